From an optimization exercise on the open Yosys and OpenROAD flow, aimed at small area, a short achievable clock period and few clock cycles; shortcuts taken in it are not production practice. The RTL was checked by simulation tests, not by an equivalence proof against the original design. The runs stand in the order in which they began. Some may have run side by side, so a run need not build on the results above it, and the first need not be the original design. Some runs may be left out. An edit can pass the tests and still lose a function that they never use. Power figures rest on the tool's default switching activity, not on a simulated workload.

### run.sh
#!/bin/bash
# synth_recipe.tcl (not shown) runs the flow's synth.tcl, then flattens the netlist and writes it again
# the make line also repeats each setting of config.mk as NAME=value (left out here)
make -C /OpenROAD-flow-scripts/flow DESIGN_CONFIG=/design/flow/config.mk WORK_HOME=/design/flow/orfs CLKGATE_MAP_FILE= SYNTH_SCRIPT=/design/flow/synth_recipe.tcl finish
### config.mk
export PLATFORM = sky130hd
export DESIGN_NAME = circuit
export DESIGN_NICKNAME = circuit
export VERILOG_FILES = /design/flow/design.v
export SDC_FILE = /design/flow/constraint.sdc
export NUM_CORES = 4
export LEC_CHECK = 0
export CAP_MARGIN = 20
export CORE_MARGIN = 2
export CORE_UTILIZATION = 40
export PLACE_DENSITY = 0.6
export SLEW_MARGIN = 20
### constraint.sdc
create_clock -name core_clock -period 10.0 [get_ports {clk}]
set_input_delay 2.0000 -clock core_clock [delete_from_list [all_inputs] [get_ports {clk}]]
set_output_delay 2.0000 -clock core_clock [all_outputs]
set_load 0.01 [all_outputs]
### design.v
module memory( input logic rd, wr, clk, input logic [7:0] rdaddr, wraddr,
              input logic [7:0] in, output logic [7:0] out
);
  logic [7:0] mem [0:255];
  assign out = mem[rdaddr];
  always_ff @(posedge clk) if (wr) mem[wraddr] <= in;
endmodule
module interpreter(input clk, nrst, in_valid,out_ack,start,input logic [7:0] in_data,
output logic in_ack, out_valid, ready, output logic [7:0] out_data);
const logic [2:0] READY = 0, ZERO = 1, WORK = 2, WRITE = 3, 
READ = 4, RIGHT = 5, LEFT = 6;
const logic [7:0] PLUS = 8'h2b, MINUS = 8'h2d, BRC_L = 8'h5b,
BRC_R = 8'h5d, SHIFT_L = 8'h3c, SHIFT_R = 8'h3e, DOT = 8'h2e,
COMMA = 8'h2c, EOF = 8'h00;
logic [2:0] state;
logic [7:0] program_counter,head,op,value,c,data;
logic we_code,we_tape;
always_comb begin
  out_valid = state == WRITE;
  in_ack = state == READ || in_valid && state == READY && !start;
  we_code = in_valid && state == READY && !start;
  we_tape = (state == WORK && (op == PLUS || op == MINUS)) 
  || state == READ || state == ZERO || state == READY && start;
  data = state == READ ? in_data : 
  state == WORK && op == PLUS ? value + 1 :
  state == WORK && op == MINUS ? value - 1 : 0;
end
memory code(1'b1,we_code,clk,program_counter,program_counter,in_data,op);
memory tape(1'b1,we_tape,clk,head,head,data,value);
always_ff @(posedge clk or negedge nrst)
if(!nrst) begin 
  state <= READY;
  program_counter <= 0;
  head <= 0;
  ready <= 1;
end else case(state)
READY: if (start && ready) begin
  state <= ZERO;
  head <= head + 1;
  program_counter <= 0;
  ready <= 0;
end else if(in_valid) program_counter <= program_counter + 1;
ZERO: if(head == 255) begin 
  state <= WORK;
  head <= 0;
end else begin 
  head <= head + 1;
end
WORK: begin 
  case(op)
  SHIFT_L: begin head <= head - 1; program_counter <= program_counter + 1; end
  SHIFT_R: begin head <= head + 1; program_counter <= program_counter + 1; end
  DOT: state <= WRITE;
  COMMA: state <= READ;
  BRC_L: if(value != 0) program_counter <= program_counter + 1;
  else begin program_counter <= program_counter + 1; state <= RIGHT; c <= 0;end
  BRC_R: if(value != 0) begin program_counter <= program_counter - 1; state <= LEFT; c <= 0;end
  else program_counter <= program_counter + 1;
  EOF: begin program_counter <= 0; head <= 0; state <= READY; ready <= 1; end
  PLUS: program_counter <= program_counter + 1;
  MINUS: program_counter <= program_counter + 1;
  default: begin program_counter <= 0; head <= 0; state <= READY; ready <= 1; end
  endcase
end
WRITE: if(out_ack) begin program_counter <= program_counter + 1; state <= WORK; end
READ: if(in_valid) begin program_counter <= program_counter + 1; state <= WORK; end
RIGHT: begin 
  case(op)
  BRC_L: begin c <= c + 1; program_counter <= program_counter + 1; end
  BRC_R: if(c > 0) begin c <= c - 1; program_counter <= program_counter + 1; end
  else  begin program_counter <= program_counter + 1; state <= WORK; end
  default: program_counter <= program_counter + 1;
  endcase
end
LEFT: begin 
  case (op)
    BRC_R: begin c <= c + 1; program_counter <= program_counter - 1; end
    BRC_L: if(c > 0) begin c <= c - 1; program_counter <= program_counter - 1; end
    else begin program_counter <= program_counter + 1; state <= WORK; end
    default: program_counter <= program_counter - 1;
  endcase
end
endcase
  assign out_data = value;
endmodule
module circuit(input clk, nrst, in_valid,out_ack,start,input logic [7:0] in_data,
output in_ack, out_valid, ready, output logic [7:0] out_data);
interpreter brainfk(clk,nrst,in_valid,out_ack,start,in_data,in_ack,out_valid,ready,out_data);
endmodule
==> flow_summary.yaml, run 1 <==
outcome:
  run_status: "timing/DRC/antenna clean"
detailed_routing:
  avgViaCountPerCell: 6.02
  via_count: 83300
  detail_route.wl_per_cell_microns: 33.3
  highest-signal-layer: "met5"
  post-route-drc-count: 0
  detail_route.first_pass.iterations: 6
  detail_route.wirelength.met1_microns: 178000
  wl_met3_microns: 42500
  drt.antenna.violating_nets: 0
  routed_wire_length_microns: 460000
  met2WireLength_microns: 217000
  drt-initial-drc-count: 11000
clock_tree:
  cts.hold.buffers_added: 0
  postCtsResizedCells: 0
  tritoncts.num_buffers: 392
  cts_setup_buffers: 0
  clkSlewWorstSetupHoldPaths_ns: 0.07
  worstSkewPairLatency_ns: 0.95
  cts_root_buffer: "sky130_fd_sc_hd__clkbuf_16"
  clock_sink_count: 4124
  cts_htree_levels: 5
  cts_tree: "done"
  clockBufferDepth: 4
setup_path:
  worstPathMaxFanout: 24
  reg2reg_depth: 14
  worst_r2r_startpoint: "brainfk.program_counter[0]"
  worst_ep_required_time_ns: 8.00
  critical-path-slowest-cell: "sky130_fd_sc_hd__nor4b_1"
  timing.critical_path.max_delay_family: "simple AND/OR/NAND/NOR gates"
  cp.arrival_ns: 6.82
  timing.rr.end: "brainfk.tape.mem[110][7]"
  critPathBufInv: 2
  slowest_delay_ns: 1.04
  timing.setup.critical_path_class: "reg -> out"
  crit_path_end_kind: "primary output"
  cp_cell_sequence: "buf_4 -> mux4_2 -> mux2i_1 -> o32ai_1 -> a211o_1 -> nor4b_1 -> nand4_1 -> clkdlybuf4s50_1"
  cp-start-kind: "flip-flop"
  r2r_slack_ns: 1.84
power:
  switching_share_pct: 34.0
  combinationalPowerShare_pct: 31.2
  share_clk_of_total_power_pct: 27.3
  power.static_leakage_nw: 55.8
  p_int_mw: 35.6
  sequentialPowerShare_pct: 41.5
  switching_power_of_the_nets_mw: 18.3
  p_per_area_nw_per_um2: 296
  total_power_mw: 53.9
  ir_drop_uv: 997
timing:
  final.setup.worst_slack_ns: 1.18
  maxSlewHeadroom_pct: 11.9
  fmax_ghz: 0.113
  hold_slack_ns: 0.578
  timing.final.setup_violations: 0
  timing_worst_slew_pin_value_ns: 1.31
  clock_skew_ns: 0.0548
  period_minus_slack_ns: 8.82
  timing.final.max_slew_violations: 0
  rsz_0062_raised_after_global_routing: "no"
  setup-tns-final_ns: 0
  finalHoldViolCount: 0
  finalCritPeriodShare_pct: 88.2
grt:
  pin_count_of_the_biggest_net_entering_global_routing: 174
  grt.total_usage_pct: 22.1
  grt.overflow.total: 0
  wire_length_of_the_first_global_routing_pass_microns: 647000
  grt_pass1_vias: 82700
  grt_antenna_before_repair: 18
hold_path:
  min_to: "brainfk.ready"
  whs_path_depth: 2
  min_path_type: "reg -> reg"
  hold_startpoint: "brainfk.ready"
yosys:
  synthDominantAreaCellType: "sky130_fd_sc_hd__edfxtp_1"
  synth_net_count: 7961
  sequential_share_of_the_synthesized_area_pct: 76.1
  synth_edf_count: 4104
  main_area_contributors_after_synthesis: "sky130_fd_sc_hd__edfxtp_1 76%, sky130_fd_sc_hd__mux4_2 13%, sky130_fd_sc_hd__mux2i_1 2.1%"
  average_footprint_of_a_synthesized_cell_sq_um: 20.5
  synthDominantCellAreaShare_pct: 75.8
  async_set_or_reset_flop_fraction_in_the_synthesized_netlist_pct: 0.485
  syn_area_sq_um: 163000
  ys_seq_elements: 4124
  synth-main-ff-cell: "sky130_fd_sc_hd__edfxtp_1"
  yosys_warnings: 2
  postSynthCellCount: 7933
  synthDistinctLibCells: 93
floorplan:
  core_area_sq_um: 406000
  ios: 24
  initial_utilization_pct: 40.1
  die_span_y_microns: 642
  floorplan.die.width_microns: 642
  rows: 234
  die_area_sq_um: 412000
final_layout:
  finish.net_count: 8103
  regArea_sq_um: 124000
  drive_above_1_share_pct: 22.3
  nFillCells: 33800
  multiInputGateArea_sq_um: 36500
  syn_to_layout_area_delta_pct: 11.9
  stdcell_area_sq_um: 182000
place:
  placedInstanceArea_sq_um: 169000
  place.gp.congestion: 0.930
  dp_hpwl_microns: 286000
  detailedPlace.worstSlack_ns: 2.01
  number_of_i_o_port_buffers: 23
job:
  max_cap_viol_count: 0
==> cell usage in the layout, fill, tap and decap left out, types with 13 or more instances in the layout <==
cell / synthesis / routed
sky130_fd_sc_hd__a211oi_1: 20 / 20
sky130_fd_sc_hd__a21oi_1: 157 / 157
sky130_fd_sc_hd__a221oi_1: 28 / 28
sky130_fd_sc_hd__a22o_1: 24 / 21
sky130_fd_sc_hd__a22oi_1: 337 / 337
sky130_fd_sc_hd__a31oi_1: 15 / 15
sky130_fd_sc_hd__and3_1: 17 / 17
sky130_fd_sc_hd__buf_12: 2 / 30
sky130_fd_sc_hd__buf_4: 49 / 193
sky130_fd_sc_hd__bufinv_16: 0 / 38
sky130_fd_sc_hd__clkbuf_1: 210 / 73
sky130_fd_sc_hd__clkbuf_16: 0 / 398
sky130_fd_sc_hd__clkdlybuf4s50_1: 0 / 15
sky130_fd_sc_hd__clkinv_1: 2 / 88
sky130_fd_sc_hd__clkinv_2: 0 / 84
sky130_fd_sc_hd__edfxtp_1: 4104 / 4104
sky130_fd_sc_hd__ha_1: 15 / 15
sky130_fd_sc_hd__inv_1: 29 / 27
sky130_fd_sc_hd__inv_6: 0 / 13
sky130_fd_sc_hd__mux2_2: 17 / 17
sky130_fd_sc_hd__mux2i_1: 339 / 339
sky130_fd_sc_hd__mux4_2: 944 / 944
sky130_fd_sc_hd__nand2_1: 191 / 187
sky130_fd_sc_hd__nand2b_1: 32 / 31
sky130_fd_sc_hd__nand3_1: 90 / 90
sky130_fd_sc_hd__nand4_1: 36 / 36
sky130_fd_sc_hd__nor2_1: 579 / 565
sky130_fd_sc_hd__nor2_2: 30 / 41
sky130_fd_sc_hd__nor2b_1: 25 / 17
sky130_fd_sc_hd__nor3_1: 29 / 28
sky130_fd_sc_hd__nor4_1: 27 / 24
sky130_fd_sc_hd__o211ai_1: 17 / 17
sky130_fd_sc_hd__o21ai_0: 50 / 49
sky130_fd_sc_hd__o22ai_1: 20 / 20
sky130_fd_sc_hd__or4_1: 15 / 15
==> tightest hold or removal path: stages, from the launching register on <==
cell                      delay [ns]
sky130_fd_sc_hd__dfstp_2        0.39
sky130_fd_sc_hd__a21oi_1        0.12
sky130_fd_sc_hd__nor2_1         0.06
==> worst max path at each step <==
stage                                          start                        to  cells past startpoint
after floorplan                      brainfk.head[1]    brainfk.tape.mem[0][3]                     13
after global placement    brainfk.program_counter[0]  brainfk.tape.mem[173][2]                     14
after detailed placement  brainfk.program_counter[0]  brainfk.tape.mem[169][7]                     14
after CTS                            brainfk.head[0]               out_data[1]                      9
after global routing                 brainfk.head[0]               out_data[1]                      9
final                                brainfk.head[0]               out_data[7]                      8
==> metal layers <==
layer  up-vias  global-route usage (%)
li1      33300                       -
met5         -                       0
met3       955                    4.36
met2      4650                    35.0
met1     44300                    29.8
met4        12                    9.40
==> synth_stat cells, types with 9 or more instances <==
| cell type | instances |
|---|---|
| sky130_fd_sc_hd__nand3_1 | 90 |
| sky130_fd_sc_hd__buf_4 | 49 |
| sky130_fd_sc_hd__buf_2 | 134 |
| sky130_fd_sc_hd__mux2_2 | 17 |
| sky130_fd_sc_hd__or4_1 | 15 |
| sky130_fd_sc_hd__o22ai_1 | 20 |
| sky130_fd_sc_hd__mux2i_1 | 339 |
| sky130_fd_sc_hd__nand4_1 | 36 |
| sky130_fd_sc_hd__a22o_1 | 24 |
| sky130_fd_sc_hd__a31oi_1 | 15 |
| sky130_fd_sc_hd__o21ai_0 | 50 |
| sky130_fd_sc_hd__a211oi_1 | 20 |
| sky130_fd_sc_hd__and3_1 | 17 |
| sky130_fd_sc_hd__xor2_1 | 11 |
| sky130_fd_sc_hd__buf_6 | 45 |
| sky130_fd_sc_hd__a22oi_1 | 337 |
| sky130_fd_sc_hd__buf_1 | 56 |
| sky130_fd_sc_hd__or3_1 | 10 |
| sky130_fd_sc_hd__a21oi_1 | 157 |
| sky130_fd_sc_hd__ha_1 | 15 |
| sky130_fd_sc_hd__xnor2_1 | 11 |
| sky130_fd_sc_hd__or2_2 | 9 |
| sky130_fd_sc_hd__inv_1 | 29 |
| sky130_fd_sc_hd__nor4_1 | 27 |
| sky130_fd_sc_hd__o211ai_1 | 17 |
| sky130_fd_sc_hd__nor2_1 | 579 |
| sky130_fd_sc_hd__mux4_2 | 944 |
| sky130_fd_sc_hd__clkbuf_1 | 210 |
| sky130_fd_sc_hd__nand2_1 | 191 |
| sky130_fd_sc_hd__a221oi_1 | 28 |
| sky130_fd_sc_hd__nor2b_1 | 25 |
| sky130_fd_sc_hd__edfxtp_1 | 4104 |
| sky130_fd_sc_hd__nor2_2 | 30 |
| sky130_fd_sc_hd__nand2b_1 | 32 |
| sky130_fd_sc_hd__nor3_1 | 29 |
| sky130_fd_sc_hd__a41oi_1 | 12 |
| sky130_fd_sc_hd__a32oi_1 | 11 |
| sky130_fd_sc_hd__dfrtp_1 | 19 |
| sky130_fd_sc_hd__and2_1 | 13 |
==> area by class of cell <==
cell class                 instances  share of cell area [%]
inverter                          31                  0.0667
antenna                            8                  0.0110
tap                             5428                    3.73
clock inverter                   236                    1.20
multi-input combinational       3276                    20.0
clock buffer                     471                    5.62
sequential                      4124                    68.0
timing repair buffer             250                    1.31
==> power groups by stage <==
stage | clock network, mW | registers, mW | logic (mW)
detailed placement | 0 | 22.7 | 16.8
CTS | 14.8 | 22.3 | 16.8
global placement | 0 | 22.7 | 16.5
floorplan | 0 | 22.9 | 9.62
global route | 15.5 | 22.4 | 17.5
finish | 14.7 | 22.4 | 16.8
==> state kept, by name, summed over array words and instances, names as in the netlist <==
signal and flops:
brainfk.program_counter 8, brainfk.c 8, brainfk.code.mem 2048, brainfk.tape.mem 2048, brainfk.ready 1, brainfk.state 3
brainfk.head 8
==> stage by stage <==
step           std cells  util, %
2_1_floorplan       7933        -
3_3_place_gp       13100     41.8
3_5_place_dp       13100     41.8
4_1_cts            13800     44.9
5_1_grt            13800     44.9
6_report           13800     44.9
==> cells by family (layout without fill, tap and decap cells) <==
group | count (synthesis) | count (layout) | share of synthesized area (%)
multiplexers | 1301 | 1301 | 15.3
buffers and inverters | 533 | 988 | 1.70
XOR/XNOR | 22 | 22 | 0.118
adder cells (fa/ha/maj) | 15 | 15 | 0.115
AND/OR/NAND/NOR | 1156 | 1156 | 3.29
other | 0 | 8 | 0
flip-flops | 4124 | 4124 | 76.1
AO/OA/AOI/OAI | 782 | 782 | 3.41
Testbench counts, summed over its fixed seeds: cycles 1,483,687.
==> run 2: changes to the inputs <==
==> design.v (replaced) <==
module circuit(input clk, nrst, in_valid, out_ack, start, input logic [7:0] in_data,
               output logic in_ack, out_valid, ready, output logic [7:0] out_data);
  localparam logic [3:0] C_END = 4'b0000, C_DOT = 4'b0001, C_COM = 4'b0010,
                         C_LB  = 4'b0100, C_RB  = 4'b0101,
                         C_INC = 4'b1000, C_DEC = 4'b1001,
                         C_RT  = 4'b1100, C_LT  = 4'b1101;
  localparam logic [2:0] S_READY = 3'd0, S_RUN = 3'd1, S_READ = 3'd2,
                         S_SKIPF = 3'd3, S_SKIPB = 3'd4, S_FIN = 3'd5;
  localparam int NSTK = 3;     
  localparam int NLST = 3;     
  localparam int NPAIR = 10;   
  logic [2:0] state;
  logic [7:0] pc, h, sp, depth;
  logic       lv;              
  logic [3:0] lcode;
  logic [7:0] laddr;
  logic [7:0] lsp;
  logic [NLST-1:0][7:0] lstk;
  logic [3:0] enc;
  always_comb begin
    case (in_data)
      8'h2b: enc = C_INC;
      8'h2d: enc = C_DEC;
      8'h3e: enc = C_RT;
      8'h3c: enc = C_LT;
      8'h2e: enc = C_DOT;
      8'h2c: enc = C_COM;
      8'h5b: enc = C_LB;
      8'h5d: enc = C_RB;
      default: enc = C_END;
    endcase
  end
  logic [3:0][63:0][3:0] pm;        
  logic [5:0] prow, prow1;
  logic [3:0][3:0] bo;              
  logic [3:0] w [0:3];              
  assign prow  = pc[7:2];
  assign prow1 = pc[7:2] + 6'd1;
  always_comb begin
    for (int b = 0; b < 4; b++)
      bo[b] = pm[b][(b < pc[1:0]) ? prow1 : prow];
    for (int j = 0; j < 4; j++)
      w[j] = bo[(pc[1:0] + j) & 2'd3];
  end
  always_ff @(posedge clk)
    for (int b = 0; b < 4; b++)
      for (int r = 0; r < 64; r++)
        if (lv && laddr == {r[5:0], b[1:0]}) pm[b][r] <= lcode;
  logic [NPAIR-1:0]      pv;
  logic [NPAIR-1:0][7:0] pkey, ptgt;
  logic       phit;
  logic [7:0] ptarget;
  always_comb begin
    phit = 1'b0;
    ptarget = 8'd0;
    for (int i = 0; i < NPAIR; i++)
      if (pv[i] && pkey[i] == pc) begin
        phit = 1'b1;
        ptarget = ptarget | ptgt[i];
      end
  end
  logic [255:0][7:0] tape;
  logic [7:0] cur;
  logic       tclr, twe;
  logic [7:0] tdata, wdata;
  assign cur  = tape[h];
  assign tclr  = state == S_READY;
  assign twe   = state == S_RUN || state == S_READ;
  assign wdata = tclr ? 8'd0 : tdata;
  always_ff @(posedge clk)
    for (int r = 0; r < 256; r++)
      if (tclr || (twe && h == r[7:0])) tape[r] <= wdata;
  logic [3:0] isA, isM, A, M;
  logic [2:0] n;
  logic [3:0] sd, sk;         
  logic [3:0] op;             
  logic       anyM, full;
  logic [7:0] cellp;
  logic       zero;
  always_comb begin
    for (int j = 0; j < 4; j++) begin
      isA[j] = w[j][3:2] == 2'b10;
      isM[j] = w[j][3:2] == 2'b11;
    end
    A[0] = isA[0];
    M[0] = isM[0];
    for (int j = 1; j < 4; j++) begin
      A[j] = A[j-1] & isA[j];
      M[j] = isM[j] & (A[j-1] | M[j-1]);
    end
    sd = 4'd0;
    sk = 4'd0;
    for (int j = 0; j < 4; j++) begin
      if (A[j]) sd = sd + (w[j][0] ? 4'hf : 4'h1);
      if (M[j]) sk = sk + (w[j][0] ? 4'hf : 4'h1);
    end
    n = 3'd0;
    for (int j = 0; j < 4; j++)
      if (A[j] | M[j]) n = n + 3'd1;
    anyM = |M;
    full = n[2];
    op = w[n[1:0]];
    cellp = cur + {{4{sd[3]}}, sd};
    zero = cellp == 8'd0;
  end
  logic stk_ok;
  logic [NSTK-1:0][7:0] stk;
  assign stk_ok = sp != 8'd0 && sp <= NSTK;
  logic [2:0] state_n;
  logic [7:0] pc_n, h_n, sp_n, depth_n;
  logic       push, pop, dot, done;
  always_comb begin
    state_n = state;
    pc_n = pc;
    h_n = h;
    sp_n = sp;
    depth_n = depth;
    push = 1'b0;
    pop = 1'b0;
    dot = 1'b0;
    done = 1'b0;
    tdata = cellp;
    case (state)
      S_READY: if (start) begin
        state_n = S_RUN;
        pc_n = 8'd0;
        h_n = 8'd0;
        sp_n = 8'd0;
      end
      S_RUN: begin
        h_n = h + {{4{sk[3]}}, sk};
        if (full) pc_n = pc + 8'd4;
        else if (op == C_COM) begin
          pc_n = pc + n;
          state_n = S_READ;
        end else if (anyM) pc_n = pc + n;
        else case (op)
          C_DOT: if (!out_valid) begin
            pc_n = pc + n + 8'd1;
            dot = 1'b1;
          end else pc_n = pc + n;
          C_RB: if (!zero) begin
            if (stk_ok) pc_n = stk[0];
            else begin
              pc_n = pc + n;
              depth_n = 8'd0;
              state_n = S_SKIPB;
            end
          end else begin
            pc_n = pc + n + 8'd1;
            pop = 1'b1;
          end
          C_LB: if (!zero) begin
            pc_n = pc + n + 8'd1;
            push = 1'b1;
          end else if (n != 3'd0) pc_n = pc + n;
          else if (phit) pc_n = ptarget;
          else begin
            depth_n = 8'd0;
            state_n = S_SKIPF;
          end
          default: begin
            pc_n = pc + n;
            done = 1'b1;
            state_n = S_FIN;
          end
        endcase
      end
      S_READ: begin
        tdata = in_valid ? in_data : cur;
        if (in_valid) begin
          pc_n = pc + 8'd1;
          state_n = S_RUN;
        end
      end
      S_SKIPF: begin
        pc_n = pc + 8'd1;
        if (w[0] == C_LB) depth_n = depth + 8'd1;
        else if (w[0] == C_RB) begin
          depth_n = depth - 8'd1;
          if (depth == 8'd1) state_n = S_RUN;
        end
      end
      S_SKIPB: begin
        pc_n = pc - 8'd1;
        if (w[0] == C_RB) depth_n = depth + 8'd1;
        else if (w[0] == C_LB) begin
          depth_n = depth - 8'd1;
          if (depth == 8'd1) begin
            pc_n = pc + 8'd1;
            state_n = S_RUN;
          end
        end
      end
      default: ;   
    endcase
    if (push) sp_n = sp + 8'd1;
    if (pop) sp_n = sp - 8'd1;
    if (state_n == S_FIN && (!out_valid || out_ack)) state_n = S_READY;
  end
  always_ff @(posedge clk or negedge nrst)
    if (!nrst) begin
      state <= S_READY;
      ready <= 1'b1;
      in_ack <= 1'b1;
      out_valid <= 1'b0;
      pc <= 8'd0;
      h <= 8'd0;
      sp <= 8'd0;
      depth <= 8'd0;
      lv <= 1'b0;
      laddr <= 8'd0;
      lsp <= 8'd0;
      pv <= '0;
    end else begin
      state <= state_n;
      ready <= state_n == S_READY;
      in_ack <= state_n == S_READY || state_n == S_READ;
      out_valid <= (out_valid && !out_ack) || dot;
      pc <= pc_n;
      h <= h_n;
      sp <= sp_n;
      depth <= depth_n;
      lv <= state == S_READY && !start && in_valid;
      if (state == S_READY && start) begin
        laddr <= 8'd0;
        lsp <= 8'd0;
      end else if (lv) begin
        laddr <= laddr + 8'd1;
        if (lcode == C_LB) lsp <= lsp + 8'd1;
        else if (lcode == C_RB) lsp <= lsp - 8'd1;
      end
      if (lv && laddr == 8'd0) pv <= '0;
      else if (lv && lcode == C_RB && lsp != 8'd0 && lsp <= NLST)
        pv <= {pv[NPAIR-2:0], 1'b1};
    end
  always_ff @(posedge clk) begin
    if (state == S_READY && !start && in_valid) lcode <= enc;
    if (dot) out_data <= cellp;
    if (push && sp < NSTK) begin
      stk[0] <= pc_n;
      for (int i = 1; i < NSTK; i++) stk[i] <= stk[i-1];
    end else if (pop && sp <= NSTK)
      for (int i = 0; i < NSTK - 1; i++) stk[i] <= stk[i+1];
    if (lv && lcode == C_LB && lsp < NLST) begin
      lstk[0] <= laddr;
      for (int i = 1; i < NLST; i++) lstk[i] <= lstk[i-1];
    end else if (lv && lcode == C_RB && lsp != 8'd0 && lsp <= NLST)
      for (int i = 0; i < NLST - 1; i++) lstk[i] <= lstk[i+1];
    if (lv && lcode == C_RB && lsp != 8'd0 && lsp <= NLST) begin
      pkey[0] <= lstk[0];
      ptgt[0] <= laddr + 8'd1;
      for (int i = 1; i < NPAIR; i++) begin
        pkey[i] <= pkey[i-1];
        ptgt[i] <= ptgt[i-1];
      end
    end
  end
endmodule
==> run 2 against run 1 <==
Die area down 12%. Clock skew up 0.060 ns. Utilization up 1.0 points. Setup slack worse by 0.71 ns. Sequential share of layout area down 6.3 points. Wire length down 17%. Sequential cell count down 767. Final area down 11%. Count of clock-buffer cells in the layout down 6. Register-to-register slack worse by 1.4 ns. Worst hold slack worse by 0.14 ns. Critical path depth up 29.
==> flow_summary.yaml, run 2 <==
place:
  place.gp.congestion: 0.901
  detailedPlace.worstSlack_ns: 0.0675
  number_of_i_o_port_buffers: 23
  dp_hpwl_microns: 245000
floorplan:
  rows: 219
  core_area_sq_um: 355000
  ios: 24
  initial_utilization_pct: 40.1
  floorplan.die.width_microns: 600
  die_area_sq_um: 361000
  die_span_y_microns: 600
yosys:
  postSynthCellCount: 7656
  synthDistinctLibCells: 111
  synthDominantAreaCellType: "sky130_fd_sc_hd__edfxtp_1"
  main_area_contributors_after_synthesis: "sky130_fd_sc_hd__edfxtp_1 69%, sky130_fd_sc_hd__mux4_2 15%, sky130_fd_sc_hd__mux2i_1 2.1%"
  post-synth-top-count-cell: "sky130_fd_sc_hd__edfxtp_1"
  sequential_share_of_the_synthesized_area_pct: 70.6
  yosys_warnings: 2
  synth-main-ff-cell: "sky130_fd_sc_hd__edfxtp_1"
  synth_edf_count: 3292
  synth_net_count: 7732
  average_footprint_of_a_synthesized_cell_sq_um: 18.6
  synth.cells.most_frequent: "3,292 x sky130_fd_sc_hd__edfxtp_1, 919 x sky130_fd_sc_hd__mux4_2, 448 x sky130_fd_sc_hd__nor2_1"
  syn_area_sq_um: 142000
  async_set_or_reset_flop_fraction_in_the_synthesized_netlist_pct: 1.94
  synthDominantCellAreaShare_pct: 69.5
  ys_seq_elements: 3357
final_layout:
  drive_above_1_share_pct: 25.7
  layout.core_utilization_pct: 45.9
  reg.largest.list: "tape: 2048 flops, pm: 1024 flops"
  max_flop_register: "tape"
  final_common_cell: "sky130_fd_sc_hd__edfxtp_1"
  finish.net_count: 8150
  nFillCells: 29700
  largest_register_ffs: 2048
  syn_to_layout_area_delta_pct: 14.4
  layout.cells.most_common_list: "3,292 x sky130_fd_sc_hd__edfxtp_1, 919 x sky130_fd_sc_hd__mux4_2, 474 x sky130_fd_sc_hd__buf_4, 439 x sky130_fd_sc_hd__nor2_1, 362 x sky130_fd_sc_hd__clkbuf_16"
clock_tree:
  tritoncts.num_buffers: 351
  clkSlewWorstSetupHoldPaths_ns: 0.06
  cts_root_buffer: "sky130_fd_sc_hd__clkbuf_16"
  clockBufferDepth: 4
  cts_tree: "done"
  clock_sink_count: 3357
  cts.hold.buffers_added: 0
  cts_htree_levels: 5
  worstSkewPairLatency_ns: 0.97
hold_path:
  min_path_type: "reg -> reg"
timing:
  maxSlewHeadroom_pct: 19.7
  final.setup.worst_slack_ns: 0.473
  finalHoldViolCount: 0
  timing_worst_slew_pin_value_ns: 1.20
  hold_slack_ns: 0.437
  finalCritPeriodShare_pct: 95.3
  period_minus_slack_ns: 9.53
  clock_skew_ns: 0.114
  fmax_ghz: 0.105
  timing.final.max_slew_violations: 0
  timing.final.setup_violations: 0
grt:
  grt_antenna_before_repair: 29
  wire_length_of_the_first_global_routing_pass_microns: 555000
  pin_count_of_the_biggest_net_entering_global_routing: 185
  grt_pass1_vias: 78100
  grt.overflow.total: 0
  grt.total_usage_pct: 20.7
detailed_routing:
  avgViaCountPerCell: 5.97
  detail_route.wl_per_cell_microns: 29.2
  drt.antenna.violating_nets: 0
  drt-initial-drc-count: 9945
  routed_wire_length_microns: 384000
  post-route-drc-count: 0
  detail_route.first_pass.iterations: 6
  via_count: 78300
setup_path:
  crit_path_end_kind: "flip-flop"
  worstPathMaxFanout: 8
  cp.arrival_ns: 10.25
  slowest_delay_ns: 0.57
  timing.setup.critical_path_class: "reg -> reg"
  r2r_slack_ns: 0.47
  cp-start-kind: "flip-flop"
  critical-path-slowest-cell: "sky130_fd_sc_hd__or4_1"
  worst_ep_required_time_ns: 10.73
job:
  max_cap_viol_count: 0
outcome:
  run_status: "timing/DRC/antenna clean"
-- run 2: changes by cell type after synthesis, sizes merged, moves of 61 or more --
cell,delta
edfxtp,-812
o21ai,+306
a22oi,-261
nor2,-159
xnor2,+80
nand2,+65
o22ai,+61
xor2,+61
-- run 2: worst paths after layout --
path	from	end	depth (start not counted)
worst max-delay path	pc[2]	pc[3]	37
worst min-delay path	ptgt[64]	ptgt[72]	0
worst max register to register	pc[2]	pc[3]	37
worst min register to register	ptgt[64]	ptgt[72]	0
max in group asynchronous	nrst	h[3]	1
min in group asynchronous	nrst	pv[0]	1
-- run 2: area by class of cell --
class	instances	area (sq um)	share of cell area (%)
Sequential cell	3357	101000	61.8
Multi-Input combinational cell	3712	39600	24.3
Clock buffer	465	9460	5.81
Tap cell	4751	5940	3.65
Timing Repair Buffer	569	5240	3.22
Clock inverter	172	1630	1.00
Inverter	83	332	0.204
Antenna cell	7	17.5	0.0108
-- run 2: cell families after synthesis --
group,Yosys count,share of synthesized area [%]
DFF,3357,70.6
xor gates and xnor gates,165,1.06
AOI/OAI and AO/OA,1004,4.69
adders and majority gates,63,0.607
and+or+nand+nor,1198,4.00
buffers and inverters,587,1.87
muxes,1282,17.2
-- run 2: worst max-delay path: cells and delay by family, from the launching register on --
family,cells,cell delay [ns]
compound gates,15,3.01
simple gates,6,1.84
fa+ha+maj,5,1.57
mux,3,0.96
xor+xnor,4,0.75
buf+inv,4,0.69
flops,1,0.50
-- run 2: repair_timing --
item	4_1_cts	5_1_grt
endpoints found under the hold margin	0	0
gates resized for setup	0	38
setup buffers	0	18
setup endpoints to repair	0	212
-- run 2: stage by stage --
stage	setup TNS (ns)	instances	instance area (sq um)
after CTS	0	13100	162000
final	0	13100	163000
after detailed placement	0	12400	151000
after floorplan	-3174.03	7656	143000
after global routing	-0.00461	13100	163000
after global placement	-0.000878	12400	151000
-- run 2: metal layers --
layer | part of all wire [%] | GRT usage, % | vias up
li1 | - | - | 32400
met1 | 42 | 29.4 | 41600
met2 | 47 | 32.9 | 3636
met3 | 8.0 | 3.39 | 620
met4 | 3.1 | 6.12 | 4
met5 | 0.0070 | 0 | -
Testbench counts for the RTL of run 2, summed over its fixed seeds: cycles 225,248.
Power of run 2 is not shown: the default activity estimate is doubtful for this run.
==> run 3: changes to the inputs <==
==> design.v (replaced) <==
module circuit(input clk, nrst, in_valid, out_ack, start, input logic [7:0] in_data,
               output logic in_ack, out_valid, ready, output logic [7:0] out_data);
  localparam logic [3:0] C_END = 4'b0000, C_DOT = 4'b0001, C_COM = 4'b0010,
                         C_LB  = 4'b0100, C_RB  = 4'b0101,
                         C_INC = 4'b1000, C_DEC = 4'b1001,
                         C_RT  = 4'b1100, C_LT  = 4'b1101;
  localparam int NSTK = 3;     
  localparam int NLST = 3;     
  localparam int NPAIR = 10;   
  logic st_ready, st_run, st_read, st_skipf, st_skipb, st_fin;
  logic [7:0] pc, h, hm4, sp, depth;
  logic [7:0] acc;
  logic       wv;                   
  logic [3:0][3:0] win;             
  logic       lv;                   
  logic [3:0] lcode;
  logic [7:0] laddr;
  logic [7:0] lsp;
  logic [NLST-1:0][7:0] lstk;
  logic [3:0] enc;
  always_comb begin
    case (in_data)
      8'h2b: enc = C_INC;
      8'h2d: enc = C_DEC;
      8'h3e: enc = C_RT;
      8'h3c: enc = C_LT;
      8'h2e: enc = C_DOT;
      8'h2c: enc = C_COM;
      8'h5b: enc = C_LB;
      8'h5d: enc = C_RB;
      default: enc = C_END;
    endcase
  end
  logic [7:0][31:0][3:0] pm;        
  logic [7:0][3:0] po;              
  logic [4:0] prow1;                
  logic [7:0][4:0] pbrow;
  logic [7:0] pnext;                
  always_comb begin
    for (int b = 0; b < 8; b++) begin
      pnext[b] = 1'b0;
      for (int m = b + 1; m < 8; m++) pnext[b] = pnext[b] | (pc[2:0] == m[2:0]);
    end
    for (int b = 0; b < 8; b++) begin
      pbrow[b] = pnext[b] ? prow1 : pc[7:3];
      po[b] = pm[b][pbrow[b]];
    end
  end
  always_ff @(posedge clk)
    for (int b = 0; b < 8; b++)
      for (int r = 0; r < 32; r++)
        if (lv && laddr == {r[4:0], b[2:0]}) pm[b][r] <= lcode;
  logic [NPAIR-1:0]      pv;
  logic [NPAIR-1:0][7:0] pkey, ptgt;
  logic       phit;
  logic [7:0] ptarget;
  always_comb begin
    phit = 1'b0;
    ptarget = 8'd0;
    for (int i = 0; i < NPAIR; i++)
      if (pv[i] && pkey[i] == pc) begin
        phit = 1'b1;
        ptarget = ptarget | ptgt[i];
      end
  end
  logic [15:0][15:0][7:0] tape;     
  logic [15:0][7:0] to;             
  logic [3:0] trow1;                
  logic [15:0][3:0] tbrow;
  logic [15:0] tnext;               
  logic       twe;
  logic [7:0] twd;
  always_comb begin
    for (int b = 0; b < 16; b++) begin
      tnext[b] = 1'b0;
      for (int m = b + 1; m < 16; m++) tnext[b] = tnext[b] | (hm4[3:0] == m[3:0]);
    end
    for (int b = 0; b < 16; b++) begin
      tbrow[b] = tnext[b] ? trow1 : hm4[7:4];
      to[b] = tape[b][tbrow[b]];
    end
  end
  always_ff @(posedge clk)
    for (int b = 0; b < 16; b++)
      for (int r = 0; r < 16; r++)
        if (st_ready || (twe && h == {r[3:0], b[3:0]}))
          tape[b][r] <= st_ready ? 8'd0 : twd;
  logic [3:0] isA, isM, A, M, act, stp;
  logic [4:0] noh;                  
  logic [8:0] dsel, ksel;           
  logic       anyM, full;
  logic       opDOT, opCOM, opLB, opRB;
  logic [8:0][7:0] acck, hk, hkm4, hkp8;
  logic [8:0] zk;
  logic [7:0] cellp, hmove, hm4move;
  logic [3:0] trow1move;
  logic [15:0] hoh16, toh;          
  logic [7:0] tsel;
  logic       zero;
  always_comb begin
    for (int j = 0; j < 4; j++) begin
      isA[j] = win[j][3:2] == 2'b10;
      isM[j] = win[j][3:2] == 2'b11;
    end
    A[0] = isA[0];
    M[0] = isM[0];
    for (int j = 1; j < 4; j++) begin
      A[j] = A[j-1] & isA[j];
      M[j] = isM[j] & (A[j-1] | M[j-1]);
    end
    act = A | M;
    stp[0] = !act[0];
    for (int j = 1; j < 4; j++) stp[j] = act[j-1] & !act[j];
    noh = {act[3], stp};
    full = act[3];
    anyM = |M;
    opDOT = 1'b0; opCOM = 1'b0; opLB = 1'b0; opRB = 1'b0;
    for (int j = 0; j < 4; j++) begin
      opDOT = opDOT | (stp[j] && win[j] == C_DOT);
      opCOM = opCOM | (stp[j] && win[j] == C_COM);
      opLB  = opLB  | (stp[j] && win[j] == C_LB);
      opRB  = opRB  | (stp[j] && win[j] == C_RB);
    end
    dsel = 9'b000010000;
    ksel = 9'b000010000;
    for (int j = 0; j < 4; j++) begin
      if (A[j]) dsel = win[j][0] ? (dsel >> 1) : (dsel << 1);
      if (M[j]) ksel = win[j][0] ? (ksel >> 1) : (ksel << 1);
    end
    for (int k = 0; k < 9; k++) begin
      acck[k] = acc + 8'(k - 4);
      hk[k] = h + 8'(k - 4);
      hkm4[k] = h + 8'(k - 8);
      hkp8[k] = h + 8'(k + 8);
      zk[k] = acc == 8'(4 - k);
    end
    cellp = 8'd0;
    hmove = 8'd0;
    hm4move = 8'd0;
    trow1move = 4'd0;
    zero = 1'b0;
    for (int k = 0; k < 9; k++) begin
      cellp = cellp | ({8{dsel[k]}} & acck[k]);
      hmove = hmove | ({8{ksel[k]}} & hk[k]);
      hm4move = hm4move | ({8{ksel[k]}} & hkm4[k]);
      trow1move = trow1move | ({4{ksel[k]}} & hkp8[k][7:4]);
      zero = zero | (dsel[k] & zk[k]);
    end
    for (int b = 0; b < 16; b++) hoh16[b] = h[3:0] == b[3:0];
    toh = 16'd0;
    for (int k = 0; k < 9; k++)
      for (int b = 0; b < 16; b++)
        if (ksel[k]) toh[b] = toh[b] | hoh16[(b - k + 4) & 15];
    tsel = 8'd0;
    for (int b = 0; b < 16; b++) tsel = tsel | ({8{toh[b]}} & to[b]);
  end
  logic stk_ok;
  logic [NSTK-1:0][7:0] stka;
  logic [NSTK-1:0][3:0][3:0] stkw;
  assign stk_ok = sp != 8'd0 && sp <= NSTK;
  logic [4:0][7:0] pck;
  logic [4:0] adv;                  
  logic [7:0] pcoh8, soh;           
  logic [4:0][4:0] pck1;            
  logic [4:0] prow1_n;
  logic [7:0] hm4_n;
  logic [3:0] trow1_n;
  logic [3:0][3:0] wnext;           
  logic [7:0] pc_n, h_n, acc_n, depth_n;
  logic [3:0][3:0] win_n;
  logic       wv_n;
  logic       ex, plain, use1, useS, useT, skipf, skipb, endrun;
  logic       push, pop, dot;
  logic       fin_n, run_n, read_n, skipf_n, skipb_n, ready_n;
  always_comb begin
    for (int j = 0; j < 5; j++) pck[j] = pc + 8'(j);
    ex    = st_run && wv;
    plain = full | anyM;
    use1  = !plain && ((opDOT && !out_valid) || (opRB && zero) || (opLB && !zero));
    useS  = !plain && opRB && !zero && stk_ok;
    useT  = !plain && opLB && zero && stp[0] && phit;
    skipb = !plain && opRB && !zero && !stk_ok;
    skipf = !plain && opLB && zero && stp[0] && !phit;
    endrun = !plain && !opDOT && !opCOM && !opLB && !opRB;
    push  = ex && !plain && opLB && !zero;
    pop   = ex && !plain && opRB && zero;
    dot   = ex && !plain && opDOT && !out_valid;
    adv = 5'b00001;
    if (ex) adv = use1 ? {noh[3:0], 1'b0} : noh;
    if ((st_read && in_valid) || (st_skipf && wv)) adv = 5'b00010;
    for (int m = 0; m < 8; m++) pcoh8[m] = pc[2:0] == m[2:0];
    soh = 8'd0;
    for (int a = 0; a < 5; a++)
      for (int m = 0; m < 8; m++)
        if (adv[a]) soh[m] = soh[m] | pcoh8[(m - a) & 7];
    for (int j = 0; j < 4; j++) begin
      wnext[j] = 4'd0;
      for (int m = 0; m < 8; m++)
        wnext[j] = wnext[j] | ({4{soh[m]}} & po[(m + j) & 7]);
    end
    for (int a = 0; a < 5; a++) pck1[a] = pck[a][7:3] + 5'd1;
    pc_n = 8'd0;
    prow1_n = 5'd0;
    for (int a = 0; a < 5; a++) begin
      pc_n = pc_n | ({8{adv[a]}} & pck[a]);
      prow1_n = prow1_n | ({5{adv[a]}} & pck1[a]);
    end
    hm4_n = hm4;
    trow1_n = trow1;
    win_n = wnext;
    wv_n = 1'b1;
    h_n = h;
    acc_n = acc;
    depth_n = depth;
    run_n = st_run;
    read_n = 1'b0;
    skipf_n = st_skipf;
    skipb_n = st_skipb;
    fin_n = st_fin;
    twe = ex;
    twd = cellp;
    if (st_ready) begin
      wv_n = 1'b0;
      acc_n = 8'd0;
      if (start) begin
        run_n = 1'b1;
        pc_n = 8'd0;
        prow1_n = 5'd1;
        h_n = 8'd0;
        hm4_n = 8'd252;
        trow1_n = 4'd0;
      end
    end
    if (ex) begin
      h_n = hmove;
      hm4_n = hm4move;
      trow1_n = trow1move;
      acc_n = ksel[4] ? cellp : tsel;
      depth_n = 8'd0;
      if (useS) begin
        pc_n = stka[0];
        prow1_n = stka[0][7:3] + 5'd1;
        win_n = stkw[0];
      end else if (useT) begin
        pc_n = ptarget;
        prow1_n = ptarget[7:3] + 5'd1;
        wv_n = 1'b0;
      end
      if (opCOM) begin run_n = 1'b0; read_n = 1'b1; end
      else if (plain) ;
      else if (skipb) begin run_n = 1'b0; skipb_n = 1'b1; wv_n = 1'b0; end
      else if (skipf) begin run_n = 1'b0; skipf_n = 1'b1; end
      else if (endrun) begin run_n = 1'b0; fin_n = 1'b1; end
    end
    if (st_read) begin
      if (in_valid) begin
        acc_n = in_data;
        run_n = 1'b1;
      end else read_n = 1'b1;
    end
    if (st_skipf && wv) begin
      if (win[0] == C_LB) depth_n = depth + 8'd1;
      else if (win[0] == C_RB) begin
        depth_n = depth - 8'd1;
        if (depth == 8'd1) begin skipf_n = 1'b0; run_n = 1'b1; end
      end
    end
    if (st_skipb && wv) begin
      wv_n = 1'b0;
      pc_n = pc - 8'd1;
      prow1_n = pc_n[7:3] + 5'd1;
      if (win[0] == C_RB) depth_n = depth + 8'd1;
      else if (win[0] == C_LB) begin
        depth_n = depth - 8'd1;
        if (depth == 8'd1) begin
          pc_n = pck[1];
          prow1_n = pck1[1];
          skipb_n = 1'b0;
          run_n = 1'b1;
        end
      end
    end
    ready_n = st_ready && !start;
    if (fin_n && (!out_valid || out_ack)) begin
      fin_n = 1'b0;
      ready_n = 1'b1;
    end
  end
  always_ff @(posedge clk or negedge nrst)
    if (!nrst) begin
      st_ready <= 1'b1;
      st_run <= 1'b0;
      st_read <= 1'b0;
      st_skipf <= 1'b0;
      st_skipb <= 1'b0;
      st_fin <= 1'b0;
      ready <= 1'b1;
      in_ack <= 1'b1;
      out_valid <= 1'b0;
      wv <= 1'b0;
      pc <= 8'd0;
      prow1 <= 5'd1;
      h <= 8'd0;
      hm4 <= 8'd252;
      trow1 <= 4'd0;
      acc <= 8'd0;
      sp <= 8'd0;
      depth <= 8'd0;
      lv <= 1'b0;
      laddr <= 8'd0;
      lsp <= 8'd0;
      pv <= '0;
    end else begin
      st_ready <= ready_n;
      st_run <= run_n;
      st_read <= read_n;
      st_skipf <= skipf_n;
      st_skipb <= skipb_n;
      st_fin <= fin_n;
      ready <= ready_n;
      in_ack <= ready_n || read_n;
      out_valid <= (out_valid && !out_ack) || dot;
      wv <= wv_n;
      pc <= pc_n;
      prow1 <= prow1_n;
      h <= h_n;
      hm4 <= hm4_n;
      trow1 <= trow1_n;
      acc <= acc_n;
      depth <= depth_n;
      if (st_ready) sp <= 8'd0;
      else if (push) sp <= sp + 8'd1;
      else if (pop) sp <= sp - 8'd1;
      lv <= st_ready && !start && in_valid;
      if (st_ready && start) begin
        laddr <= 8'd0;
        lsp <= 8'd0;
      end else if (lv) begin
        laddr <= laddr + 8'd1;
        if (lcode == C_LB) lsp <= lsp + 8'd1;
        else if (lcode == C_RB) lsp <= lsp - 8'd1;
      end
      if (lv && laddr == 8'd0) pv <= '0;
      else if (lv && lcode == C_RB && lsp != 8'd0 && lsp <= NLST)
        pv <= {pv[NPAIR-2:0], 1'b1};
    end
  always_ff @(posedge clk) begin
    win <= win_n;
    if (st_ready && !start && in_valid) lcode <= enc;
    if (dot) out_data <= cellp;
    if (push && sp < NSTK) begin
      stka[0] <= pc_n;
      stkw[0] <= win_n;
      for (int i = 1; i < NSTK; i++) begin
        stka[i] <= stka[i-1];
        stkw[i] <= stkw[i-1];
      end
    end else if (pop && sp <= NSTK)
      for (int i = 0; i < NSTK - 1; i++) begin
        stka[i] <= stka[i+1];
        stkw[i] <= stkw[i+1];
      end
    if (lv && lcode == C_LB && lsp < NLST) begin
      lstk[0] <= laddr;
      for (int i = 1; i < NLST; i++) lstk[i] <= lstk[i-1];
    end else if (lv && lcode == C_RB && lsp != 8'd0 && lsp <= NLST)
      for (int i = 0; i < NLST - 1; i++) lstk[i] <= lstk[i+1];
    if (lv && lcode == C_RB && lsp != 8'd0 && lsp <= NLST) begin
      pkey[0] <= lstk[0];
      ptgt[0] <= laddr + 8'd1;
      for (int i = 1; i < NPAIR; i++) begin
        pkey[i] <= pkey[i-1];
        ptgt[i] <= ptgt[i-1];
      end
    end
  end
endmodule
--- a/config.mk
+++ b/config.mk
@@ -7,6 +7,7 @@
 export LEC_CHECK = 0
 export CAP_MARGIN = 20
 export CORE_MARGIN = 2
-export CORE_UTILIZATION = 40
-export PLACE_DENSITY = 0.6
+export CORE_UTILIZATION = 55
+export PLACE_DENSITY = 0.7
+export SETUP_SLACK_MARGIN = 5
 export SLEW_MARGIN = 20
==> run 3 against run 2 <==
First-iteration DRC count rose by 17%. Synthesized area rose by 2.9%. Global-route usage rose by 8.1 points. Register-to-register slack improved by 4.5 ns. Sequential cell count rose by 90. Wire length rose by 3.2%. Die area fell by 25%. Critical endpoint is now acc[5]. Largest cell class unchanged.
==> flow_summary.yaml, run 3 <==
yosys:
  synthDistinctLibCells: 117
  synth_edf_count: 3340
  ys_seq_elements: 3447
  synth.cells.most_frequent: "3,340 x sky130_fd_sc_hd__edfxtp_1, 684 x sky130_fd_sc_hd__mux4_2, 621 x sky130_fd_sc_hd__nand2_1"
  synthDominantAreaCellType: "sky130_fd_sc_hd__edfxtp_1"
  synth_net_count: 8939
  post-synth-top-count-cell: "sky130_fd_sc_hd__edfxtp_1"
  yosys_warnings: 1
  sequential_share_of_the_synthesized_area_pct: 70.3
  average_footprint_of_a_synthesized_cell_sq_um: 16.6
  async_set_or_reset_flop_fraction_in_the_synthesized_netlist_pct: 2.64
  syn_area_sq_um: 146000
  postSynthCellCount: 8848
  synthDominantCellAreaShare_pct: 68.5
  main_area_contributors_after_synthesis: "sky130_fd_sc_hd__edfxtp_1 68%, sky130_fd_sc_hd__mux4_2 11%, sky130_fd_sc_hd__mux2i_1 2.2%"
  synth-main-ff-cell: "sky130_fd_sc_hd__edfxtp_1"
setup_path:
  timing.critical_path.max_delay_family: "simple AND/OR/NAND/NOR gates"
  timing.setup.critical_path_class: "reg -> reg"
  cp-start-kind: "flip-flop"
  worst_ep_required_time_ns: 10.78
  cp.arrival_ns: 5.81
  worst_setup_path_startpoint: "h[2]"
  crit_path_end_kind: "flip-flop"
  slowest_delay_ns: 0.75
  worstPathMaxFanout: 18
  critPathBufInv: 2
  worst_r2r_startpoint: "h[2]"
  critical-path-slowest-cell: "sky130_fd_sc_hd__dfrtp_1"
  cp_cell_sequence: "inv_1 -> ha_1 -> nand2_1 -> o22ai_1 -> nand2_1 -> o221ai_1 -> nor3_1 -> o221ai_1 -> buf_4 -> o211ai_1 -> nand4_1 -> nor4_4 -> o22ai_1"
grt:
  grt.overflow.total: 0
  grt_antenna_before_repair: 14
  grt_pass1_vias: 84600
  pin_count_of_the_biggest_net_entering_global_routing: 241
  grt.total_usage_pct: 28.8
  wire_length_of_the_first_global_routing_pass_microns: 577000
timing:
  timing_worst_slew_pin_value_ns: 1.19
  setup-tns-final_ns: 0
  finalHoldViolCount: 0
  maxSlewHeadroom_pct: 20.3
  fmax_ghz: 0.199
  timing.final.setup_violations: 0
  clock_skew_ns: 0.0670
  timing.final.max_slew_violations: 0
  period_minus_slack_ns: 5.03
  rsz_0062_raised_after_global_routing: "yes"
  finalCritPeriodShare_pct: 50.3
outcome:
  run_status: "timing/DRC/antenna clean"
final_layout:
  stdcell_area_sq_um: 166000
  nFillCells: 18300
  final_common_cell: "sky130_fd_sc_hd__edfxtp_1"
  layout.cells.most_common_list: "3,340 x sky130_fd_sc_hd__edfxtp_1, 684 x sky130_fd_sc_hd__mux4_2, 584 x sky130_fd_sc_hd__nand2_1, 517 x sky130_fd_sc_hd__nor2_1, 461 x sky130_fd_sc_hd__buf_4"
  finish.net_count: 9267
  max_flop_register: "tape"
  reg.largest.list: "tape: 2048 flops, pm: 1024 flops"
  drive_above_1_share_pct: 22.6
  layout.cells.non_filler: 13000
  syn_to_layout_area_delta_pct: 13.6
  largest_register_ffs: 2048
power:
  sequentialPowerShare_pct: 34.7
  switching_power_of_the_nets_mw: 25.1
  ir_drop_uv: 466
  p_int_mw: 40.1
  switching_share_pct: 38.5
  p_per_area_nw_per_um2: 391
  combinationalPowerShare_pct: 45.6
  power.static_leakage_nw: 54.4
  share_clk_of_total_power_pct: 19.7
hold_path:
  min_path_type: "reg -> reg"
  hold_startpoint: "ptgt[21]"
floorplan:
  die_area_sq_um: 270000
  die_span_y_microns: 520
  ios: 24
  initial_utilization_pct: 55.2
  core_area_sq_um: 265000
  rows: 189
  floorplan.die.width_microns: 520
job:
  max_cap_viol_count: 0
detailed_routing:
  detail_route.wl_per_cell_microns: 30.4
  via_count: 86300
  detail_route.first_pass.iterations: 21
  drt-initial-drc-count: 11600
  avgViaCountPerCell: 6.63
  routed_wire_length_microns: 396000
  drt.antenna.violating_nets: 0
  post-route-drc-count: 0
clock_tree:
  worstSkewPairLatency_ns: 0.96
  clockBufferDepth: 4
  cts_root_buffer: "sky130_fd_sc_hd__clkbuf_16"
  tritoncts.num_buffers: 346
  clock_sink_count: 3447
  cts_htree_levels: 5
  clkSlewWorstSetupHoldPaths_ns: 0.08
  cts_tree: "done"
place:
  placed_cells_incl_taps: 12300
  place.gp.congestion: 0.972
  number_of_i_o_port_buffers: 23
  placedInstanceArea_sq_um: 153000
  dp_hpwl_microns: 239000
-- run 3: power groups by stage --
stage | logic (mW) | clock network, mW | registers, mW
after detailed placement | 27.6 | 0 | 22.8
final | 29.7 | 12.9 | 22.6
after floorplan | 18.0 | 0 | 22.3
after global placement | 27.2 | 0 | 22.6
after CTS | 28.7 | 13.0 | 22.6
after global routing | 31.3 | 13.6 | 22.8
-- run 3: path summary, 6_finish.rpt --
check                      cells after the start  endpoint  slack, ns
setup / recovery                              13    acc[5]       4.97
hold / removal                                 0  ptgt[29]       0.45
setup reg to reg                              13    acc[5]       4.97
hold reg to reg                                0  ptgt[29]       0.45
max in group asynchronous                      2    acc[2]       7.46
min in group asynchronous                      1    lsp[5]       1.10
-- run 3: cell type report --
| cell class | count | area, sq um | area share (%) |
|---|---|---|---|
| clock inverters | 199 | 2150 | 1.29 |
| diodes | 21 | 52.6 | 0.0316 |
| flip-flops and latches | 3447 | 103000 | 61.8 |
| clock buffers | 425 | 9050 | 5.44 |
| multi-input cells | 4766 | 42800 | 25.7 |
| well taps | 3533 | 4420 | 2.66 |
| inverters | 74 | 314 | 0.189 |
| repair buffers | 541 | 4720 | 2.84 |
-- run 3: timing repair --
item                                   4_1_cts  5_1_grt
gates cloned                                 5        6
resized for setup                          147       70
buffers inserted                            42       24
setup endpoints to repair                  286      566
pin swaps                                   12       10
endpoints found under the hold margin        0        0
hold buffers                                 0        0
-- run 3: cells by family (layout without fill, tap and decap cells) --
family,Yosys count,after routing,share of synthesized area [%]
AO/OA/AOI/OAI,1632,1632,7.28
XOR/XNOR,175,175,1.05
adder cells (fa/ha/maj),78,78,0.677
buffers and inverters,641,1239,1.71
flip-flops,3447,3447,70.3
multiplexers,1095,1098,13.4
other,0,21,0
AND/OR/NAND/NOR,1780,1783,5.61
-- run 3: per-layer routing --
layer	GRT usage (%)	vias up	routed length [microns]
met4	9.77	2	14100
met5	0	-	11
met3	7.22	742	43100
met2	43.9	4827	183000
met1	41.0	44500	156000
li1	-	36200	-
-- run 3: metrics by stage --
stage               hold slack (ns)  power (mW)  util (%)  worst slack, ns
floorplan                     0.421        40.3         -             4.24
global placement              0.430        49.8      57.8             3.19
detailed placement            0.433        50.5      57.8             3.10
CTS                           0.448        64.3      62.5             4.89
global route                  0.460        67.7      62.8             4.88
finish                        0.448        65.2      62.8             4.97
Testbench counts for the RTL of run 3, summed over its fixed seeds: cycles 234,471.
==> run 4: changes to the inputs <==
--- a/design.v
+++ b/design.v
@@ -8,7 +8,7 @@
   localparam int NLST = 3;     
   localparam int NPAIR = 10;   
   logic st_ready, st_run, st_read, st_skipf, st_skipb, st_fin;
-  logic [7:0] pc, h, hm4, sp, depth;
+  logic [7:0] pc, h, sp, depth;
   logic [7:0] acc;
   logic       wv;                   
   logic [3:0][3:0] win;             
@@ -33,19 +33,9 @@
   end
   logic [7:0][31:0][3:0] pm;        
   logic [7:0][3:0] po;              
-  logic [4:0] prow1;                
-  logic [7:0][4:0] pbrow;
-  logic [7:0] pnext;                
-  always_comb begin
-    for (int b = 0; b < 8; b++) begin
-      pnext[b] = 1'b0;
-      for (int m = b + 1; m < 8; m++) pnext[b] = pnext[b] | (pc[2:0] == m[2:0]);
-    end
-    for (int b = 0; b < 8; b++) begin
-      pbrow[b] = pnext[b] ? prow1 : pc[7:3];
-      po[b] = pm[b][pbrow[b]];
-    end
-  end
+  logic [7:0][4:0] pbrow;           
+  always_comb
+    for (int b = 0; b < 8; b++) po[b] = pm[b][pbrow[b]];
   always_ff @(posedge clk)
     for (int b = 0; b < 8; b++)
       for (int r = 0; r < 32; r++)
@@ -65,21 +55,11 @@
   end
   logic [15:0][15:0][7:0] tape;     
   logic [15:0][7:0] to;             
-  logic [3:0] trow1;                
-  logic [15:0][3:0] tbrow;
-  logic [15:0] tnext;               
+  logic [15:0][3:0] tbrow;          
   logic       twe;
   logic [7:0] twd;
-  always_comb begin
-    for (int b = 0; b < 16; b++) begin
-      tnext[b] = 1'b0;
-      for (int m = b + 1; m < 16; m++) tnext[b] = tnext[b] | (hm4[3:0] == m[3:0]);
-    end
-    for (int b = 0; b < 16; b++) begin
-      tbrow[b] = tnext[b] ? trow1 : hm4[7:4];
-      to[b] = tape[b][tbrow[b]];
-    end
-  end
+  always_comb
+    for (int b = 0; b < 16; b++) to[b] = tape[b][tbrow[b]];
   always_ff @(posedge clk)
     for (int b = 0; b < 16; b++)
       for (int r = 0; r < 16; r++)
@@ -158,25 +138,33 @@
   logic [NSTK-1:0][7:0] stka;
   logic [NSTK-1:0][3:0][3:0] stkw;
   assign stk_ok = sp != 8'd0 && sp <= NSTK;
-  logic [4:0][7:0] pck;
-  logic [4:0] adv;                  
+  logic [5:0][7:0] pck;
+  logic [5:0][4:0] pck1;            
+  logic [4:0] nsel;                 
   logic [7:0] pcoh8, soh;           
-  logic [4:0][4:0] pck1;            
-  logic [4:0] prow1_n;
-  logic [7:0] hm4_n;
-  logic [3:0] trow1_n;
-  logic [3:0][3:0] wnext;           
+  logic [4:0][3:0] w5;              
+  logic [7:0] pcA, pcB;             
+  logic [4:0] prA, prB;
+  logic [7:0] pcX;                  
+  logic [4:0] prX;
+  logic [7:0][4:0] pbA, pbB, pbX, pbrow_n;
+  logic [15:0][3:0] tbrow_n;
   logic [7:0] pc_n, h_n, acc_n, depth_n;
   logic [3:0][3:0] win_n;
   logic       wv_n;
-  logic       ex, plain, use1, useS, useT, skipf, skipb, endrun;
+  logic       ex, plain, use1, useS, useT, skipf, skipb, endrun, takeB;
   logic       push, pop, dot;
   logic       fin_n, run_n, read_n, skipf_n, skipb_n, ready_n;
   always_comb begin
-    for (int j = 0; j < 5; j++) pck[j] = pc + 8'(j);
+    for (int j = 0; j < 6; j++) begin
+      pck[j] = pc + 8'(j);
+      pck1[j] = pck[j][7:3] + 5'd1;
+    end
+    pcX = st_skipb ? pc - 8'd1 : opRB ? stka[0] : ptarget;
+    prX = pcX[7:3] + 5'd1;
     ex    = st_run && wv;
     plain = full | anyM;
-    use1  = !plain && ((opDOT && !out_valid) || (opRB && zero) || (opLB && !zero));
+    use1  = opCOM || (!plain && ((opDOT && !out_valid) || (opRB && zero) || (opLB && !zero)));
     useS  = !plain && opRB && !zero && stk_ok;
     useT  = !plain && opLB && zero && stp[0] && phit;
     skipb = !plain && opRB && !zero && !stk_ok;
@@ -185,65 +173,81 @@
     push  = ex && !plain && opLB && !zero;
     pop   = ex && !plain && opRB && zero;
     dot   = ex && !plain && opDOT && !out_valid;
-    adv = 5'b00001;
-    if (ex) adv = use1 ? {noh[3:0], 1'b0} : noh;
-    if ((st_read && in_valid) || (st_skipf && wv)) adv = 5'b00010;
+    takeB = (ex && use1) || (st_skipf && wv);
+    nsel = ex ? noh : 5'b00001;
     for (int m = 0; m < 8; m++) pcoh8[m] = pc[2:0] == m[2:0];
     soh = 8'd0;
     for (int a = 0; a < 5; a++)
       for (int m = 0; m < 8; m++)
-        if (adv[a]) soh[m] = soh[m] | pcoh8[(m - a) & 7];
-    for (int j = 0; j < 4; j++) begin
-      wnext[j] = 4'd0;
+        if (nsel[a]) soh[m] = soh[m] | pcoh8[(m - a) & 7];
+    for (int j = 0; j < 5; j++) begin
+      w5[j] = 4'd0;
       for (int m = 0; m < 8; m++)
-        wnext[j] = wnext[j] | ({4{soh[m]}} & po[(m + j) & 7]);
+        w5[j] = w5[j] | ({4{soh[m]}} & po[(m + j) & 7]);
     end
-    for (int a = 0; a < 5; a++) pck1[a] = pck[a][7:3] + 5'd1;
-    pc_n = 8'd0;
-    prow1_n = 5'd0;
+    pcA = 8'd0; pcB = 8'd0; prA = 5'd0; prB = 5'd0;
     for (int a = 0; a < 5; a++) begin
-      pc_n = pc_n | ({8{adv[a]}} & pck[a]);
-      prow1_n = prow1_n | ({5{adv[a]}} & pck1[a]);
+      pcA = pcA | ({8{nsel[a]}} & pck[a]);
+      pcB = pcB | ({8{nsel[a]}} & pck[a+1]);
+      prA = prA | ({5{nsel[a]}} & pck1[a]);
+      prB = prB | ({5{nsel[a]}} & pck1[a+1]);
+    end
+    for (int b = 0; b < 8; b++) begin
+      pbA[b] = pcA[7:3];
+      pbB[b] = pcB[7:3];
+      pbX[b] = pcX[7:3];
+      for (int m = b + 1; m < 8; m++) begin
+        if (pcA[2:0] == m[2:0]) pbA[b] = prA;
+        if (pcB[2:0] == m[2:0]) pbB[b] = prB;
+        if (pcX[2:0] == m[2:0]) pbX[b] = prX;
+      end
+    end
+    if (takeB) begin
+      pc_n = pcB;
+      pbrow_n = pbB;
+      win_n = w5[4:1];
+    end else begin
+      pc_n = pcA;
+      pbrow_n = pbA;
+      win_n = w5[3:0];
     end
-    hm4_n = hm4;
-    trow1_n = trow1;
-    win_n = wnext;
+    tbrow_n = tbrow;
     wv_n = 1'b1;
     h_n = h;
     acc_n = acc;
     depth_n = depth;
     run_n = st_run;
-    read_n = 1'b0;
+    read_n = st_read;
     skipf_n = st_skipf;
     skipb_n = st_skipb;
     fin_n = st_fin;
     twe = ex;
     twd = cellp;
     if (st_ready) begin
-      wv_n = 1'b0;
+      pc_n = 8'd0;
+      pbrow_n = '0;
+      h_n = 8'd0;
+      for (int b = 0; b < 16; b++) tbrow_n[b] = (b >= 12) ? 4'd15 : 4'd0;
       acc_n = 8'd0;
-      if (start) begin
-        run_n = 1'b1;
-        pc_n = 8'd0;
-        prow1_n = 5'd1;
-        h_n = 8'd0;
-        hm4_n = 8'd252;
-        trow1_n = 4'd0;
-      end
+      wv_n = 1'b0;
+      run_n = start;
     end
     if (ex) begin
       h_n = hmove;
-      hm4_n = hm4move;
-      trow1_n = trow1move;
+      for (int b = 0; b < 16; b++) begin
+        tbrow_n[b] = hm4move[7:4];
+        for (int m = b + 1; m < 16; m++)
+          if (hm4move[3:0] == m[3:0]) tbrow_n[b] = trow1move;
+      end
       acc_n = ksel[4] ? cellp : tsel;
       depth_n = 8'd0;
       if (useS) begin
-        pc_n = stka[0];
-        prow1_n = stka[0][7:3] + 5'd1;
+        pc_n = pcX;
+        pbrow_n = pbX;
         win_n = stkw[0];
       end else if (useT) begin
-        pc_n = ptarget;
-        prow1_n = ptarget[7:3] + 5'd1;
+        pc_n = pcX;
+        pbrow_n = pbX;
         wv_n = 1'b0;
       end
       if (opCOM) begin run_n = 1'b0; read_n = 1'b1; end
@@ -252,11 +256,10 @@
       else if (skipf) begin run_n = 1'b0; skipf_n = 1'b1; end
       else if (endrun) begin run_n = 1'b0; fin_n = 1'b1; end
     end
-    if (st_read) begin
-      if (in_valid) begin
-        acc_n = in_data;
-        run_n = 1'b1;
-      end else read_n = 1'b1;
+    if (st_read && in_valid) begin
+      acc_n = in_data;
+      read_n = 1'b0;
+      run_n = 1'b1;
     end
     if (st_skipf && wv) begin
       if (win[0] == C_LB) depth_n = depth + 8'd1;
@@ -267,14 +270,14 @@
     end
     if (st_skipb && wv) begin
       wv_n = 1'b0;
-      pc_n = pc - 8'd1;
-      prow1_n = pc_n[7:3] + 5'd1;
+      pc_n = pcX;
+      pbrow_n = pbX;
       if (win[0] == C_RB) depth_n = depth + 8'd1;
       else if (win[0] == C_LB) begin
         depth_n = depth - 8'd1;
         if (depth == 8'd1) begin
-          pc_n = pck[1];
-          prow1_n = pck1[1];
+          pc_n = pcB;
+          pbrow_n = pbB;
           skipb_n = 1'b0;
           run_n = 1'b1;
         end
@@ -299,10 +302,7 @@
       out_valid <= 1'b0;
       wv <= 1'b0;
       pc <= 8'd0;
-      prow1 <= 5'd1;
       h <= 8'd0;
-      hm4 <= 8'd252;
-      trow1 <= 4'd0;
       acc <= 8'd0;
       sp <= 8'd0;
       depth <= 8'd0;
@@ -322,17 +322,14 @@
       out_valid <= (out_valid && !out_ack) || dot;
       wv <= wv_n;
       pc <= pc_n;
-      prow1 <= prow1_n;
       h <= h_n;
-      hm4 <= hm4_n;
-      trow1 <= trow1_n;
       acc <= acc_n;
       depth <= depth_n;
       if (st_ready) sp <= 8'd0;
       else if (push) sp <= sp + 8'd1;
       else if (pop) sp <= sp - 8'd1;
-      lv <= st_ready && !start && in_valid;
-      if (st_ready && start) begin
+      lv <= st_ready && in_valid;
+      if (!st_ready) begin
         laddr <= 8'd0;
         lsp <= 8'd0;
       end else if (lv) begin
@@ -346,11 +343,13 @@
     end
   always_ff @(posedge clk) begin
     win <= win_n;
-    if (st_ready && !start && in_valid) lcode <= enc;
+    pbrow <= pbrow_n;
+    tbrow <= tbrow_n;
+    lcode <= enc;
     if (dot) out_data <= cellp;
     if (push && sp < NSTK) begin
-      stka[0] <= pc_n;
-      stkw[0] <= win_n;
+      stka[0] <= pcB;
+      stkw[0] <= w5[4:1];
       for (int i = 1; i < NSTK; i++) begin
         stka[i] <= stka[i-1];
         stkw[i] <= stkw[i-1];
==> flow/run.sh (new file) <==
#!/bin/bash
# The standard layout (standard.sh, unchanged synthesis and steps), with timing
# repair asked to leave 6 ns of setup slack at the design's clock period.
set -euo pipefail
bash standard.sh SETUP_SLACK_MARGIN=6 finish > standard_make.log 2>&1
==> standard.sh (new file) <==
#!/bin/bash
# synth_recipe.tcl (not shown) runs the flow's synth.tcl, then flattens the netlist and writes it again
# the make line also repeats each setting of config.mk as NAME=value (left out here)
make -C /OpenROAD-flow-scripts/flow DESIGN_CONFIG=/design/flow/config.mk WORK_HOME=/design/flow/orfs CLKGATE_MAP_FILE= SYNTH_SCRIPT=/design/flow/synth_recipe.tcl "${@:-finish}"
--- a/config.mk
+++ b/config.mk
@@ -9,5 +9,4 @@
 export CORE_MARGIN = 2
 export CORE_UTILIZATION = 55
 export PLACE_DENSITY = 0.7
-export SETUP_SLACK_MARGIN = 5
 export SLEW_MARGIN = 20
removed: run.sh
==> run 4 against run 3 <==
Still clean on timing, DRC and antenna. Clock skew up 0.012 ns. Synthesized cell count down 4.0%. Clock power up 3%. Wire length up 1.5%. Non-clock buffer count down 32. Register-to-register slack better by 0.99 ns. Cell count down 2.6%. Critical path depth unchanged. First-iteration DRC count up 16%. Critical path type unchanged.
==> flow_summary.yaml, run 4 <==
setup_path:
  cp-start-kind: "flip-flop"
  worst_ep_required_time_ns: 10.81
  timing.setup.critical_path_class: "reg -> reg"
  timing.rr.end: "acc[4]"
  worstPathMaxFanout: 17
  worst_r2r_startpoint: "win[0]"
  reg2reg_depth: 13
  r2r_slack_ns: 5.96
  cp.arrival_ns: 4.86
  crit_path_end_kind: "flip-flop"
grt:
  pin_count_of_the_biggest_net_entering_global_routing: 142
  grt.total_usage_pct: 28.7
  grt_antenna_before_repair: 23
  wire_length_of_the_first_global_routing_pass_microns: 584000
  grt.overflow.total: 0
  grt_pass1_vias: 83900
detailed_routing:
  post-route-drc-count: 0
  avgViaCountPerCell: 6.74
  via_count: 85300
  drt.antenna.violating_nets: 0
  detail_route.first_pass.iterations: 15
  drt-initial-drc-count: 13500
  routed_wire_length_microns: 402000
  detail_route.wl_per_cell_microns: 31.7
clock_tree:
  clockBufferDepth: 4
  cts_tree: "done"
  tritoncts.num_buffers: 357
  clkSlewWorstSetupHoldPaths_ns: 0.07
  cts_htree_levels: 5
  worstSkewPairLatency_ns: 0.98
  cts.hold.buffers_added: 0
  cts_root_buffer: "sky130_fd_sc_hd__clkbuf_16"
  clock_sink_count: 3536
yosys:
  average_footprint_of_a_synthesized_cell_sq_um: 17.6
  synthDominantAreaCellType: "sky130_fd_sc_hd__edfxtp_1"
  synthDistinctLibCells: 103
  main_area_contributors_after_synthesis: "sky130_fd_sc_hd__edfxtp_1 68%, sky130_fd_sc_hd__mux4_2 14%, sky130_fd_sc_hd__nor2_1 1.4%"
  synth.cells.most_frequent: "3,400 x sky130_fd_sc_hd__edfxtp_1, 961 x sky130_fd_sc_hd__mux4_2, 542 x sky130_fd_sc_hd__nor2_1"
  syn_area_sq_um: 150000
  async_set_or_reset_flop_fraction_in_the_synthesized_netlist_pct: 2.15
  synthDominantCellAreaShare_pct: 68.2
  postSynthCellCount: 8490
  ys_seq_elements: 3536
  post-synth-top-count-cell: "sky130_fd_sc_hd__edfxtp_1"
  synth-main-ff-cell: "sky130_fd_sc_hd__edfxtp_1"
  yosys_warnings: 1
  synth_edf_count: 3400
  sequential_share_of_the_synthesized_area_pct: 70.3
  synth_net_count: 8586
floorplan:
  rows: 191
  floorplan.die.width_microns: 526
  ios: 24
  die_area_sq_um: 276000
  die_span_y_microns: 526
  core_area_sq_um: 271000
  initial_utilization_pct: 55.3
timing:
  finalCritPeriodShare_pct: 40.4
  finalHoldViolCount: 0
  hold_slack_ns: 0.443
  clock_skew_ns: 0.0792
  maxSlewHeadroom_pct: 28.8
  rsz_0062_raised_after_global_routing: "yes"
  setup-tns-final_ns: 0
  timing_worst_slew_pin_value_ns: 1.05
  period_minus_slack_ns: 4.04
  final.setup.worst_slack_ns: 5.96
  timing.final.max_slew_violations: 0
  timing.final.setup_violations: 0
  fmax_ghz: 0.248
final_layout:
  layout.cells.most_common_list: "3,400 x sky130_fd_sc_hd__edfxtp_1, 961 x sky130_fd_sc_hd__mux4_2, 527 x sky130_fd_sc_hd__nor2_1, 486 x sky130_fd_sc_hd__nand2_1, 437 x sky130_fd_sc_hd__buf_4"
  regArea_sq_um: 105000
  reg.largest.list: "tape: 2048 flops, pm: 1024 flops"
  max_flop_register: "tape"
  stdcell_area_sq_um: 169000
  syn_to_layout_area_delta_pct: 13.1
  nFillCells: 18600
  finish.net_count: 8877
  largest_register_ffs: 2048
  multiInputGateArea_sq_um: 43200
  final_common_cell: "sky130_fd_sc_hd__edfxtp_1"
  drive_above_1_share_pct: 25.6
outcome:
  run_status: "timing/DRC/antenna clean"
power:
  power.static_leakage_nw: 52.0
  ir_drop_uv: 336
  p_per_area_nw_per_um2: 342
place:
  place.gp.congestion: 0.964
  number_of_i_o_port_buffers: 23
  placedInstanceArea_sq_um: 155000
  detailedPlace.worstSlack_ns: 4.19
  dp_hpwl_microns: 252000
hold_path:
  min_to: "ptgt[66]"
  hold_startpoint: "ptgt[58]"
  min_path_type: "reg -> reg"
  whs_path_depth: 0
job:
  max_cap_viol_count: 0
-- run 4: routing by layer --
metal  GRT usage, %  part of all wire, %  up-vias
met1           42.6                   40    44400
met5              0                0.018        -
met3           7.19                   12      730
met2           42.9                   46     5025
li1               -                    -    35200
met4           7.50                  2.8       10
-- run 4: layout make-up --
type / instances / share of cell area [%]
timing repair buffer: 509 / 2.58
multi-input combinational: 4307 / 25.5
antenna: 19 / 0.0281
inverter: 70 / 0.177
clock inverter: 227 / 1.43
clock buffer: 424 / 5.45
tap: 3570 / 2.64
sequential: 3536 / 62.2
-- run 4: worst max-delay path: stages, from the launching register on --
cell,delay (ns)
sky130_fd_sc_hd__dfxtp_4,0.35
sky130_fd_sc_hd__buf_12,0.14
sky130_fd_sc_hd__xor2_4,0.17
sky130_fd_sc_hd__buf_4,0.17
sky130_fd_sc_hd__a2111oi_4,0.43
sky130_fd_sc_hd__nor3_1,0.12
sky130_fd_sc_hd__o21ai_2,0.14
sky130_fd_sc_hd__buf_4,0.31
sky130_fd_sc_hd__and2_4,0.39
sky130_fd_sc_hd__o32ai_1,0.20
sky130_fd_sc_hd__or3_4,0.44
sky130_fd_sc_hd__a21o_1,0.18
sky130_fd_sc_hd__or4_1,0.60
sky130_fd_sc_hd__o31a_1,0.28
-- run 4: through the flow --
step                total power, mW  cells  utilization, %
finish                         57.9  12700            62.5
global route                   59.8  12600            62.5
CTS                            57.3  12600            62.2
detailed placement             43.4  11900            57.4
global placement               42.8  11900            57.4
floorplan                      35.6   8490               -
-- run 4: logic make-up after synthesis --
kind of cell,after synthesis,share of synthesized area [%]
and+or+nand+nor,1668,5.13
muxes,1094,15.4
AOI/OAI and AO/OA,1226,5.42
adders and majority gates,83,0.704
DFF,3536,70.3
buffers and inverters,650,1.69
xor gates and xnor gates,233,1.36
-- run 4: worst max-delay path by stage --
stage | start | slack, ns | cells past startpoint | to
4_1_cts | pc[7] | 5.94 | 13 | pbrow[24]
6_report | win[0] | 5.96 | 13 | acc[4]
5_1_grt | win[11] | 5.81 | 18 | sp[7]
3_5_place_dp | win[3] | 4.19 | 11 | tape[806]
3_3_place_gp | win[3] | 4.39 | 11 | tape[150]
2_1_floorplan | lcode[2] | 3.63 | 3 | lstk[0]
-- run 4: what timing repair did --
| action | 4_1_cts | 5_1_grt |
|---|---|---|
| cloned | 6 | 5 |
| pin swaps | 19 | 24 |
| setup endpoints to repair | 2199 | 1109 |
| setup buffers | 46 | 39 |
| resized for setup | 217 | 111 |
-- run 4: power by group --
part | internal, mW | total (mW) | switching, mW
Combinational | 7.83 | 21.0 | 13.2
Clock | 7.54 | 13.3 | 5.71
Sequential | 22.1 | 23.6 | 1.58
Testbench counts for the RTL of run 4, summed over its fixed seeds: cycles 234,471.
==> run 5: changes to the inputs <==
==> flow/run.sh (replaced) <==
#!/bin/bash
# The standard layout (standard.sh, unchanged synthesis and steps), with timing
# repair asked to leave 6.5 ns of setup slack at the design's clock period.
set -euo pipefail
bash standard.sh SETUP_SLACK_MARGIN=6.5 finish > standard_make.log 2>&1
--- a/config.mk
+++ b/config.mk
@@ -7,6 +7,8 @@
 export LEC_CHECK = 0
 export CAP_MARGIN = 20
 export CORE_MARGIN = 2
-export CORE_UTILIZATION = 55
-export PLACE_DENSITY = 0.7
+export CORE_UTILIZATION = 60
+export CTS_CLUSTER_DIAMETER = 70
+export CTS_CLUSTER_SIZE = 24
+export PLACE_DENSITY = 0.72
 export SLEW_MARGIN = 20
==> run 5 against run 4 <==
Still clean. Register-to-register slack better by 0.14 ns. Clock power is 37% lower. Critical path depth up 2. Critical endpoint is now acc[1]. Synthesized area stayed put. Total power rose by 1.1%.
==> flow_summary.yaml, run 5 <==
setup_path:
  cp.arrival_ns: 4.67
  reg2reg_depth: 15
  cp-start-kind: "flip-flop"
  worst_ep_required_time_ns: 10.77
  worst_r2r_startpoint: "win[6]"
  r2r_slack_ns: 6.10
  timing.rr.end: "acc[1]"
  worstPathMaxFanout: 10
  timing.setup.critical_path_class: "reg -> reg"
  crit_path_end_kind: "flip-flop"
final_layout:
  syn_to_layout_area_delta_pct: 13.7
  final_common_cell: "sky130_fd_sc_hd__edfxtp_1"
  max_flop_register: "tape"
  layout.cells.most_common_list: "3,400 x sky130_fd_sc_hd__edfxtp_1, 961 x sky130_fd_sc_hd__mux4_2, 563 x sky130_fd_sc_hd__buf_4, 510 x sky130_fd_sc_hd__nor2_1, 475 x sky130_fd_sc_hd__nand2_1"
  drive_above_1_share_pct: 29.7
  reg.largest.list: "tape: 2048 flops, pm: 1024 flops"
  stdcell_area_sq_um: 170000
  largest_register_ffs: 2048
  finish.net_count: 9058
floorplan:
  initial_utilization_pct: 60.3
  ios: 24
  die_area_sq_um: 253000
  die_span_y_microns: 503
  rows: 183
  core_area_sq_um: 248000
  floorplan.die.width_microns: 503
hold_path:
  min_to: "ptgt[31]"
  min_path_type: "reg -> reg"
  hold_startpoint: "ptgt[23]"
  whs_path_depth: 0
detailed_routing:
  routed_wire_length_microns: 435000
  post-route-drc-count: 0
  drt-initial-drc-count: 15700
  via_count: 88800
  avgViaCountPerCell: 7.16
  detail_route.wl_per_cell_microns: 35.1
  drt.antenna.violating_nets: 0
  detail_route.first_pass.iterations: 14
grt:
  grt.total_usage_pct: 32.9
  grt_pass1_vias: 84000
  pin_count_of_the_biggest_net_entering_global_routing: 248
  wire_length_of_the_first_global_routing_pass_microns: 598000
  grt.overflow.total: 0
  grt_antenna_before_repair: 25
place:
  number_of_i_o_port_buffers: 23
  placedInstanceArea_sq_um: 155000
  place.gp.congestion: 0.981
  dp_hpwl_microns: 254000
yosys:
  sequential_share_of_the_synthesized_area_pct: 70.3
  syn_area_sq_um: 150000
  ys_seq_elements: 3536
  average_footprint_of_a_synthesized_cell_sq_um: 17.6
  synthDistinctLibCells: 103
  synth_edf_count: 3400
  post-synth-top-count-cell: "sky130_fd_sc_hd__edfxtp_1"
  synth-main-ff-cell: "sky130_fd_sc_hd__edfxtp_1"
  async_set_or_reset_flop_fraction_in_the_synthesized_netlist_pct: 2.15
  synthDominantCellAreaShare_pct: 68.2
  main_area_contributors_after_synthesis: "sky130_fd_sc_hd__edfxtp_1 68%, sky130_fd_sc_hd__mux4_2 14%, sky130_fd_sc_hd__nor2_1 1.4%"
  postSynthCellCount: 8490
  yosys_warnings: 1
  synth.cells.most_frequent: "3,400 x sky130_fd_sc_hd__edfxtp_1, 961 x sky130_fd_sc_hd__mux4_2, 542 x sky130_fd_sc_hd__nor2_1"
  synth_net_count: 8586
  synthDominantAreaCellType: "sky130_fd_sc_hd__edfxtp_1"
timing:
  fmax_ghz: 0.256
  clock_skew_ns: 0.0739
  setup-tns-final_ns: 0
  period_minus_slack_ns: 3.90
  timing.final.setup_violations: 0
  finalHoldViolCount: 0
  rsz_0062_raised_after_global_routing: "yes"
  timing.final.max_slew_violations: 0
  finalCritPeriodShare_pct: 39.0
  maxSlewHeadroom_pct: 16.1
  timing_worst_slew_pin_value_ns: 1.25
clock_tree:
  clock_sink_count: 3536
  cts_tree: "done"
  clockBufferDepth: 3
  cts_root_buffer: "sky130_fd_sc_hd__clkbuf_16"
  clkSlewWorstSetupHoldPaths_ns: 0.09
  cts_htree_levels: 4
  tritoncts.num_buffers: 183
  worstSkewPairLatency_ns: 0.91
job:
  max_cap_viol_count: 0
outcome:
  run_status: "timing/DRC/antenna clean"
power:
  p_per_area_nw_per_um2: 344
  power.static_leakage_nw: 52.2
  ir_drop_uv: 349
run 5: cell counts after synthesis:
No cell type changed its count.
run 5: through the flow:
stage               power [mW]  worst slack, ns  utilization, %  cells  hold WS, ns
detailed placement        43.7             4.32            62.5  11700        0.427
floorplan                 35.6             3.63               -   8490        0.417
CTS                       55.1             6.21            66.8  12200        0.441
global placement          43.1             4.48            62.5  11700        0.429
global route              59.9             6.01            68.5  12400        0.457
finish                    58.5             6.10            68.5  12400        0.445
run 5: critical path, stage by stage, from the launching register on:
cell,delay (ns)
sky130_fd_sc_hd__dfxtp_4,0.40
sky130_fd_sc_hd__buf_4,0.18
sky130_fd_sc_hd__and3_4,0.23
sky130_fd_sc_hd__a2111oi_4,0.36
sky130_fd_sc_hd__buf_4,0.19
sky130_fd_sc_hd__buf_6,0.11
sky130_fd_sc_hd__nor3_4,0.03
sky130_fd_sc_hd__o21ai_2,0.16
sky130_fd_sc_hd__buf_6,0.13
sky130_fd_sc_hd__buf_12,0.11
sky130_fd_sc_hd__o22ai_2,0.06
sky130_fd_sc_hd__or4_4,0.49
sky130_fd_sc_hd__or4_4,0.60
sky130_fd_sc_hd__a22o_1,0.27
sky130_fd_sc_hd__a211o_1,0.26
sky130_fd_sc_hd__o31a_1,0.24
run 5: layout make-up:
cell class | count | area (sq um)
sequential | 3536 | 105000
fill | 15600 | 78200
multi-input combinational | 4314 | 45200
antenna | 18 | 45.0
clock inverter | 66 | 837
clock buffer | 209 | 4840
timing repair buffer | 857 | 9450
inverter | 70 | 314
tap | 3330 | 4170
run 5: cell families (layout without fill, tap and decap cells):
| family | count (synthesis) | after routing | share of synthesized area, % |
|---|---|---|---|
| DFF | 3536 | 3536 | 70.3 |
| and+or+nand+nor | 1668 | 1677 | 5.13 |
| AOI/OAI and AO/OA | 1226 | 1227 | 5.42 |
| adders and majority gates | 83 | 83 | 0.704 |
| buffers and inverters | 650 | 1202 | 1.69 |
| other | 0 | 18 | 0 |
| muxes | 1094 | 1094 | 15.4 |
| xor gates and xnor gates | 233 | 233 | 1.36 |
run 5: what timing repair did:
action / CTS / global route
cloned: 31 / 61
resized for setup: 693 / 379
buffers inserted: 205 / 142
hold buffers: 0 / 0
endpoints found under the setup margin: 3640 / 2172
pin swaps: 93 / 114
run 5: worst max-delay path by stage:
stage	start	end	slack [ns]	depth (start not counted)
6_report	win[6]	acc[1]	6.10	15
4_1_cts	win[0]	acc[4]	6.21	17
2_1_floorplan	lcode[2]	lstk[0]	3.63	3
3_5_place_dp	win[0]	tape[771]	4.32	14
3_3_place_gp	win[0]	tape[771]	4.48	14
5_1_grt	win[0]	sp[7]	6.01	20
run 5: metal layers:
metal / GRT usage [%] / vias up / wire length, microns
li1: - / 35300 / -
met1: 48.1 / 45800 / 161000
met2: 49.0 / 6641 / 196000
met3: 9.00 / 1056 / 61000
met4: 9.70 / 26 / 16300
met5: 0 / - / 310
run 5: power by group:
part / internal (mW) / switching, mW / total [mW]
Clock: 3.73 / 4.70 / 8.43
Sequential: 22.0 / 1.67 / 23.7
Combinational: 10.8 / 15.7 / 26.5
==> run 6: changes to the inputs <==
--- a/design.v
+++ b/design.v
@@ -153,7 +153,7 @@
   logic [3:0][3:0] win_n;
   logic       wv_n;
   logic       ex, plain, use1, useS, useT, skipf, skipb, endrun, takeB;
-  logic       push, pop, dot;
+  logic       push, pop, popb, dot;
   logic       fin_n, run_n, read_n, skipf_n, skipb_n, ready_n;
   always_comb begin
     for (int j = 0; j < 6; j++) begin
@@ -173,6 +173,7 @@
     push  = ex && !plain && opLB && !zero;
     pop   = ex && !plain && opRB && zero;
     dot   = ex && !plain && opDOT && !out_valid;
+    popb  = st_skipb && wv && win[0] == C_LB && depth == 8'd1;
     takeB = (ex && use1) || (st_skipf && wv);
     nsel = ex ? noh : 5'b00001;
     for (int m = 0; m < 8; m++) pcoh8[m] = pc[2:0] == m[2:0];
@@ -268,18 +269,20 @@
         if (depth == 8'd1) begin skipf_n = 1'b0; run_n = 1'b1; end
       end
     end
-    if (st_skipb && wv) begin
-      wv_n = 1'b0;
+    if (st_skipb) begin
       pc_n = pcX;
       pbrow_n = pbX;
-      if (win[0] == C_RB) depth_n = depth + 8'd1;
-      else if (win[0] == C_LB) begin
-        depth_n = depth - 8'd1;
-        if (depth == 8'd1) begin
-          pc_n = pcB;
-          pbrow_n = pbB;
-          skipb_n = 1'b0;
-          run_n = 1'b1;
+      if (wv) begin
+        if (win[0] == C_RB) depth_n = depth + 8'd1;
+        else if (win[0] == C_LB) begin
+          depth_n = depth - 8'd1;
+          if (depth == 8'd1) begin
+            pc_n = pcB;
+            pbrow_n = pbB;
+            wv_n = 1'b0;
+            skipb_n = 1'b0;
+            run_n = 1'b1;
+          end
         end
       end
     end
@@ -327,7 +330,7 @@
       depth <= depth_n;
       if (st_ready) sp <= 8'd0;
       else if (push) sp <= sp + 8'd1;
-      else if (pop) sp <= sp - 8'd1;
+      else if (pop || popb) sp <= sp - 8'd1;
       lv <= st_ready && in_valid;
       if (!st_ready) begin
         laddr <= 8'd0;
==> run 6 against run 5 <==
Still clean on timing, DRC and antenna. Utilization down 0.44 points. Via count down 3.5%. Worst hold slack better by 0.0023 ns. Register-to-register slack better by 0.06 ns. Final area down 0.65%. Die area about the same. Critical path type unchanged. Largest cell class unchanged.
==> flow_summary.yaml, run 6 <==
setup_path:
  worst_r2r_startpoint: "win[0]"
  r2r_slack_ns: 6.16
  worst_path_depth: 14
  timing.rr.end: "tbrow[57]"
  cp_cell_sequence: "buf_12 -> xor2_4 -> buf_6 -> nand3_2 -> o311a_4 -> buf_6 -> a211oi_4 -> buf_4 -> o21ai_4 -> o211ai_1 -> nand3_4 -> and2_4 -> nor3_4 -> mux2_2"
  critPathBufInv: 4
  worstPathMaxFanout: 5
  worst_ep_required_time_ns: 10.61
  critical-path-slowest-cell: "sky130_fd_sc_hd__a211oi_4"
  reg2reg_depth: 14
  cp-endpoint: "tbrow[57]"
  timing.setup.critical_path_class: "reg -> reg"
  cp-start-kind: "flip-flop"
  cp.arrival_ns: 4.45
  timing.critical_path.max_delay_family: "compound AO/OA/AOI/OAI gates"
  slowest_delay_ns: 0.58
  worst_setup_path_startpoint: "win[0]"
  timing.critical_path.mode_cell: "sky130_fd_sc_hd__buf_6"
  crit_path_end_kind: "flip-flop"
timing:
  timing.final.setup_violations: 0
  finalCritPeriodShare_pct: 38.4
  maxSlewHeadroom_pct: 11.1
  period_minus_slack_ns: 3.84
  fmax_ghz: 0.261
  clock_skew_ns: 0.0563
  setup-tns-final_ns: 0
  final.setup.worst_slack_ns: 6.16
  rsz_0062_raised_after_global_routing: "yes"
  hold_slack_ns: 0.447
  timing.final.max_slew_violations: 0
  finalHoldViolCount: 0
  timing_worst_slew_pin_value_ns: 1.33
yosys:
  ys_seq_elements: 3536
  post_synthesis_share_of_cell_area_spent_on_full_adders_half_adders_and_majority_gates_pct: 0.703
  average_footprint_of_a_synthesized_cell_sq_um: 18.0
  synthDominantCellAreaShare_pct: 68.2
  main_area_contributors_after_synthesis: "sky130_fd_sc_hd__edfxtp_1 68%, sky130_fd_sc_hd__mux4_2 14%, sky130_fd_sc_hd__o21bai_1 1.3%"
  synth_net_count: 8422
  synth_xor_area_share_pct: 1.35
  synthDominantAreaCellType: "sky130_fd_sc_hd__edfxtp_1"
  syn_area_sq_um: 150000
  synth_edf_count: 3400
  synth-main-ff-cell: "sky130_fd_sc_hd__edfxtp_1"
  yosys_warnings: 1
  synthDistinctLibCells: 110
  sequential_share_of_the_synthesized_area_pct: 70.2
  synth_compound_gate_area_share_pct: 6.03
  async_set_or_reset_flop_fraction_in_the_synthesized_netlist_pct: 2.15
  synth.cells.most_frequent: "3,400 x sky130_fd_sc_hd__edfxtp_1, 962 x sky130_fd_sc_hd__mux4_2, 494 x sky130_fd_sc_hd__nor2_1"
  muxShareOfSynthArea_pct: 15.6
  postSynthCellCount: 8326
  synth-simple-area-share_pct: 4.41
  synth_top_family_by_area: "multiplexers"
  post-synth-top-count-cell: "sky130_fd_sc_hd__edfxtp_1"
floorplan:
  die_area_sq_um: 254000
  rows: 183
  die_span_y_microns: 504
  ios: 24
  core_area_sq_um: 248000
  initial_utilization_pct: 60.3
  floorplan.die.width_microns: 504
clock_tree:
  clockBufferDepth: 3
  tritoncts.num_buffers: 186
  cts_tree: "done"
  clkSlewWorstSetupHoldPaths_ns: 0.09
  cts.hold.buffers_added: 0
  cts_htree_levels: 4
  clock_sink_count: 3536
  cts_root_buffer: "sky130_fd_sc_hd__clkbuf_16"
  worstSkewPairLatency_ns: 0.91
power:
  switching_share_pct: 38.2
  total_power_mw: 53.6
  p_per_area_nw_per_um2: 317
  p_int_mw: 33.1
  ir_drop_uv: 369
  sequentialPowerShare_pct: 39.5
  combinationalPowerShare_pct: 44.5
  share_clk_of_total_power_pct: 16.0
  power.static_leakage_nw: 51.0
  switching_power_of_the_nets_mw: 20.5
detailed_routing:
  post-route-drc-count: 0
  detail_route.first_pass.iterations: 6
  detail_route.wl_per_cell_microns: 34.8
  via_count: 85600
  avgViaCountPerCell: 7.10
  drt-initial-drc-count: 13200
  routed_wire_length_microns: 420000
  drt.antenna.violating_nets: 0
grt:
  grt_antenna_before_repair: 18
  grt.total_usage_pct: 31.7
  grt.overflow.total: 0
  grt_pass1_vias: 81000
  pin_count_of_the_biggest_net_entering_global_routing: 113
  wire_length_of_the_first_global_routing_pass_microns: 578000
final_layout:
  stdcell_area_sq_um: 169000
  final_common_cell: "sky130_fd_sc_hd__edfxtp_1"
  layout.cells.non_filler: 12100
  drive_above_1_share_pct: 30.0
  largest_register_ffs: 2048
  finish.net_count: 8716
  layout.core_utilization_pct: 68.1
  max_flop_register: "tape"
  syn_to_layout_area_delta_pct: 12.9
  reg.largest.list: "tape: 2048 flops, pm: 1024 flops"
  layout.cells.most_common_list: "3,400 x sky130_fd_sc_hd__edfxtp_1, 962 x sky130_fd_sc_hd__mux4_2, 461 x sky130_fd_sc_hd__nor2_1, 398 x sky130_fd_sc_hd__buf_4, 388 x sky130_fd_sc_hd__nand2_1"
place:
  detailedPlace.worstSlack_ns: 4.10
  placed_cells_incl_taps: 11300
  placedInstanceArea_sq_um: 154000
  dp_hpwl_microns: 253000
  number_of_i_o_port_buffers: 23
  place.gp.congestion: 0.953
job:
  max_cap_viol_count: 0
hold_path:
  min_path_type: "reg -> reg"
outcome:
  run_status: "timing/DRC/antenna clean"
==> run 6: cell types whose count changed after synthesis, sizes merged, moves of 60 or more <==
cell,change
nand2,-83
o21ai,-238
o21bai,+256
o22ai,+60
xnor2,+65
xor2,-67
==> run 6: worst min path at each step <==
stage / from / end / slack (ns) / cells past startpoint
floorplan: ptgt[1] / ptgt[9] / 0.42 / 0
global placement: ptgt[44] / ptgt[52] / 0.43 / 0
detailed placement: lstk[8] / lstk[16] / 0.43 / 0
CTS: ptgt[11] / ptgt[19] / 0.44 / 0
global route: ptgt[37] / ptgt[45] / 0.46 / 0
finish: ptgt[37] / ptgt[45] / 0.45 / 0
==> run 6: cell type report <==
| cell class | instances | area (sq um) |
|---|---|---|
| flip-flops and latches | 3536 | 105000 |
| fillers | 15700 | 79300 |
| multi-input cells | 4154 | 46200 |
| repair buffers | 655 | 7180 |
| clock buffers | 233 | 4980 |
| well taps | 3330 | 4170 |
| clock inverters | 67 | 920 |
| inverters | 87 | 370 |
| diodes | 8 | 20.0 |
==> run 6: worst reg2reg max path, cell delays in order, from the launching register on <==
cell                       delay (ns)
sky130_fd_sc_hd__dfxtp_4         0.43
sky130_fd_sc_hd__buf_12          0.14
sky130_fd_sc_hd__xor2_4          0.25
sky130_fd_sc_hd__buf_6           0.14
sky130_fd_sc_hd__nand3_2         0.08
sky130_fd_sc_hd__o311a_4         0.18
sky130_fd_sc_hd__buf_6           0.13
sky130_fd_sc_hd__a211oi_4        0.58
sky130_fd_sc_hd__buf_4           0.24
sky130_fd_sc_hd__o21ai_4         0.08
sky130_fd_sc_hd__o211ai_1        0.20
sky130_fd_sc_hd__nand3_4         0.21
sky130_fd_sc_hd__and2_4          0.25
sky130_fd_sc_hd__nor3_4          0.29
sky130_fd_sc_hd__mux2_2          0.38
==> run 6: cell families (layout without fill, tap and decap cells) <==
kind of cell             after synthesis  in the layout
adder cells (fa/ha/maj)               83             83
XOR/XNOR                             231            231
buffers and inverters                650           1042
multiplexers                        1120           1120
flip-flops                          3536           3536
other                                  0              8
AND/OR/NAND/NOR                     1439           1453
AO/OA/AOI/OAI                       1267           1267
==> run 6: repair_timing <==
item,4_1_cts,5_1_grt
buffers inserted,122,238
setup endpoints to repair,4259,2702
gates resized for setup,569,610
cloned,22,49
pin swaps,41,114
==> run 6: per-layer routing <==
metal | global-route usage, % | share of wire, % | up-vias | wire length (microns)
met4 | 9.87 | 4.0 | 0 | 16900
met3 | 7.51 | 12 | 946 | 50400
met2 | 47.4 | 45 | 5459 | 191000
met5 | 0 | 0 | - | 0
met1 | 47.1 | 39 | 44800 | 162000
li1 | - | - | 34500 | -
==> run 6: power by group through the flow <==
stage               Clock (mW)  Sequential, mW  Combinational [mW]
floorplan                    0            20.8                12.5
global placement             0            21.5                18.7
detailed placement           0            21.6                19.0
CTS                       8.67            21.2                20.6
global route              9.16            21.3                24.7
finish                    8.60            21.2                23.8
Testbench counts for the RTL of run 6, summed over its fixed seeds: cycles 234,471.
==> run 7: changes to the inputs <==
==> flow/run.sh (replaced) <==
#!/bin/bash
# The standard layout (standard.sh, unchanged synthesis and steps), with timing
# repair asked to leave 6.75 ns of setup slack at the design's clock period.
set -euo pipefail
bash standard.sh SETUP_SLACK_MARGIN=6.75 finish > standard_make.log 2>&1
==> run 7 against run 6 <==
Final area is 4.9% higher. Utilization increased by 3.4 points. Clock power rose by 0.5%. Clock skew grew 0.0028 ns. First-iteration DRC count increased by 14%. Fmax decreased by 4.7%. Count of clock-buffer cells in the layout unchanged. Register-to-register slack got worse by 0.19 ns. Synthesized cell count is the same.
==> flow_summary.yaml, run 7 <==
clock_tree:
  clock_sink_count: 3536
  worstSkewPairLatency_ns: 0.91
  clkSlewWorstSetupHoldPaths_ns: 0.10
  clockBufferDepth: 3
  cts.hold.buffers_added: 0
  cts_tree: "done"
  cts_root_buffer: "sky130_fd_sc_hd__clkbuf_16"
  cts_htree_levels: 4
  tritoncts.num_buffers: 186
detailed_routing:
  routed_wire_length_microns: 463000
  detail_route.wl_per_cell_microns: 37.3
  drt.antenna.violating_nets: 0
  post-route-drc-count: 0
  drt-initial-drc-count: 15100
  detail_route.first_pass.iterations: 10
  avgViaCountPerCell: 7.24
  via_count: 90000
timing:
  hold_slack_ns: 0.441
  fmax_ghz: 0.249
  clock_skew_ns: 0.0592
  rsz_0062_raised_after_global_routing: "yes"
  timing.final.setup_violations: 0
  period_minus_slack_ns: 4.02
  finalCritPeriodShare_pct: 40.2
  timing.final.max_slew_violations: 0
  setup-tns-final_ns: 0
  maxSlewHeadroom_pct: 11.1
  timing_worst_slew_pin_value_ns: 1.33
  finalHoldViolCount: 0
setup_path:
  cp.arrival_ns: 4.74
  worstPathMaxFanout: 6
  timing.rr.end: "pbrow[19]"
  slowest_delay_ns: 0.61
  critical-path-slowest-cell: "sky130_fd_sc_hd__a211oi_2"
  timing.setup.critical_path_class: "reg -> reg"
  worst_ep_required_time_ns: 10.72
  r2r_slack_ns: 5.98
  reg2reg_depth: 19
  timing.critical_path.max_delay_family: "compound AO/OA/AOI/OAI gates"
  critPathBufInv: 9
  crit_path_end_kind: "flip-flop"
  cp_cell_sequence: "buf_12 -> xor2_4 -> a211o_1 -> a31o_4 -> buf_6 -> buf_6 -> buf_6 -> buf_6 -> a32oi_1 -> nand4_1 -> buf_6 -> buf_4 -> nor3_4 -> buf_12 -> buf_6 -> or2_4 -> nor2_4 -> o31a_1 -> a211oi_2"
  worst_r2r_startpoint: "win[4]"
  timing.critical_path.mode_cell: "sky130_fd_sc_hd__buf_6"
  cp-start-kind: "flip-flop"
final_layout:
  layout.cells.most_common_list: "3,400 x sky130_fd_sc_hd__edfxtp_1, 962 x sky130_fd_sc_hd__mux4_2, 444 x sky130_fd_sc_hd__nor2_1, 427 x sky130_fd_sc_hd__buf_4, 358 x sky130_fd_sc_hd__nand2_1"
  finish.net_count: 9061
  multiInputGateArea_sq_um: 48000
  layout.core_utilization_pct: 71.4
  largest_register_ffs: 2048
  reg.largest.list: "tape: 2048 flops, pm: 1024 flops"
  final_common_cell: "sky130_fd_sc_hd__edfxtp_1"
  nFillCells: 14500
  max_flop_register: "tape"
  drive_above_1_share_pct: 35.8
  regArea_sq_um: 105000
  syn_to_layout_area_delta_pct: 18.5
floorplan:
  die_area_sq_um: 254000
  die_span_y_microns: 504
  rows: 183
  initial_utilization_pct: 60.3
  ios: 24
  floorplan.die.width_microns: 504
  core_area_sq_um: 248000
power:
  total_power_mw: 59.0
  combinationalPowerShare_pct: 49.3
  sequentialPowerShare_pct: 36.0
  switching_share_pct: 38.7
  switching_power_of_the_nets_mw: 22.9
  ir_drop_uv: 297
  p_int_mw: 36.1
  p_per_area_nw_per_um2: 333
  share_clk_of_total_power_pct: 14.6
  power.static_leakage_nw: 55.3
yosys:
  average_footprint_of_a_synthesized_cell_sq_um: 18.0
  postSynthCellCount: 8326
  main_area_contributors_after_synthesis: "sky130_fd_sc_hd__edfxtp_1 68%, sky130_fd_sc_hd__mux4_2 14%, sky130_fd_sc_hd__o21bai_1 1.3%"
  sequential_share_of_the_synthesized_area_pct: 70.2
  yosys_warnings: 1
  synthDominantCellAreaShare_pct: 68.2
  post-synth-top-count-cell: "sky130_fd_sc_hd__edfxtp_1"
  synthDominantAreaCellType: "sky130_fd_sc_hd__edfxtp_1"
  synth_net_count: 8422
  synth.cells.most_frequent: "3,400 x sky130_fd_sc_hd__edfxtp_1, 962 x sky130_fd_sc_hd__mux4_2, 494 x sky130_fd_sc_hd__nor2_1"
  syn_area_sq_um: 150000
  synth_edf_count: 3400
  ys_seq_elements: 3536
  async_set_or_reset_flop_fraction_in_the_synthesized_netlist_pct: 2.15
  synth-main-ff-cell: "sky130_fd_sc_hd__edfxtp_1"
  synthDistinctLibCells: 110
grt:
  grt.overflow.total: 0
  grt_pass1_vias: 84600
  grt.total_usage_pct: 34.4
  pin_count_of_the_biggest_net_entering_global_routing: 113
  grt_antenna_before_repair: 21
  wire_length_of_the_first_global_routing_pass_microns: 621000
hold_path:
  whs_path_depth: 0
  hold_startpoint: "ptgt[11]"
  min_path_type: "reg -> reg"
  min_to: "ptgt[19]"
place:
  number_of_i_o_port_buffers: 23
  place.gp.congestion: 0.953
  dp_hpwl_microns: 253000
outcome:
  run_status: "timing/DRC/antenna clean"
job:
  max_cap_viol_count: 0
run 7: worst reg2reg max path, delay by kind of cell (launching register included):
| family | cells | cell delay, ns |
|---|---|---|
| AO/OA/AOI/OAI | 5 | 1.55 |
| buffers and inverters | 9 | 1.18 |
| flip-flops | 1 | 0.38 |
| XOR/XNOR | 1 | 0.19 |
| AND/OR/NAND/NOR | 4 | 0.54 |
run 7: per-layer routing:
| metal | global-route usage (%) | wire length, microns | vias up |
|---|---|---|---|
| met2 | 51.4 | 209000 | 6786 |
| met4 | 12.0 | 24500 | 14 |
| li1 | - | - | 35200 |
| met5 | 0 | 277 | - |
| met1 | 50.0 | 168000 | 46600 |
| met3 | 8.87 | 61500 | 1296 |
run 7: power by group through the flow:
| stage | Sequential [mW] | Clock, mW | Combinational [mW] |
|---|---|---|---|
| 6_report | 21.2 | 8.64 | 29.1 |
| 5_1_grt | 21.3 | 9.16 | 29.7 |
| 4_1_cts | 21.2 | 8.67 | 25.0 |
| 3_5_place_dp | 21.6 | 0 | 19.0 |
| 3_3_place_gp | 21.5 | 0 | 18.7 |
| 2_1_floorplan | 20.8 | 0 | 12.5 |
run 7: area by class of cell:
cell class,count,area share [%]
antenna,12,0.0169
clock inverter,67,0.518
tap,3330,2.35
sequential,3536,59.3
multi-input combinational,4160,27.0
clock buffer,233,2.81
inverter,87,0.211
timing repair buffer,994,7.71
run 7: stage by stage:
step | area [sq um] | worst slack [ns] | instances
finish | 177000 | 5.98 | 12400
global route | 177000 | 6.03 | 12400
CTS | 172000 | 6.27 | 12200
detailed placement | 154000 | 4.10 | 11300
global placement | 154000 | 3.98 | 11300
floorplan | 150000 | 3.59 | 8326
run 7: worst max path at each step:
stage | endpoint | cells after the start | slack (ns) | start
2_1_floorplan | lstk[0] | 3 | 3.59 | lcode[2]
3_3_place_gp | tape[629] | 9 | 3.98 | win[7]
3_5_place_dp | tape[1269] | 9 | 4.10 | win[7]
4_1_cts | ready | 1 | 6.27 | ready
5_1_grt | pbrow[19] | 19 | 6.03 | win[4]
6_report | pbrow[19] | 19 | 5.98 | win[4]
run 7: what timing repair did:
action                                  4_1_cts  5_1_grt
buffers inserted                            425      145
endpoints found under the hold margin         0        0
endpoints found under the setup margin     4536     3595
pin swaps                                   186      141
cloned                                      111       94
resized for setup                          1439      463
run 7: cells by family (layout without fill, tap and decap cells):
group                      after synthesis  after routing  synth area share (%)
muxes                                 1120           1120                  15.6
and+or+nand+nor                       1439           1458                  4.41
adders and majority gates               83             83                 0.703
other                                    0             12                     0
xor gates and xnor gates               231            231                  1.35
AOI/OAI and AO/OA                     1267           1268                  6.03
DFF                                   3536           3536                  70.2
buffers and inverters                  650           1381                  1.71
==> run 8: changes to the inputs <==
==> flow/run.sh (replaced) <==
#!/bin/bash
# The standard layout (standard.sh, unchanged synthesis and steps), with timing
# repair asked to leave 6.5 ns of setup slack at the design's clock period.
set -euo pipefail
bash standard.sh SETUP_SLACK_MARGIN=6.5 finish > standard_make.log 2>&1
--- a/config.mk
+++ b/config.mk
@@ -5,10 +5,10 @@
 export SDC_FILE = /design/flow/constraint.sdc
 export NUM_CORES = 4
 export LEC_CHECK = 0
-export CAP_MARGIN = 20
+export CAP_MARGIN = 10
 export CORE_MARGIN = 2
 export CORE_UTILIZATION = 60
 export CTS_CLUSTER_DIAMETER = 70
 export CTS_CLUSTER_SIZE = 24
 export PLACE_DENSITY = 0.72
-export SLEW_MARGIN = 20
+export SLEW_MARGIN = 10
==> run 8 against run 7 <==
Still clean. Clock power down 0.6%. Combinational power fell by 18%. Global-route usage is 2.7 points lower. Critical path depth decreased by 7. Wire length is 10% lower. Critical path type unchanged. Critical endpoint is now tbrow[59]. Largest cell class unchanged. Highest routed layer unchanged.
==> flow_summary.yaml, run 8 <==
final_layout:
  largest_register_ffs: 2048
  layout.cells.most_common_list: "3,400 x sky130_fd_sc_hd__edfxtp_1, 962 x sky130_fd_sc_hd__mux4_2, 467 x sky130_fd_sc_hd__nor2_1, 399 x sky130_fd_sc_hd__buf_4, 387 x sky130_fd_sc_hd__nand2_1"
  syn_to_layout_area_delta_pct: 12.5
  layout.core_utilization_pct: 67.9
  regArea_sq_um: 105000
  multiInputGateArea_sq_um: 46100
  max_flop_register: "tape"
  drive_above_1_share_pct: 29.3
  stdcell_area_sq_um: 169000
  finish.net_count: 8679
  nFillCells: 15800
  reg.largest.list: "tape: 2048 flops, pm: 1024 flops"
  final_common_cell: "sky130_fd_sc_hd__edfxtp_1"
setup_path:
  cp_cell_sequence: "buf_6 -> buf_6 -> nand4_1 -> o311a_4 -> mux4_2 -> a21o_4 -> buf_12 -> nand4_1 -> xnor2_2 -> or2_4 -> nor3_4 -> mux2_4"
  timing.setup.critical_path_class: "reg -> reg"
  slowest_delay_ns: 0.56
  worstPathMaxFanout: 7
  cp.arrival_ns: 4.40
  worst_setup_path_startpoint: "win[2]"
  critical-path-slowest-cell: "sky130_fd_sc_hd__mux4_2"
  worst_r2r_startpoint: "win[2]"
  crit_path_end_kind: "flip-flop"
  cp-start-kind: "flip-flop"
  worst_ep_required_time_ns: 10.63
detailed_routing:
  detail_route.wl_per_cell_microns: 34.7
  via_count: 85100
  drt.antenna.violating_nets: 0
  drt-initial-drc-count: 12900
  avgViaCountPerCell: 7.08
  routed_wire_length_microns: 417000
  detail_route.first_pass.iterations: 7
  post-route-drc-count: 0
yosys:
  sequential_share_of_the_synthesized_area_pct: 70.2
  ys_seq_elements: 3536
  main_area_contributors_after_synthesis: "sky130_fd_sc_hd__edfxtp_1 68%, sky130_fd_sc_hd__mux4_2 14%, sky130_fd_sc_hd__o21bai_1 1.3%"
  synth-main-ff-cell: "sky130_fd_sc_hd__edfxtp_1"
  synth_edf_count: 3400
  synthDominantAreaCellType: "sky130_fd_sc_hd__edfxtp_1"
  synthDistinctLibCells: 110
  average_footprint_of_a_synthesized_cell_sq_um: 18.0
  post-synth-top-count-cell: "sky130_fd_sc_hd__edfxtp_1"
  yosys_warnings: 1
  postSynthCellCount: 8326
  syn_area_sq_um: 150000
  synth.cells.most_frequent: "3,400 x sky130_fd_sc_hd__edfxtp_1, 962 x sky130_fd_sc_hd__mux4_2, 494 x sky130_fd_sc_hd__nor2_1"
  synthDominantCellAreaShare_pct: 68.2
  async_set_or_reset_flop_fraction_in_the_synthesized_netlist_pct: 2.15
  synth_net_count: 8422
timing:
  maxSlewHeadroom_pct: 15.5
  timing_worst_slew_pin_value_ns: 1.26
  final.setup.worst_slack_ns: 6.23
  finalCritPeriodShare_pct: 37.7
  fmax_ghz: 0.265
  setup-tns-final_ns: 0
  clock_skew_ns: 0.0426
  rsz_0062_raised_after_global_routing: "yes"
  timing.final.max_slew_violations: 0
  period_minus_slack_ns: 3.77
  timing.final.setup_violations: 0
  finalHoldViolCount: 0
  hold_slack_ns: 0.447
floorplan:
  initial_utilization_pct: 60.3
  core_area_sq_um: 248000
  die_span_y_microns: 504
  die_area_sq_um: 254000
  ios: 24
  rows: 183
  floorplan.die.width_microns: 504
place:
  detailedPlace.worstSlack_ns: 3.70
  placedInstanceArea_sq_um: 154000
  dp_hpwl_microns: 253000
  place.gp.congestion: 0.953
  number_of_i_o_port_buffers: 23
grt:
  grt_antenna_before_repair: 21
  grt_pass1_vias: 80600
  grt.total_usage_pct: 31.7
  grt.overflow.total: 0
  wire_length_of_the_first_global_routing_pass_microns: 577000
  pin_count_of_the_biggest_net_entering_global_routing: 113
hold_path:
  min_path_type: "reg -> reg"
  hold_startpoint: "ptgt[11]"
clock_tree:
  clock_sink_count: 3536
  cts_root_buffer: "sky130_fd_sc_hd__clkbuf_16"
  cts.hold.buffers_added: 0
  tritoncts.num_buffers: 185
  worstSkewPairLatency_ns: 0.90
  clkSlewWorstSetupHoldPaths_ns: 0.09
  cts_htree_levels: 4
  clockBufferDepth: 3
  cts_tree: "done"
power:
  power.static_leakage_nw: 50.7
  ir_drop_uv: 308
  p_per_area_nw_per_um2: 318
outcome:
  run_status: "timing/DRC/antenna clean"
job:
  max_cap_viol_count: 0
run 8: worst max-delay path, delay by kind of cell (launching register included):
family | cells | cell delay [ns]
AOI/OAI and AO/OA | 2 | 0.72
DFF | 1 | 0.42
and+or+nand+nor | 4 | 0.98
xor gates and xnor gates | 1 | 0.13
buffers and inverters | 3 | 0.36
muxes | 2 | 0.90
run 8: layer usage:
layer  track usage [%]  vias up  share of wire, %
li1                  -    34400                 -
met1              47.1    44500                39
met2              47.4     5309                46
met3              7.68      847                12
met4              9.50       12               3.7
met5                 0        -             0.018
run 8: cell type report:
| cell class | instances | share of cell area [%] |
|---|---|---|
| Sequential cell | 3536 | 62.5 |
| Multi-Input combinational cell | 4154 | 27.3 |
| Timing Repair Buffer | 619 | 4.03 |
| Clock buffer | 216 | 2.88 |
| Tap cell | 3330 | 2.47 |
| Clock inverter | 76 | 0.597 |
| Inverter | 87 | 0.218 |
| Antenna cell | 6 | 0.00891 |
run 8: metrics by stage:
| stage | cells | total power [mW] |
|---|---|---|
| floorplan | 8326 | 33.3 |
| global placement | 11300 | 40.2 |
| detailed placement | 11300 | 40.6 |
| CTS | 11800 | 50.4 |
| global route | 12000 | 55.1 |
| finish | 12000 | 53.5 |
run 8: repair_timing:
item,4_1_cts,5_1_grt
gates cloned,20,42
endpoints found under the setup margin,4328,2541
buffers inserted,115,219
resized for setup,554,541
pin swaps,33,145
run 8: cells by family after synthesis:
kind of cell               after synthesis  share of synthesized area (%)
xor gates and xnor gates               231                           1.35
AOI/OAI and AO/OA                     1267                           6.03
adders and majority gates               83                          0.703
DFF                                   3536                           70.2
and+or+nand+nor                       1439                           4.41
buffers and inverters                  650                           1.71
muxes                                 1120                           15.6
run 8: path summary, 6_finish.rpt:
kind                                   to  slack [ns]  cells past startpoint
worst max-delay path            tbrow[59]        6.23                     12
worst min-delay path             ptgt[19]        0.45                      0
worst max register to register  tbrow[59]        6.23                     12
worst min register to register   ptgt[19]        0.45                      0
max in group asynchronous          acc[2]        7.54                      2
min in group asynchronous          lsp[2]        1.04                      1
run 8: where the power goes:
part	internal, mW	switching (mW)
clock network	3.81	4.78
logic	9.28	14.5
registers	20.1	1.12
total	33.2	20.4

-- port drivers added, routing unchanged --
The results above use ideal ports. As a check the final layouts listed here were re-extracted and re-timed, cells and wires unchanged. Step 1, drivers: a clkbuf_16 drives clk and a buf_2 each remaining input, both assumed. Step 2, shift: input delay + t, output delay - t, t = (earliest + latest rising clock arrival at the registers) / 2. This alone moves slack from input paths to output paths. Slacks: ideal / step 1 / step 2; pairs: ideal / step 1.
run	t (ns)	setup WS [ns]	pins driven straight from the clock port
run 1	1.038	1.182 / 1.067 / 1.844	1
run 2	1.014	0.473 / 0.473 / 0.473	1
run 3	1.006	4.969 / 4.969 / 4.329	1
run 4	1.023	5.960 / 5.960 / 5.290	1
run 5	0.966	6.101 / 6.101 / 5.536	1
run 6	0.972	6.164 / 6.164 / 5.389	1
run 7	0.970	5.976 / 5.976 / 5.597	1
run 8	0.977	6.226 / 6.226 / 5.448	1
After both steps every run listed still meets setup and hold. The setup slack of run 8, which loses most, moves by 0.000 ns with the drivers and by -0.778 ns with both steps.
